Context: an optimization exercise on an open-source flow, tuned for small area. The choices shown serve that exercise and are no tape-out recipe.
At most, simulation tests tie the RTL to the original design; equivalence was not proved.
Order is by start time. A run may have started before the one above it ended, and the first run may already hold edits.
Not every run is shown, and edits may drop behaviour that the tests do not exercise.
Only the layout flow was run in runs 1, 3 and 4; the RTL was not checked for function there.
Power is estimated from default activity; no workload was simulated.

==> flow/design.v <==
`timescale 1ns / 1ps
module CPU(result,pc_value,r0_value,rf_we,instr,rst, clk);
input clk;
input rst;
input [15:0] instr;
output [15:0] result;
output [15:0] pc_value;
output [15:0] r0_value;
output rf_we;
wire [15:0] r0;
wire [15:0]out_ireg;
wire [3:0]out_idec_to_addrRdest;
wire [3:0]out_idec_to_addrRsrc;
wire [2:0]out_idec_to_alu_select;
wire [3:0]out_immHigh_idec;
wire out_wr_en_idec;
wire out_arith_mux_select0_idec;
wire out_arith_mux_select1_idec;
wire [15:0]out_arith_mux_to_alu_input;
wire [15:0] out_rfRsrc_to_arith_mux;
wire [15:0] out_imm_sign_extended_to_arith_mux;
wire [15:0] out_imm_zero_extended_to_arith_mux;
wire [15:0]out_rfRdest_to_alu;
wire [15:0] out_alu_to_mux;
wire C,V,N,Z;
wire [15:0] out_muxload;
wire select_mux_load;
wire select_mux_mov;
wire [15:0] out_left_shifted_to_muxload_in;
wire [15:0] out_ram_to_muxload_in;
wire ram_en;
wire [15:0]out_pc;
assign pc_value = out_pc;
assign r0_value = r0;
assign rf_we = out_wr_en_idec;
wire [2:0]select_mux_which_load;
wire [15:0] out_mov_mux;
wire [15:0] out_mux_to_rf;
assign result = out_mux_to_rf;
wire [15:0] out_shifter_to_select_mux_which_load;
wire [15:0] out_mux_to_shifter_in;
wire select_which_to_shift;
wire branch;
wire jump;
wire [15:0] bj_value;
wire select_br_or_jump;
wire [15:0] out_psr;
wire [15:0]input_psr;
assign input_psr[0] = C;
assign input_psr[1] = V;
assign input_psr[2] = N;
assign input_psr[3] = Z;
assign input_psr[15:4] = 12'b0;
inde dec(ram_en, select_br_or_jump, branch, jump, select_which_to_shift, select_mux_mov, select_mux_load,select_mux_which_load,out_immHigh_idec,out_idec_to_addrRdest, out_idec_to_addrRsrc, out_idec_to_alu_select, out_wr_en_idec,out_arith_mux_select1_idec, out_arith_mux_select0_idec, out_ireg, out_psr[3:0]);
reg16 inst_reg(rst, clk, instr, out_ireg);
reg16 psr(rst, clk, input_psr, out_psr);
multiplexer_4_1 arith_mux(out_arith_mux_to_alu_input, out_rfRsrc_to_arith_mux, out_imm_sign_extended_to_arith_mux, out_imm_zero_extended_to_arith_mux, 16'b0, out_arith_mux_select1_idec, out_arith_mux_select0_idec);
Sign_Ex_Test sign_extended(out_idec_to_addrRsrc, out_immHigh_idec, out_imm_sign_extended_to_arith_mux, out_left_shifted_to_muxload_in, out_imm_zero_extended_to_arith_mux);
ALU alu(out_alu_to_mux,C,V,N,Z,out_rfRdest_to_alu,out_arith_mux_to_alu_input,out_idec_to_alu_select);
reg_file	reg_file16(rst, clk, out_wr_en_idec, out_idec_to_addrRdest, out_idec_to_addrRsrc,out_idec_to_addrRdest, out_mux_to_rf,out_rfRdest_to_alu, out_rfRsrc_to_arith_mux, r0);
multiplexer_2_1 muxload(out_muxload, out_ram_to_muxload_in,out_left_shifted_to_muxload_in , select_mux_load);
multiplexer_8_1	which_to_load_wdat_mux(out_mux_to_rf, out_alu_to_mux, out_muxload, out_mov_mux, out_shifter_to_select_mux_which_load, out_pc, 16'b1111111111111111, 16'b1111111111111111, 16'b1111111111111111, select_mux_which_load);
multiplexer_2_1 mux_mov(out_mov_mux, out_rfRsrc_to_arith_mux,out_imm_zero_extended_to_arith_mux , select_mux_mov);
multiplexer_2_1 mux_which_shift(out_mux_to_shifter_in, out_rfRsrc_to_arith_mux,out_imm_sign_extended_to_arith_mux , select_which_to_shift);
shifter shift(out_shifter_to_select_mux_which_load, out_rfRdest_to_alu, out_mux_to_shifter_in);
PC pc(clk,rst, branch, jump,bj_value, out_pc);
multiplexer_2_1 mux_brach(bj_value, out_rfRsrc_to_arith_mux, out_imm_sign_extended_to_arith_mux , select_br_or_jump);
spblockram_data ram(clk, ram_en, out_idec_to_addrRsrc, out_rfRdest_to_alu, out_ram_to_muxload_in);
endmodule
module PC(clock,rst, branch, jump,bj_value, count);
	 input clock;
	 input branch;
	 input jump;
	 input rst;
	 input [15:0]bj_value;
	 reg [15:0] new_count;  
	 output [15:0] count;  
	assign count = new_count;
	 always @(posedge rst or posedge clock) begin
	 if(rst)
	 begin
	 new_count <= 0;
	 end
	 else if(branch)
	 begin
	 new_count <= new_count + bj_value;	 
	 end
	 else if(jump)
	 begin
	 new_count <= bj_value;
	 end
	 else
	 begin
	 new_count <= new_count + 16'd1;
	 end  
    end
	 endmodule
module inde(ram_en, select_br_or_jump, branch, jump, select_which_to_shift,select_mux_mov,select_mux_load,select_mux_which_load,immHigh, rdest, rsrc, alu_out, wr_en,arith_mux_select1, arith_mux_select0, instruction, out_psr);
input [15:0] instruction;
output reg [2:0] alu_out;
output reg arith_mux_select0;
output reg arith_mux_select1;
output reg wr_en;
output reg ram_en;
output reg select_mux_load;
output reg select_mux_mov;
output reg select_which_to_shift;
output reg select_br_or_jump;
input  [3:0]out_psr;
output [3:0] rdest;
output [3:0] rsrc;
output [3:0] immHigh;
output reg [2:0]select_mux_which_load;
output reg branch;
output reg jump;
wire [3:0] op;
wire [3:0] rdest;
wire [3:0] op_ex ;
wire [3:0] rsrc ;
wire [3:0] immLow ;
assign op     = instruction[15:12];
assign rdest  = instruction[11:8];
assign op_ex  = instruction[7:4];
assign rsrc   = instruction[3:0];
assign immLow = instruction[3:0];
assign immHigh = instruction[7:4];
always @(*)
begin
	branch<=1'b0;
	jump<=1'b0;
	wr_en<=1'b0;
	ram_en<=1'b0;
	select_mux_load<=1'b0;
	select_mux_mov<=1'b0;
	select_which_to_shift<=1'b0;
	select_br_or_jump<=1'b0;
	select_mux_which_load<=3'b000;
	arith_mux_select0<=1'b0;
	arith_mux_select1<=1'b0;
	alu_out<=3'b000;
	if(op == 4'b0000)
	begin
	branch<=1'b0;
	jump<=1'b0;
	if(op_ex == 4'b1101)
	begin
	wr_en <= 1;
	select_mux_which_load <= 3'b010;
	select_mux_mov<=0;	 
	end
	else if(op_ex == 4'b1011)
	begin
	wr_en <= 0;
	select_mux_which_load <= 3'b000;
	arith_mux_select0 <= 1'b0;				 
	arith_mux_select1 <= 1'b0;	
	alu_out <= 3'b100;	 
	end
	else
	begin
	wr_en <= 1;
	select_mux_which_load <= 3'b000;
	arith_mux_select0 <= 1'b0;				 
	arith_mux_select1 <= 1'b0;	
	case(op_ex)
				4'b0101:alu_out <= 3'b000;	 
				4'b1001:alu_out <= 3'b001;	 
				4'b0001:alu_out <= 3'b010;	 
				4'b0010:alu_out <= 3'b011;	 
				4'b0011:alu_out <= 3'b100;	 
	endcase
	end
	end
	else if(op == 4'b0100)
	begin
	if (op_ex==4'b0000)
	begin
	branch<=1'b0;
	jump<=1'b0;
	wr_en <= 1; 
	select_mux_which_load <= 3'b001;
	select_mux_load<=0;	 
	ram_en <= 0;
	end	
	else if(op_ex == 4'b0100)	 
	begin
	branch<=1'b0;
	jump<=1'b0;
	wr_en <= 0; 
	ram_en <= 1;
	end
	else if (op_ex==4'b1100)
	begin
	if(rdest == 4'b0000)	 
	begin
	if(out_psr[3] == 1'b1)
	begin
	branch<=1'b0;
	jump<=1'b1;
	select_br_or_jump <= 1'b0;
	end
	else
	begin
	branch<=1'b0;
	jump<=1'b0;
	end
	end
	else if(rdest == 4'b0001)	 
	begin
	if(out_psr[3] == 1'b1)
	begin
	branch<=1'b0;
	jump<=1'b0;
	end
	else
	begin		
	branch<=1'b0;
	jump<=1'b1;
	select_br_or_jump <= 1'b0;
	end
	end
	end
	else if(op_ex==4'b1000)
	begin
	select_mux_which_load <= 3'b100; 
	wr_en <= 1;
	select_br_or_jump <= 1'b0;	
	branch<=1'b0;
	jump<=1'b1;
	end
	end
	else if(op == 4'b1111)
	begin
	branch<=1'b0;
	jump<=1'b0;
	wr_en <= 1;
	select_mux_which_load <= 3'b001;
	select_mux_load<=1;  
	ram_en <= 0;
	end
	else if(op == 4'b1101)
	begin
	branch<=1'b0;
	jump<=1'b0;
	wr_en <= 1;
	select_mux_which_load <= 3'b010;
	select_mux_mov<=1;  
	end
	else if(op == 4'b1000)
	begin
	if (op_ex==4'b0100)
	begin
	branch<=1'b0;
	jump<=1'b0;
	wr_en <= 1; 
	select_mux_which_load <= 3'b011;
	select_which_to_shift <= 0;	 
	end	
	else if (op_ex==4'b0000)
	begin
	branch<=1'b0;
	jump<=1'b0;
	wr_en <= 1; 
	select_mux_which_load <= 3'b011;
	select_which_to_shift <= 1;	 
	end	
	else if (op_ex==4'b0001)
	begin
	branch<=1'b0;
	jump<=1'b0;
	wr_en <= 1; 
	select_mux_which_load <= 3'b011;
	select_which_to_shift <= 1;	 
	end	
	end
	else if(op == 4'b1100)	 
	begin 
	if(rdest == 4'b0000)	 
	begin
	if(out_psr[3] == 1'b1)
	begin
	wr_en<= 1'b0;
	select_br_or_jump <= 1'b1;
	branch<=1'b1;
	jump<=1'b0;
	end
	else
	begin
	branch<=1'b0;
	jump<=1'b0;
	end
	end
	else if(rdest == 4'b0001)	 
	begin
	if(out_psr[3] == 1'b1)
	begin
	branch<=1'b0;
	jump<=1'b0;
	end
	else
	begin		
	select_br_or_jump <= 1'b1;
	branch<=1'b1;
	jump<=1'b0;
	end
	end
	end
	else if(op == 4'b0101)
	begin
	branch<=1'b0;
	jump<=1'b0;
	select_mux_which_load <= 3'b000;
	wr_en <= 1;
	arith_mux_select0 <= 1'b1;					 
	arith_mux_select1 <= 1'b0;	
	alu_out <= 3'b000;	 
	end
	else if(op == 4'b1001)
	begin
	branch<=1'b0;
	jump<=1'b0;
	select_mux_which_load <= 3'b000;
	wr_en <= 1;
	arith_mux_select0 <= 1'b1;					 
	arith_mux_select1 <= 1'b0;	
	alu_out <= 3'b001;	 
	end
	else if(op == 4'b1011)
	begin
	branch<=1'b0;
	jump<=1'b0;
	select_mux_which_load <= 3'b000;
	wr_en <= 0;
	arith_mux_select0 <= 1'b1;					 
	arith_mux_select1 <= 1'b0;		
	alu_out <= 3'b100;	 
	end
	else if(op == 4'b0001)
	begin
	branch<=1'b0;
	jump<=1'b0;
	select_mux_which_load <= 3'b000;
	wr_en <= 1;
	arith_mux_select0 <= 1'b0;					 
	arith_mux_select1 <= 1'b1;					 
	alu_out <= 3'b010;	 
	end
	else if(op == 4'b0010)
	begin
	branch<=1'b0;
	jump<=1'b0;
	select_mux_which_load <= 3'b000;
	wr_en <= 1;
	arith_mux_select0 <= 1'b0;					 
	arith_mux_select1 <= 1'b1;	
	alu_out <= 3'b011;	 
	end
	else if(op == 4'b0011)
	begin
	branch<=1'b0;
	jump<=1'b0;
	select_mux_which_load <= 3'b000;
	wr_en <= 1;
	arith_mux_select0 <= 1'b0;					 
	arith_mux_select1 <= 1'b1;		
	alu_out <= 3'b100;	 
	end
end
endmodule
module shifter(shifted_result, shifting_value, amount_of_shift);
input [15:0]amount_of_shift;
input [15:0]shifting_value;
output reg [15:0]shifted_result;
wire [3:0]amount ;
assign amount = amount_of_shift[3:0];
always @ (amount_of_shift or shifting_value)
begin
if(amount_of_shift[4] == 0)
begin
shifted_result <= shifting_value << amount;
end
else
begin
shifted_result <= shifting_value >> amount;
end
end
endmodule
module Sign_Ex_Test(immLow, immHigh, imm_sign_extended,left_shifted_value,zero_extended_value);
   output [15:0] imm_sign_extended;  
	output [15:0] left_shifted_value;
	output [15:0] zero_extended_value;
   input [3:0] immLow ;
	input [3:0] immHigh;
	wire [7:0]a;
	assign a = {immHigh,immLow};
	assign imm_sign_extended ={{8{a[7]}}, a};
	assign left_shifted_value={a, 8'b00000000};
	assign zero_extended_value={8'b00000000, a};
endmodule
module ALU(Y,C,V,N,Z,A,B,Op);
    output [15:0] Y;
    output C;  
    output N;  
    output V;  
    output Z;  
    input [15:0] A;
    input [15:0] B;
    input [2:0] Op;
    wire  [15:0] 	 AS, And, Or, Xor, Not, Xnor;
    wire 	 s; 
    wire 	 Vas;
    wire 	 Cas;
   carry_select_adder_subtractor addsub(AS, Cas, Vas, A, B, Op[0]);       
   andop aluand(And, A, B);                                               
   orop aluor(Or, A, B);                                                  
   xorop aluxor(Xor, A, B);                                               
   notop alunot(Not, A);                                                  
   xnorop aluxnor(Xnor, A, B);                                            
multiplexer_8_1 muxy(Y, AS, AS, And, Or, Xor, Not, Xnor, 16'b0, Op);  
   nor(s, Op[1], Op[2]);    
   and(C, Cas, s);
   and(V, Vas, s);
   and(N, Y[15], s);        
   zero z(Z, Y);            
endmodule
module andop(Y, A, B);
   output [15:0] Y;   
   input [15:0]  A;   
   input [15:0]  B;   
   and(Y[0], A[0], B[0]);
   and(Y[1], A[1], B[1]);
   and(Y[2], A[2], B[2]);
   and(Y[3], A[3], B[3]);
   and(Y[4], A[4], B[4]);
   and(Y[5], A[5], B[5]);
   and(Y[6], A[6], B[6]);
   and(Y[7], A[7], B[7]);
   and(Y[8], A[8], B[8]);
   and(Y[9], A[9], B[9]);
   and(Y[10], A[10], B[10]);
   and(Y[11], A[11], B[11]);
   and(Y[12], A[12], B[12]);
   and(Y[13], A[13], B[13]);
   and(Y[14], A[14], B[14]);
   and(Y[15], A[15], B[15]);
endmodule
module orop(Y, A, B);
   output [15:0] Y;  
   input [15:0]  A;  
   input [15:0]  B;  
   or(Y[0], A[0], B[0]);
   or(Y[1], A[1], B[1]);
   or(Y[2], A[2], B[2]);
   or(Y[3], A[3], B[3]);
   or(Y[4], A[4], B[4]);
   or(Y[5], A[5], B[5]);
   or(Y[6], A[6], B[6]);
   or(Y[7], A[7], B[7]);
   or(Y[8], A[8], B[8]);
   or(Y[9], A[9], B[9]);
   or(Y[10], A[10], B[10]);
   or(Y[11], A[11], B[11]);
   or(Y[12], A[12], B[12]);
   or(Y[13], A[13], B[13]);
   or(Y[14], A[14], B[14]);
   or(Y[15], A[15], B[15]);
endmodule
module xorop(Y, A, B);
   output [15:0] Y;  
   input [15:0]  A;  
   input [15:0]  B;  
   xor(Y[0], A[0], B[0]);
   xor(Y[1], A[1], B[1]);
   xor(Y[2], A[2], B[2]);
   xor(Y[3], A[3], B[3]);
   xor(Y[4], A[4], B[4]);
   xor(Y[5], A[5], B[5]);
   xor(Y[6], A[6], B[6]);
   xor(Y[7], A[7], B[7]);
   xor(Y[8], A[8], B[8]);
   xor(Y[9], A[9], B[9]);
   xor(Y[10], A[10], B[10]);
   xor(Y[11], A[11], B[11]);
   xor(Y[12], A[12], B[12]);
   xor(Y[13], A[13], B[13]);
   xor(Y[14], A[14], B[14]);
   xor(Y[15], A[15], B[15]);
endmodule
module notop(Y, A);
   output [15:0] Y;  
   input [15:0]  A;  
   not(Y[0], A[0]);
   not(Y[1], A[1]);
   not(Y[2], A[2]);
   not(Y[3], A[3]);
   not(Y[4], A[4]);
   not(Y[5], A[5]);
   not(Y[6], A[6]);
   not(Y[7], A[7]);
   not(Y[8], A[8]);
   not(Y[9], A[9]);
   not(Y[10], A[10]);
   not(Y[11], A[11]);
   not(Y[12], A[12]);
   not(Y[13], A[13]);
   not(Y[14], A[14]);
   not(Y[15], A[15]);
endmodule
module xnorop(Y, A, B);
   output [15:0] Y;  
   input [15:0]  A;  
   input [15:0]  B;  
   xnor(Y[0], A[0], B[0]);
   xnor(Y[1], A[1], B[1]);
   xnor(Y[2], A[2], B[2]);
   xnor(Y[3], A[3], B[3]);
   xnor(Y[4], A[4], B[4]);
   xnor(Y[5], A[5], B[5]);
   xnor(Y[6], A[6], B[6]);
   xnor(Y[7], A[7], B[7]);
   xnor(Y[8], A[8], B[8]);
   xnor(Y[9], A[9], B[9]);
   xnor(Y[10], A[10], B[10]);
   xnor(Y[11], A[11], B[11]);
   xnor(Y[12], A[12], B[12]);
   xnor(Y[13], A[13], B[13]);
   xnor(Y[14], A[14], B[14]);
   xnor(Y[15], A[15], B[15]);
endmodule
module zero(Z, A);
   output Z;         
   input [15:0]  A;  
   wire [15:0] 	 Y;  
   xnor(Y[0], A[0], 1'b0);
   xnor(Y[1], A[1], 1'b0);
   xnor(Y[2], A[2], 1'b0);
   xnor(Y[3], A[3], 1'b0);
   xnor(Y[4], A[4], 1'b0);
   xnor(Y[5], A[5], 1'b0);
   xnor(Y[6], A[6], 1'b0);
   xnor(Y[7], A[7], 1'b0);
   xnor(Y[8], A[8], 1'b0);
   xnor(Y[9], A[9], 1'b0);
   xnor(Y[10], A[10], 1'b0);
   xnor(Y[11], A[11], 1'b0);
   xnor(Y[12], A[12], 1'b0);
   xnor(Y[13], A[13], 1'b0);
   xnor(Y[14], A[14], 1'b0);
   xnor(Y[15], A[15], 1'b0);
   and(Z, Y[0], Y[1], Y[2], Y[3], Y[4],
       Y[5], Y[6], Y[7], Y[8],
       Y[9], Y[10], Y[11], Y[12],
       Y[13], Y[14], Y[15]);
endmodule
module carry_select_adder_subtractor(S, C, V, A, B, Op);
   output [15:0] S;    
   output 	 C;    
   output 	 V;    
   input [15:0]  A;    
   input [15:0]  B;    
   input 	 Op;   
   wire 	 C15;  
   wire [15:0] 	 Bx;
   xor(Bx[0], B[0], Op);
   xor(Bx[1], B[1], Op);
   xor(Bx[2], B[2], Op);
   xor(Bx[3], B[3], Op);
   xor(Bx[4], B[4], Op);
   xor(Bx[5], B[5], Op);
   xor(Bx[6], B[6], Op);
   xor(Bx[7], B[7], Op);
   xor(Bx[8], B[8], Op);
   xor(Bx[9], B[9], Op);
   xor(Bx[10], B[10], Op);
   xor(Bx[11], B[11], Op);
   xor(Bx[12], B[12], Op);
   xor(Bx[13], B[13], Op);
   xor(Bx[14], B[14], Op);
   xor(Bx[15], B[15], Op);
   xor(C, C15, Op);             
   carry_select_adder csa(S, C15, V, A, Bx, Op);   
endmodule
module carry_select_adder(S, C, V, A, B, Cin);
   output [15:0] S;    
   output 	 C;    
   output 	 V;    
   input [15:0]  A;    
   input [15:0]  B;    
   input 	 Cin;  
   wire [3:0] 	S1_0;    
   wire [3:0] 	S1_1;    
   wire [3:0] 	S2_0;    
   wire [3:0] 	S2_1;    
   wire [3:0] 	S3_0;    
   wire [3:0] 	S3_1;    
   wire 	C1_0;    
   wire 	C1_1;    
   wire 	C2_0;    
   wire 	C2_1;    
   wire 	C3_0;    
   wire 	C3_1;    
   wire 	C0;      
   wire 	C1;      
   wire 	C2;      
   wire         V0;      
   wire 	V1_0;    
   wire 	V1_1;    
   wire 	V2_0;    
   wire 	V2_1;    
   wire 	V3_0;    
   wire 	V3_1;    
   ripple_carry_adder rc_nibble_0(S[3:0], C0, V0, A[3:0], B[3:0], Cin);               
   ripple_carry_adder rc_nibble_1_carry_0(S1_0, C1_0, V1_0, A[7:4], B[7:4], 1'b0);       
   ripple_carry_adder rc_nibble_1_carry_1(S1_1, C1_1, V1_1, A[7:4], B[7:4], 1'b1);       
   ripple_carry_adder rc_nibble_2_carry_0(S2_0, C2_0, V2_0, A[11:8], B[11:8], 1'b0);     
   ripple_carry_adder rc_nibble_2_carry_1(S2_1, C2_1, V2_1, A[11:8], B[11:8], 1'b1);     
   ripple_carry_adder rc_nibble_3_carry_0(S3_0, C3_0, V3_0, A[15:12], B[15:12], 1'b0);   
   ripple_carry_adder rc_nibble_3_carry_1(S3_1, C3_1, V3_1, A[15:12], B[15:12], 1'b1);   
   multiplexer_2_1 #(1) muxc1(C1, C1_0, C1_1, C0);  
   multiplexer_2_1 #(1) muxc2(C2, C2_0, C2_1, C1);  
   multiplexer_2_1 #(1) muxc(C, C3_0, C3_1, C2);    
   multiplexer_2_1 #(1) muxv(V, V3_0, V3_1, C2);    
   multiplexer_2_1 #(4) muxs1(S[7:4], S1_0, S1_1, C0);     
   multiplexer_2_1 #(4) muxs2(S[11:8], S2_0, S2_1, C1);    
   multiplexer_2_1 #(4) muxs3(S[15:12], S3_0, S3_1, C2);   
endmodule
module ripple_carry_adder(S, C, V, A, B, Cin);
   output [3:0] S;    
   output 	C;    
   output       V;    
   input [3:0] 	A;    
   input [3:0] 	B;    
   input 	Cin;  
   wire 	C0;  
   wire 	C1;  
   wire 	C2;  
   full_adder fa0(S[0], C0, A[0], B[0], Cin);     
   full_adder fa1(S[1], C1, A[1], B[1], C0);
   full_adder fa2(S[2], C2, A[2], B[2], C1);
   full_adder fa3(S[3], C, A[3], B[3], C2);     
   xor(V, C, C2);   
endmodule
module full_adder(S, Cout, A, B, Cin);
   output S;
   output Cout;
   input  A;
   input  B;
   input  Cin;
   wire   w1;
   wire   w2;
   wire   w3;
   wire   w4;
   xor(w1, A, B);
   xor(S, Cin, w1);
   and(w2, A, B);   
   and(w3, A, Cin);
   and(w4, B, Cin);   
   or(Cout, w2, w3, w4);
endmodule
module multiplexer_2_1(X, A0, A1,S);
   parameter WIDTH=16;      
   output [WIDTH-1:0] X;    
   input [WIDTH-1:0]  A1;   
   input [WIDTH-1:0]  A0;   
   input 	      S;   
   assign X = (S == 1'b0) ? A0 : A1;
endmodule
module multiplexer_4_1(X, A0, A1, A2, A3, S1, S0);
   parameter WIDTH=16;      
   output [WIDTH-1:0] X;    
   input [WIDTH-1:0]  A3;   
   input [WIDTH-1:0]  A2;   
   input [WIDTH-1:0]  A1;   
   input [WIDTH-1:0]  A0;   
   input 	      S0;   
   input 	      S1;   
   assign X = (S1 == 0 
	       ? (S0 == 0 
		  ? A0        
		  : A1)       
	       : (S0 == 0 
		  ? A2        
		  : A3));     
endmodule
module multiplexer_8_1(X, A0, A1, A2, A3, A4, A5, A6, A7, S);
   parameter WIDTH=16;      
   output [WIDTH-1:0] X;    
   input [WIDTH-1:0]  A7;   
   input [WIDTH-1:0]  A6;   
   input [WIDTH-1:0]  A5;   
   input [WIDTH-1:0]  A4;   
   input [WIDTH-1:0]  A3;   
   input [WIDTH-1:0]  A2;   
   input [WIDTH-1:0]  A1;   
   input [WIDTH-1:0]  A0;   
   input [2:0]	      S;   
   assign X = (S[2] == 0 
	       ? (S[1] == 0 
		  ? (S[0] == 0 
		     ? A0        
		     : A1)       
		  : (S[0] == 0 
		     ? A2        
		     : A3))      
	       : (S[1] == 0 
		  ? (S[0] == 0 
		     ? A4        
		     : A5)       
		  : (S[0] == 0 
		     ? A6        
		     : A7)));    
endmodule
module reg_file(rst, clk, wr_en, rd0_addr, rd1_addr,wr_addr, wr_data,rd0_data, rd1_data, r0);
			input rst;
            input clk;
            input wr_en;
            input [3:0] rd0_addr;
            input [3:0] rd1_addr;
            input [3:0] wr_addr;
            input [15:0] wr_data;
            output [15:0] rd0_data;
            output [15:0] rd1_data;
			output [15:0] r0;
    reg [15:0] mem [15:0];
    integer i;
	 assign rd0_data = mem[rd0_addr];
	assign rd1_data = mem[rd1_addr];
	assign r0 = mem[0];
    always @(posedge rst or posedge clk)
    begin
        if (rst) begin
            for (i=0; i<16; i=i+1)
                mem[i] <= 0;
        end
        else if (wr_en) begin
            mem[wr_addr] <= wr_data;
        end
    end
endmodule
module reg16 (reset, CLK, D, Q);
input reset;
input CLK;
input [15:0] D;
output [15:0] Q;
reg [15:0] Q;
always @(posedge reset or posedge CLK)
if (reset)
Q <= 0;
else
Q <= D;
endmodule
module spblockram_data (clk, we, a, di, dout);		 
input clk;
input we;
input [3:0] a;
input [15:0] di;
output [15:0] dout;
reg [15:0] RAM[15:0];
always @(posedge clk) begin
if (we == 1'b1)
RAM[a] <= di;
end
assign dout = RAM[a];
endmodule
==> flow/run.sh <==
#!/bin/bash
# synth_recipe.tcl (not shown) runs the flow's synth.tcl, then flattens the netlist and writes it again
# the make line also repeats each setting of config.mk as NAME=value (left out here)
make -C /OpenROAD-flow-scripts/flow DESIGN_CONFIG=/design/flow/config.mk WORK_HOME=/design/flow/orfs CLKGATE_MAP_FILE= SYNTH_SCRIPT=/design/flow/synth_recipe.tcl finish
==> flow/config.mk <==
export PLATFORM = sky130hd
export DESIGN_NAME = CPU
export DESIGN_NICKNAME = CPU
export VERILOG_FILES = /design/flow/design.v
export SDC_FILE = /design/flow/constraint.sdc
export NUM_CORES = 4
export LEC_CHECK = 0
export CAP_MARGIN = 20
export CORE_MARGIN = 2
export CORE_UTILIZATION = 40
export PLACE_DENSITY = 0.6
export SLEW_MARGIN = 20
==> flow/constraint.sdc <==
create_clock -name core_clock -period 9.0 [get_ports {clk}]
set_input_delay 1.8000 -clock core_clock [delete_from_list [all_inputs] [get_ports {clk}]]
set_output_delay 1.8000 -clock core_clock [all_outputs]
set_load 0.01 [all_outputs]
==> summary.md, run 1 <==
| Metric | Value |
|---|---|
| Post-synth EDFFs | `256` |
| Power Density | `295.9 nW/um2` |
| DRT antenna net count | `0` |
| Fin util | `45.99%` |
| Synth Area in Compound Gates | `19.90%` |
| Internal power | `6.263 mW` |
| Mux cell area share after synthesis | `9.621%` |
| Design Area, Final | `36210 um2` |
| Clock sink count | `545` |
| Crit end category | `output pin` |
| Max Clock Skew | `0.07910 ns` |
| CTS Buf Count | `60` |
| WP data arrival | `7.05 ns` |
| Mapped Avg Cell Area | `10.46 um2` |
| Placed Cells | `4101` |
| Status | `no timing/DRC/antenna violations` |
| Initial Util | `40.30%` |
| Gate Count Post-Synth | `3033` |
| P_sw | `4.452 mW` |
| Total congestion overflow | `0` |
| Combinational Power Share | `38.0%` |
| Drt pass-1 iters | `8` |
| Clock latency (worst-skew pair) | `0.68 ns` |
| Root Buffer | `clkbuf_16` |
| Initial antenna violation count | `5` |
| Setup slack after layout | `0.1547 ns` |
| Via/cell ratio | `6.517` |
| Buffers on Ports | `66` |
| Worst path bufs/invs | `4` |
| DIE WIDTH | `285.7 um` |
| Nets@finish | `3207` |
| Synth Area in XOR/XNOR | `1.384%` |
| Post-Synth Adder-Cell Area | `2.697%` |
| Clk pwr share | `23.4%` |
| Synth-to-Final Area Change | `14.11%` |
| HPWL Detailed | `99870 um` |
| Htree depth | `2` |
| Top-count cell post-synth | `nand2_1` |
| Top-area cell type share of the netlist area | `24.23%` |
| CP Launch Type | `flip-flop` |
| Area leader, netlist | `edfxtp_1` |
| Count of unique library cells instantiated by Yosys | `117` |
| DP Worst Slack | `0.5398 ns` |
| Routability-driven placement congestion ratio | `1.013` |
| Net Sw Frac | `41.55%` |
| Hold slack | `0.5119 ns` |
| Dpl cell area | `33990 um2` |
| Largest net degree at the start of global routing | `166` |
| Worst-path fanout max | `18` |
| Cell mode on critical path | `fa_1` |
| Yosys Warn Count | `7` |
| Worst vdd ir | `184.5 uV` |
| TNS Setup | `0 ns` |
| Critical path type | `flip-flop to output pin` |
| Slowest stage delay, CP | `0.61 ns` |
| Register bit total from synthesis | `545` |
| Total power | `10.72 mW` |
| Via Count | `27523` |
| Largest family of logic cells by synthesized area | `compound AO/OA/AOI/OAI gates` |
| Tcrit/Tclk final | `98.28%` |
| Slew Limit Fails | `0` |
| Final hold vios | `0` |
| Post-synth top cells | `nand2_1 (346), dfrtp_1 (289), o21ai_0 (258)` |
| Worst rel slew slack | `18.55%` |
| Leak | `13.80 nW` |
| Residual DRC | `0` |
| Synthesized area | `31730 um2` |
| Reg clk slew, reported paths | `0.07 ns` |
| Hold-fix buffers, CTS | `0` |
| Final Non-Filler Cells | `4223` |
| CP max stage cell | `dfrtp_4` |
| CTS tree | `built` |
| Crit path cell chain | `buf_4, and3b_1, a32oi_1, o22a_1, a31oi_2, mux2i_2, xnor2_1, fa_1, fa_1, fa_1, nor2_1, a21oi_2, a21oi_1, nand3_2, and4b_1, nor4_4, and3_1, nor3_1, buf_4, o31a_2, inv_1, clkdlybuf4s50_1` |
| Die area | `81600 um2` |
| Post-synthesis simple-gate area fraction | `14.85%` |
| Wire length per cell | `33.40 um` |
| Total track usage | `33.91%` |
| Syn Nets | `3117` |
| DR iter-0 viols | `3933` |
| Register area share after synthesis | `47.02%` |
| Worst-margin pin slew | `1.219 ns` |
| Number of max-cap violations | `0` |
| RSZ-0062 raised after global routing | `true` |
| I/O pins | `67` |
| Clk buf depth | `3` |
| Final setup violation count | `0` |
| Die height | `285.7 um` |
| Layout cell share with drive strength beyond 1 | `17.16%` |
| Ys flop type | `dfrtp_1` |
| First-pass GRT wire length | `199100 um` |
| Sequential power share | `38.6%` |
| Worst Path Required | `7.20 ns` |
| Core region area | `78740 um2` |
| Number of global-route vias before repair | `26017` |
| Tmin final | `8.845 ns` |
| Maximum clock rate | `113.1 MHz` |
| Post-synth ARST share | `53.03%` |
| Top cells by area, synth | `edfxtp_1 (24%), dfrtp_1 (23%), mux4_2 (5.8%)` |
| Top delay family on crit path | `simple AND/OR/NAND/NOR gates` |
| Wirelength, routed | `141000 um` |
| HP Class | `flip-flop to flip-flop` |
| FP Rows | `103` |
power groups by stage:
stage / logic (mW) / registers (mW) / clock network, mW
after floorplan: 2.49 / 3.69 / 0
after global placement: 3.90 / 4.14 / 0
after detailed placement: 3.96 / 4.13 / 0
after CTS: 3.98 / 4.09 / 2.54
after global routing: 4.39 / 4.16 / 2.65
final: 4.07 / 4.14 / 2.51
per-layer routing:
metal | global-route usage (%) | up-vias | share of wire (%)
met5 | 0 | - | 0
met4 | 13.90 | 0 | 4.6
met3 | 6.978 | 325 | 9.8
met2 | 50.59 | 1590 | 43
met1 | 48.13 | 13972 | 42
li1 | - | 11636 | -
kinds of logic (layout without fill, tap and decap cells):
| logic type | after synthesis | after routing |
|---|---|---|
| compound gates | 923 | 923 |
| xor+xnor | 48 | 48 |
| other cells | 0 | 2 |
| buf+inv | 293 | 431 |
| mux | 195 | 195 |
| simple gates | 963 | 963 |
| flops | 545 | 545 |
| fa+ha+maj | 66 | 66 |
worst reg2reg max path, stage by stage, from the launching register on:
cell and delay [ns]:
dfrtp_4 0.61, buf_4 0.28, and3b_1 0.42, a32oi_1 0.13, o22a_1 0.24, a31oi_2 0.20
mux2i_2 0.14, xnor2_1 0.22, fa_1 0.46, fa_1 0.43, fa_1 0.47, nor2_1 0.16
a21oi_2 0.08, a21oi_1 0.25, nand3_2 0.22, a2111oi_4 0.33, buf_4 0.20, nor4_4 0.06
and3_1 0.20, nor3_1 0.17, buf_4 0.17, o31a_2 0.30, buf_4 0.28, o21ai_0 0.13
layout make-up:
type / count / area [um2]
clock buffers: 82 / 1677
diodes: 2 / 5.005
well taps: 1050 / 1314
flip-flops and latches: 545 / 14940
fillers: 7317 / 42530
repair buffers: 248 / 2098
clock inverters: 28 / 342.8
multi-input cells: 2195 / 15550
inverters: 73 / 277.8
what timing repair did:
item / CTS / global route
endpoints found under the setup margin: 2 / 8
pin swaps: 0 / 2
resized for setup: 4 / 12
buffers inserted: 1 / 9
path summary, 6_finish.rpt:
kind,startpoint,endpoint,slack [ns],cells after the start
setup / recovery,inst_reg.Q[2]$_DFF_PP0_,result[11],0.15,22
max in group asynchronous,rst,reg_file16.mem[5][3]$_DFFE_PP0P_,5.72,4
min in group asynchronous,rst,reg_file16.mem[1][14]$_DFFE_PP0P_,1.77,3
hold / removal,reg_file16.mem[15][8]$_DFFE_PP0P_,reg_file16.mem[15][8]$_DFFE_PP0P_,0.51,2
setup reg to reg,inst_reg.Q[2]$_DFF_PP0_,reg_file16.mem[13][11]$_DFFE_PP0P_,2.64,23
hold reg to reg,reg_file16.mem[15][8]$_DFFE_PP0P_,reg_file16.mem[15][8]$_DFFE_PP0P_,0.51,2
placed cells by master, fill, tap and decap left out, types with 15 or more instances in the layout:
cell and count:
a32oi_1 21, nand3_1 74, buf_4 173, nor2b_1 25
a211oi_1 29, a21oi_1 169, nand2b_1 33, clkdlybuf4s50_1 66
edfxtp_1 256, nor2_2 18, ha_1 62, o32a_1 15
nand2_1 341, dfrtp_1 281, clkbuf_1 15, a22oi_1 45
clkbuf_16 62, mux4_2 82, o211ai_1 42, a221oi_1 22
o22ai_1 21, xnor2_1 30, and3b_1 15, a31oi_1 26
inv_1 65, o21ai_0 257, a22o_1 15, o31ai_1 27
xor2_1 17, nand3b_1 30, nor3_1 35, and2_1 17
and3_1 33, mux2_2 49, mux2i_1 57, o21ai_1 20
nor2_1 221
sequential cells by signal (all words and copies together), names as in the netlist:
signal,flops
reg_file16.mem,256
inst_reg.Q,16
psr.Q,1
pc.new_count,16
ram.RAM,256
==> run 2: changes to the inputs <==
==> flow/design.v (replaced) <==
`timescale 1ns / 1ps
module CPU(result,pc_value,r0_value,rf_we,instr,rst, clk);
input clk;
input rst;
input [15:0] instr;
output [15:0] result;
output [15:0] pc_value;
output [15:0] r0_value;
output rf_we;
reg  [15:0] ir;        
reg         zf;        
reg  [15:0] pc;
reg  [15:0] r0;
reg  [15:0] rf [1:15];
reg  [15:1] valid;
reg  [15:0] dm [0:15];
always @(posedge rst or posedge clk)
  if (rst) begin
    ir[15:12] <= 4'b0;
    ir[7:4]   <= 4'b0;
  end else begin
    ir[15:12] <= instr[15:12];
    ir[7:4]   <= instr[7:4];
  end
always @(posedge clk) begin
  ir[11:8] <= instr[11:8];
  ir[3:0]  <= instr[3:0];
end
wire [3:0] op = ir[15:12];
wire [3:0] rd = ir[11:8];
wire [3:0] ex = ir[7:4];
wire [3:0] rs = ir[3:0];
wire [7:0] imm = ir[7:0];
wire op0 = (op == 4'b0000);
wire op4 = (op == 4'b0100);
wire op8 = (op == 4'b1000);
wire i_mov   = op0 & (ex == 4'b1101);
wire i_cmp   = op0 & (ex == 4'b1011);
wire i_rr    = op0 & ~i_mov & ~i_cmp;           
wire i_load  = op4 & (ex == 4'b0000);
wire i_stor  = op4 & (ex == 4'b0100);
wire i_jc    = op4 & (ex == 4'b1100);
wire i_jal   = op4 & (ex == 4'b1000);
wire i_lui   = (op == 4'b1111);
wire i_movi  = (op == 4'b1101);
wire i_lsh   = op8 & (ex == 4'b0100);
wire i_lshi  = op8 & (ex[3:1] == 3'b000);
wire i_shift = i_lsh | i_lshi;
wire i_bc    = (op == 4'b1100);
wire i_addi  = (op == 4'b0101);
wire i_subi  = (op == 4'b1001);
wire i_cmpi  = (op == 4'b1011);
wire i_andi  = (op == 4'b0001);
wire i_ori   = (op == 4'b0010);
wire i_xori  = (op == 4'b0011);
wire f_sub = (i_rr & (ex == 4'b1001)) | i_subi;
wire f_and = (i_rr & (ex == 4'b0001)) | i_andi;
wire f_or  = (i_rr & (ex == 4'b0010)) | i_ori;
wire f_xor = (i_rr & (ex == 4'b0011)) | i_cmp | i_cmpi | i_xori;
wire f_log = f_and | f_or | f_xor;
wire use_sext = i_addi | i_subi | i_cmpi;
wire use_zext = i_andi | i_ori | i_xori;
wire wr_alu = i_rr | i_addi | i_subi | i_andi | i_ori | i_xori;
wire wr_en  = wr_alu | i_mov | i_movi | i_load | i_lui | i_shift | i_jal;
wire cond = (rd[3:1] == 3'b000) & (rd[0] ^ zf);
wire take_br = i_bc & cond;
wire take_j  = (i_jc & cond) | i_jal;
wire [15:0] dec_rd, dec_rs;
genvar gi;
generate
  for (gi = 0; gi < 16; gi = gi + 1) begin : g_dec
    assign dec_rd[gi] = (rd == gi);
    assign dec_rs[gi] = (rs == gi);
  end
endgenerate
wire [15:0] vmask = {valid, 1'b1};
wire [15:0] sel_a = dec_rd & vmask;
wire [15:0] sel_b = dec_rs & vmask;
reg [15:0] ra, rb, mrd;
integer k;
always @(*) begin
  ra  = {16{sel_a[0]}} & r0;
  rb  = {16{sel_b[0]}} & r0;
  mrd = {16{dec_rs[0]}} & dm[0];
  for (k = 1; k < 16; k = k + 1) begin
    ra  = ra  | ({16{sel_a[k]}} & rf[k]);
    rb  = rb  | ({16{sel_b[k]}} & rf[k]);
    mrd = mrd | ({16{dec_rs[k]}} & dm[k]);
  end
end
wire [15:0] sext = {{8{imm[7]}}, imm};
wire [15:0] zext = {8'b0, imm};
wire [15:0] bop  = use_sext ? sext : (use_zext ? zext : rb);
wire [15:0] sum  = ra + (bop ^ {16{f_sub}}) + {15'b0, f_sub};
wire [15:0] lres = f_and ? (ra & bop) : (f_or ? (ra | bop) : (ra ^ bop));
wire [15:0] y    = f_log ? lres : sum;
wire        z_next = (y == 16'b0);
wire [4:0]  sh  = i_lsh ? rb[4:0] : imm[4:0];
wire [15:0] sin, sl, sout;
generate
  for (gi = 0; gi < 16; gi = gi + 1) begin : g_rev
    assign sin[gi]  = sh[4] ? ra[15-gi] : ra[gi];
    assign sout[gi] = sh[4] ? sl[15-gi] : sl[gi];
  end
endgenerate
assign sl = sin << sh[3:0];
reg [15:0] wd;
always @(*) begin
  if (wr_alu)       wd = y;
  else if (i_mov)   wd = rb;
  else if (i_movi)  wd = zext;
  else if (i_load)  wd = mrd;
  else if (i_lui)   wd = {imm, 8'b0};
  else if (i_shift) wd = sout;
  else              wd = pc;            
end
assign result   = wd;
assign rf_we    = wr_en;
assign pc_value = pc;
assign r0_value = r0;
always @(posedge rst or posedge clk)
  if (rst) zf <= 1'b0;
  else     zf <= z_next;
wire [15:0] pc_inc = pc + (take_br ? sext : 16'd1);
always @(posedge rst or posedge clk)
  if (rst)          pc <= 16'b0;
  else if (take_j & ~take_br) pc <= rb;
  else              pc <= pc_inc;
always @(posedge rst or posedge clk)
  if (rst)                     r0 <= 16'b0;
  else if (wr_en & dec_rd[0])  r0 <= wd;
always @(posedge rst or posedge clk)
  if (rst) valid <= 15'b0;
  else if (wr_en) valid <= valid | dec_rd[15:1];
always @(posedge clk)
  for (k = 1; k < 16; k = k + 1)
    if (wr_en & dec_rd[k]) rf[k] <= wd;
always @(posedge clk)
  for (k = 0; k < 16; k = k + 1)
    if (i_stor & dec_rs[k]) dm[k] <= ra;
endmodule
--- a/flow/config.mk
+++ b/flow/config.mk
@@ -6,7 +6,8 @@
 export NUM_CORES = 4
 export LEC_CHECK = 0
+export ABC_AREA = 1
 export CAP_MARGIN = 20
 export CORE_MARGIN = 2
-export CORE_UTILIZATION = 40
-export PLACE_DENSITY = 0.6
+export CORE_UTILIZATION = 65
+export PLACE_DENSITY = 0.75
 export SLEW_MARGIN = 20
==> run 2 against run 1 <==
Still clean on timing, DRC and antenna. Sequential power is 21% lower. Die area is 45% lower. Register-to-register slack better by 0.20 ns. Sequential share of layout area is 11 points higher. Clock-buffer cell count is 9 lower. Highest routed layer is now met5.
==> summary.md, run 2 <==
| Metric | Value |
|---|---|
| DP Worst Slack | `1.349 ns (was 0.5398 ns)` |
| Worst-margin pin slew | `1.300 ns (was 1.219 ns)` |
| Reg2reg start | `ir[11]$_DFF_P_ (was inst_reg.Q[2]$_DFF_PP0_)` |
| Slowest stage delay, CP | `0.74 ns (was 0.61 ns)` |
| Power Density | `225.5 nW/um2 (was 295.9 nW/um2)` |
| Maximum clock rate | `115.5 MHz (was 113.1 MHz)` |
| Worst path bufs/invs | `4 (unchanged)` |
| Initial antenna violation count | `4 (was 5)` |
| Largest reg by FF count | `dm` |
| Nets@finish | `3066 (was 3207)` |
| Number of global-route vias before repair | `23003 (was 26017)` |
| Layout cell share with drive strength beyond 1 | `10.17% (was 17.16%)` |
| Synthesized area | `28110 um2 (was 31730 um2)` |
| Biggest regs | `dm: 256 flops, rf: 240 flops (was ram.RAM: 256 flops, reg_file16.mem: 256 flops)` |
| Clock sink count | `560 (was 545)` |
| Most frequent cells in the layout | `nand2_1 (836), edfxtp_1 (496), nand3_1 (239), inv_1 (200), nor2_1 (200) (was nand2_1 (341), dfrtp_1 (281), o21ai_0 (257), edfxtp_1 (256), nor2_1 (221))` |
| Worst rel slew slack | `13.12% (was 18.55%)` |
| Hold-fix buffers, CTS | `0 (unchanged)` |
| Routability-driven placement congestion ratio | `1.116 (was 1.013)` |
| Via/cell ratio | `6.828 (was 6.517)` |
| Post-synth ARST share | `10.00% (was 53.03%)` |
| Post-synth EDFFs | `496 (was 256)` |
| Worst Path Required | `7.20 ns (about the same)` |
| Total congestion overflow | `0 (unchanged)` |
| Dpl cell area | `29770 um2 (was 33990 um2)` |
| Syn Nets | `2946 (was 3117)` |
| Max FFs per register | `256` |
| Synth-to-Final Area Change | `12.36% (was 14.11%)` |
| Drt pass-1 iters | `10 (was 8)` |
| Buffers on Ports | `66 (unchanged)` |
| Fin util | `73.63% (was 45.99%)` |
| Gate Count Post-Synth | `2865 (was 3033)` |
| Slew Limit Fails | `0 (unchanged)` |
| HP Class | `flip-flop to flip-flop (unchanged)` |
| Postcts setup bufs | `0 (was 1)` |
| Top-area cell type share of the netlist area | `52.99% (was 24.23%)` |
| Core region area | `42890 um2 (was 78740 um2)` |
| Top delay family on crit path | `compound AO/OA/AOI/OAI gates (was simple AND/OR/NAND/NOR gates)` |
| Total power | `7.120 mW (was 10.72 mW)` |
| I/O pins | `67 (unchanged)` |
| Ys flop type | `edfxtp_1 (was dfrtp_1)` |
| Final Non-Filler Cells | `3618 (was 4223)` |
| Worst vdd ir | `217.1 uV (was 184.5 uV)` |
| Worst-path fanout max | `18 (unchanged)` |
| Top-count cell post-synth | `nand2_1 (unchanged)` |
| Area leader, netlist | `edfxtp_1 (unchanged)` |
| Tmin final | `8.659 ns (was 8.845 ns)` |
| CP Launch Type | `flip-flop (unchanged)` |
| Reg clk slew, reported paths | `0.06 ns (was 0.07 ns)` |
| Leak | `12.48 nW (was 13.80 nW)` |
| Root Buffer | `clkbuf_16 (unchanged)` |
| Setup slack after layout | `0.3411 ns (was 0.1547 ns)` |
| CP max stage cell | `dfxtp_1 (was dfrtp_4)` |
| Cell mode on critical path | `a21oi_1 (was fa_1)` |
| Top cells by area, synth | `edfxtp_1 (53%), nand2_1 (11%), dfrtp_1 (5.0%) (was edfxtp_1 (24%), dfrtp_1 (23%), mux4_2 (5.8%))` |
| Die area | `44920 um2 (was 81600 um2)` |
| Final hold vios | `0 (unchanged)` |
| Mapped Avg Cell Area | `9.810 um2 (was 10.46 um2)` |
| Wirelength, routed | `105000 um (was 141000 um)` |
| Via Count | `24704 (was 27523)` |
| Total track usage | `46.97% (was 33.91%)` |
| DIE WIDTH | `211.9 um (was 285.7 um)` |
| Residual DRC | `0 (unchanged)` |
| Final setup violation count | `0 (unchanged)` |
| Die height | `211.9 um (was 285.7 um)` |
| Clock latency (worst-skew pair) | `0.63 ns (was 0.68 ns)` |
| Yosys Warn Count | `3 (was 7)` |
| Largest net degree at the start of global routing | `57 (was 166)` |
| CTS tree | `built (unchanged)` |
| Tcrit/Tclk final | `96.21% (was 98.28%)` |
| FP Rows | `76 (was 103)` |
| HPWL Detailed | `74460 um (was 99870 um)` |
| Status | `no timing/DRC/antenna violations (unchanged)` |
| Wire length per cell | `29.01 um (was 33.40 um)` |
| Crit path cell chain | `inv_2, nand2_4, nor2_4, nand2_2, inv_2, a22oi_1, nand2_1, a221oi_1, o2111ai_1, a2111oi_1, buf_4, o21ai_0, xnor2_1, ha_1, a21oi_1, o21ai_0, a21oi_1, o21ai_2, a21oi_1, xor2_1, a21oi_1, nand2_1, a21boi_1, clkdlybuf4s50_1 (was buf_4, and3b_1, a32oi_1, o22a_1, a31oi_2, mux2i_2, xnor2_1, fa_1, fa_1, fa_1, nor2_1, a21oi_2, a21oi_1, nand3_2, and4b_1, nor4_4, and3_1, nor3_1, buf_4, o31a_2, inv_1, clkdlybuf4s50_1)` |
| Worst hold start | `r0[5]$_DFFE_PP0P_ (was reg_file16.mem[15][8]$_DFFE_PP0P_)` |
| Number of max-cap violations | `0 (unchanged)` |
| RSZ-0062 raised after global routing | `false (was true)` |
| Crit end category | `output pin (unchanged)` |
| Count of unique library cells instantiated by Yosys | `62 (was 117)` |
| Register bit total from synthesis | `560 (was 545)` |
| Clk buf depth | `3 (unchanged)` |
| DR iter-0 viols | `4617 (was 3933)` |
| Max Clock Skew | `0.02274 ns (was 0.07910 ns)` |
| WP data arrival | `6.86 ns (was 7.05 ns)` |
| Post-CTS resize count | `0 (was 4)` |
| Crit path launch | `ir[2]$_DFF_P_ (was inst_reg.Q[2]$_DFF_PP0_)` |
| Register area share after synthesis | `58.55% (was 47.02%)` |
| DRT antenna net count | `0 (unchanged)` |
| TNS Setup | `0 ns (unchanged)` |
| Design Area, Final | `31580 um2 (was 36210 um2)` |
| Placed Cells | `3512 (was 4101)` |
| Critical path type | `flip-flop to output pin (unchanged)` |
| CTS Buf Count | `55 (was 60)` |
| Hold slack | `0.5924 ns (was 0.5119 ns)` |
| First-pass GRT wire length | `150200 um (was 199100 um)` |
| Htree depth | `2 (unchanged)` |
| Leading cell type in the layout, fill and taps excluded | `nand2_1 (unchanged)` |
| Initial Util | `65.54% (was 40.30%)` |
| Post-synth top cells | `nand2_1 (836), edfxtp_1 (496), nand3_1 (239) (was nand2_1 (346), dfrtp_1 (289), o21ai_0 (258))` |
## run 2: changes by cell type in the layout (fill, tap and decap cells not counted), sizes merged, moves of 39 or more
| cell | change |
|---|---|
| nand2 | +517 |
| inv | +154 |
| dfrtp | -233 |
| nand4 | +65 |
| a21oi | -77 |
| mux4 | -82 |
| mux2 | -54 |
| o21ai | -150 |
| mux2i | -59 |
| buf | -93 |
| edfxtp | +240 |
| a22oi | -39 |
| nand3 | +170 |
## run 2: worst paths after layout
check | end | slack [ns] | cells after the start
worst max-delay path | result[13] | 0.34 | 24
worst min-delay path | r0[5]$_DFFE_PP0P_ | 0.59 | 2
worst max register to register | pc[14]$_DFF_PP0_ | 2.84 | 24
worst min register to register | r0[5]$_DFFE_PP0P_ | 0.59 | 2
max in group asynchronous | r0[7]$_DFFE_PP0P_ | 6.59 | 3
min in group asynchronous | r0[5]$_DFFE_PP0P_ | 1.79 | 3
## run 2: layout make-up
class | count | area (um2)
Antenna cell | 3 | 7.507
Clock buffer | 73 | 1474
Clock inverter | 29 | 302.8
Fill cell | 3019 | 11310
Inverter | 232 | 878.3
Multi-Input combinational cell | 1981 | 10390
Sequential cell | 560 | 16460
Tap cell | 585 | 732.0
Timing Repair Buffer | 155 | 1344
## run 2: report_power, final
part	internal (mW)	switching [mW]	total [mW]
clock network	1.30	1.01	2.31
logic	0.483	1.07	1.56
registers	3.08	0.179	3.26
## run 2: kinds of logic after synthesis
group           Yosys count  share of synthesized area (%)
simple gates           1468                          23.03
flops                   560                          58.55
compound gates          418                          9.807
buf+inv                 324                          4.759
fa+ha+maj                63                          2.858
xor+xnor                 32                         0.9972
## run 2: tightest hold or removal path: stages, from the launching register on
cell	delay, ns
dfrtp_1	0.43
nand2_1	0.07
nand2_1	0.06
## run 2: per-layer routing
metal / global-route usage, % / part of all wire [%] / vias to the layer above
met2: 68.42 / 42 / 2442
met3: 15.75 / 16 / 564
li1: - / - / 10263
met1: 61.32 / 34 / 11433
met4: 28.14 / 7.8 / 2
met5: 0 / 0.012 / -
==> run 3: changes to the inputs <==
--- a/flow/design.v
+++ b/flow/design.v
@@ -76,5 +76,6 @@
 wire [15:0] vmask = {valid, 1'b1};
 wire [15:0] sel_a = dec_rd & vmask;
-wire [15:0] sel_b = dec_rs & vmask;
+wire        use_imm = use_sext | use_zext;
+wire [15:0] sel_b = dec_rs & vmask & {16{~use_imm}};
 reg [15:0] ra, rb, mrd;
 integer k;
@@ -91,28 +92,35 @@
 wire [15:0] sext = {{8{imm[7]}}, imm};
 wire [15:0] zext = {8'b0, imm};
-wire [15:0] bop  = use_sext ? sext : (use_zext ? zext : rb);
-wire [15:0] sum  = ra + (bop ^ {16{f_sub}}) + {15'b0, f_sub};
-wire [15:0] lres = f_and ? (ra & bop) : (f_or ? (ra | bop) : (ra ^ bop));
-wire [15:0] y    = f_log ? lres : sum;
+wire [15:0] bop  = rb | {{8{use_sext & imm[7]}}, {8{use_imm}} & imm};
+wire [15:0] bx   = bop ^ {16{f_sub}};
+wire [15:0] sum  = ra + bx + {15'b0, f_sub};
+wire [15:0] p    = ra ^ bx;
+wire [15:0] g    = ra & bx;
+wire t_g = f_and | f_or;            
+wire t_p = f_or | f_xor;            
+wire f_ar = ~f_log;
+wire [15:0] y    = ({16{t_g}} & g) | ({16{t_p}} & p) | ({16{f_ar}} & sum);
 wire        z_next = (y == 16'b0);
 wire [4:0]  sh  = i_lsh ? rb[4:0] : imm[4:0];
-wire [15:0] sin, sl, sout;
+wire [3:0]  rot = sh[4] ? (4'd0 - sh[3:0]) : sh[3:0];
+wire [15:0] r1 = rot[0] ? {ra[14:0], ra[15]}    : ra;
+wire [15:0] r2 = rot[1] ? {r1[13:0], r1[15:14]} : r1;
+wire [15:0] r4 = rot[2] ? {r2[11:0], r2[15:12]} : r2;
+wire [15:0] r8 = rot[3] ? {r4[7:0],  r4[15:8]}  : r4;
+wire [15:0] mleft, mask;
 generate
-  for (gi = 0; gi < 16; gi = gi + 1) begin : g_rev
-    assign sin[gi]  = sh[4] ? ra[15-gi] : ra[gi];
-    assign sout[gi] = sh[4] ? sl[15-gi] : sl[gi];
+  for (gi = 0; gi < 16; gi = gi + 1) begin : g_mask
+    assign mleft[gi] = (gi >= sh[3:0]);
+  end
+  for (gi = 0; gi < 16; gi = gi + 1) begin : g_mask2
+    assign mask[gi] = sh[4] ? mleft[15-gi] : mleft[gi];
   end
 endgenerate
-assign sl = sin << sh[3:0];
-reg [15:0] wd;
-always @(*) begin
-  if (wr_alu)       wd = y;
-  else if (i_mov)   wd = rb;
-  else if (i_movi)  wd = zext;
-  else if (i_load)  wd = mrd;
-  else if (i_lui)   wd = {imm, 8'b0};
-  else if (i_shift) wd = sout;
-  else              wd = pc;            
-end
+wire [15:0] wd = ({16{wr_alu}} & y)
+               | ({16{i_mov}}  & rb)
+               | ({16{i_load}} & mrd)
+               | ({16{i_shift}} & mask & r8)
+               | ({16{i_jal}}  & pc)
+               | {{8{i_lui}} & imm, {8{i_movi}} & imm};
 assign result   = wd;
 assign rf_we    = wr_en;
@@ -122,8 +130,11 @@
   if (rst) zf <= 1'b0;
   else     zf <= z_next;
-wire [15:0] pc_inc = pc + (take_br ? sext : 16'd1);
+wire [7:0]  pc_add = take_br ? imm : 8'd1;
+wire [8:0]  pc_lo  = {1'b0, pc[7:0]} + {1'b0, pc_add};
+wire [7:0]  pc_hi  = pc[15:8] + {8{take_br & imm[7]}} + {7'b0, pc_lo[8]};
+wire [15:0] pc_inc = {pc_hi, pc_lo[7:0]};
 always @(posedge rst or posedge clk)
   if (rst)          pc <= 16'b0;
-  else if (take_j & ~take_br) pc <= rb;
+  else if (take_j)  pc <= rb;
   else              pc <= pc_inc;
 always @(posedge rst or posedge clk)
==> flow/flow/run.sh (new file) <==
#!/bin/bash
# Own layout flow: the standard ORFS flow (standard.sh), with one change to
# synthesis: the ABC technology-mapping script is replaced by an area-oriented
# one (flow/abc_area.script). Everything else in synthesis is synth_recipe.tcl
# unchanged (same passes, flattening and renaming, so the registers are the
# standard synthesis's). Floorplan to finish are standard.sh's.
set -euo pipefail
W=$(pwd)
{
  cat <<EOT
proc abc {args} {
  set i [lsearch \$args -script]
  if {\$i >= 0} { lset args [expr {\$i + 1}] {$W/flow/abc_area.script} }
  yosys abc {*}\$args
}
EOT
  cat "$W/synth_recipe.tcl"
} > "$W/own_synth.tcl"
sed "s#SYNTH_SCRIPT=[^ ]*#SYNTH_SCRIPT=$W/own_synth.tcl#" "$W/standard.sh" > "$W/own_standard.sh"
grep -q "SYNTH_SCRIPT=$W/own_synth.tcl" "$W/own_standard.sh"
bash "$W/own_standard.sh" > "$W/own_flow.log" 2>&1
==> flow/flow/abc_area.script (new file) <==
&get -n
&st
&dch -f
&nf -p -R 1000
&put
&get -n
&st
&dch -f
&nf -p -R 1000
&put
topo
==> flow/standard.sh (new file) <==
#!/bin/bash
# synth_recipe.tcl (not shown) runs the flow's synth.tcl, then flattens the netlist and writes it again
# the make line also repeats each setting of config.mk as NAME=value (left out here)
make -C /OpenROAD-flow-scripts/flow DESIGN_CONFIG=/design/flow/config.mk WORK_HOME=/design/flow/orfs CLKGATE_MAP_FILE= SYNTH_SCRIPT=/design/flow/synth_recipe.tcl "${@:-finish}"
--- a/flow/config.mk
+++ b/flow/config.mk
@@ -9,5 +9,5 @@
 export CAP_MARGIN = 20
 export CORE_MARGIN = 2
-export CORE_UTILIZATION = 65
-export PLACE_DENSITY = 0.75
+export CORE_UTILIZATION = 50
+export PLACE_DENSITY = 0.65
 export SLEW_MARGIN = 20
removed: flow/run.sh
==> run 3 against run 2 <==
Via count shrank 26%. Wire length decreased by 22%. Still clean. Clock-buffer cell count unchanged. Clock power grew 2%. Die area is 11% higher.
==> summary.md, run 3 <==
| Metric | Value |
|---|---|
| Count of unique library cells instantiated by Yosys | `47 (was 62)` |
| Worst Path Required | `7.20 ns (about the same)` |
| Htree depth | `2 (unchanged)` |
| Max FFs per register | `256 (unchanged)` |
| Top-count cell post-synth | `edfxtp_1 (was nand2_1)` |
| Clock sink count | `560 (unchanged)` |
| Wirelength, routed | `81550 um (was 105000 um)` |
| Post-synth top cells | `edfxtp_1 (496), a222oi_1 (166), nand2_1 (107) (was nand2_1 (836), edfxtp_1 (496), nand3_1 (239))` |
| Mux cell area share after synthesis | `3.089% (was 0%)` |
| Largest reg by FF count | `dm (unchanged)` |
| Power Density | `230.2 nW/um2 (was 225.5 nW/um2)` |
| Routed wl met2 | `36860 um (was 44080 um)` |
| CP Launch Type | `flip-flop (unchanged)` |
| DR iter-0 viols | `4062 (was 4617)` |
| Top Metal Used | `met5 (unchanged)` |
| WP data arrival | `6.82 ns (was 6.86 ns)` |
| Hold slack | `0.5299 ns (was 0.5924 ns)` |
| Root Buffer | `clkbuf_16 (unchanged)` |
| Number of max-cap violations | `0 (unchanged)` |
| M1 wire length | `31090 um (was 35870 um)` |
| Top delay family on crit path | `compound AO/OA/AOI/OAI gates (unchanged)` |
| FP Rows | `80 (was 76)` |
| Slowest stage delay, CP | `0.46 ns (was 0.74 ns)` |
| Cell mode on critical path | `a21o_1 (was a21oi_1)` |
| Tmin final | `8.620 ns (was 8.659 ns)` |
| Synthesized area | `24100 um2 (was 28110 um2)` |
| Slew Limit Fails | `0 (unchanged)` |
| Most frequent cells in the layout | `edfxtp_1 (496), a222oi_1 (166), buf_4 (136), nand2_1 (107), a22oi_1 (96) (was nand2_1 (836), edfxtp_1 (496), nand3_1 (239), inv_1 (200), nor2_1 (200))` |
| Total track usage | `32.20% (was 46.97%)` |
| Die area | `49980 um2 (was 44920 um2)` |
| Initial antenna violation count | `2 (was 4)` |
| RSZ-0062 raised after global routing | `false (unchanged)` |
| Register bit total from synthesis | `560 (unchanged)` |
| CP max stage cell | `dfrtp_2 (was dfxtp_1)` |
| Ys flop type | `edfxtp_1 (unchanged)` |
| Leading cell type in the layout, fill and taps excluded | `edfxtp_1 (was nand2_1)` |
| First-pass GRT wire length | `117800 um (was 150200 um)` |
| Layout cell share with drive strength beyond 1 | `13.83% (was 10.17%)` |
| Final hold vios | `0 (unchanged)` |
| Largest net degree at the start of global routing | `57 (unchanged)` |
| Worst vdd ir | `163.4 uV (was 217.1 uV)` |
| Metal3 WL | `10720 um (was 16810 um)` |
| Clk buf depth | `3 (unchanged)` |
| Post-Synth Adder-Cell Area | `2.045% (was 2.858%)` |
| Max Clock Skew | `0.02796 ns (was 0.02274 ns)` |
| Tcrit/Tclk final | `95.78% (was 96.21%)` |
| Gate Count Post-Synth | `1633 (was 2865)` |
| Via Count | `18267 (was 24704)` |
| Post-synth ARST share | `10.00% (unchanged)` |
| Post-synth EDFFs | `496 (unchanged)` |
| Biggest regs | `dm: 256 flops, rf: 240 flops (unchanged)` |
| Wire length per cell | `31.93 um (was 29.01 um)` |
| Top-area cell type share of the netlist area | `61.79% (was 52.99%)` |
| Register area share after synthesis | `68.27% (was 58.55%)` |
| TNS Setup | `0 ns (unchanged)` |
| Buffers on Ports | `66 (unchanged)` |
| Routability-driven placement congestion ratio | `1.016 (was 1.116)` |
| Final setup violation count | `0 (unchanged)` |
| Worst-margin pin slew | `1.055 ns (was 1.300 ns)` |
| Residual DRC | `0 (unchanged)` |
| Synth Area in Compound Gates | `16.15% (was 9.807%)` |
| Synth Area in XOR/XNOR | `1.599% (was 0.9972%)` |
| Syn Nets | `1688 (was 2946)` |
| Clock latency (worst-skew pair) | `0.63 ns (about the same)` |
| Top cells by area, synth | `edfxtp_1 (62%), a222oi_1 (6.9%), dfrtp_1 (5.8%) (was edfxtp_1 (53%), nand2_1 (11%), dfrtp_1 (5.0%))` |
| Core region area | `47650 um2 (was 42890 um2)` |
| Total congestion overflow | `0 (unchanged)` |
| Largest family of logic cells by synthesized area | `compound AO/OA/AOI/OAI gates (was simple AND/OR/NAND/NOR gates)` |
| Worst path bufs/invs | `2 (was 4)` |
| HPWL Detailed | `55690 um (was 74460 um)` |
| Worst-path fanout max | `16 (was 18)` |
| CTS Buf Count | `56 (was 55)` |
| DRT antenna net count | `0 (unchanged)` |
| Fin util | `60.07% (was 73.63%)` |
| Leak | `10.19 nW (was 12.48 nW)` |
| Post-synthesis simple-gate area fraction | `8.705% (was 23.03%)` |
| Die height | `223.6 um (was 211.9 um)` |
| CTS tree | `built (unchanged)` |
| Area leader, netlist | `edfxtp_1 (unchanged)` |
| Mapped Avg Cell Area | `14.76 um2 (was 9.810 um2)` |
| Maximum clock rate | `116.0 MHz (was 115.5 MHz)` |
| Reg clk slew, reported paths | `0.06 ns (about the same)` |
| Via/cell ratio | `7.152 (was 6.828)` |
| Initial Util | `50.59% (was 65.54%)` |
| Synth-to-Final Area Change | `18.73% (was 12.36%)` |
| Number of global-route vias before repair | `17307 (was 23003)` |
| Yosys Warn Count | `3 (unchanged)` |
| Worst rel slew slack | `29.68% (was 13.12%)` |
| Status | `no timing/DRC/antenna violations (unchanged)` |
| Drt pass-1 iters | `11 (was 10)` |
| Critical path type | `flip-flop to output pin (unchanged)` |
| HP Class | `flip-flop to flip-flop (unchanged)` |
| I/O pins | `67 (unchanged)` |
| DIE WIDTH | `223.6 um (was 211.9 um)` |
| Crit end category | `output pin (unchanged)` |
| Nets@finish | `1948 (was 3066)` |
| Hold-fix buffers, CTS | `0 (unchanged)` |
-- run 3: cell types whose count changed in the layout (fill, tap and decap cells not counted), moves of 90 or more --
cell / previous run / this run
inv_1: 200 / 0
nand2_1: 836 / 107
nor2_1: 200 / 63
nand3_1: 239 / 59
a222oi_1: 0 / 166
a22oi_1: 6 / 96
-- run 3: path summary, 6_finish.rpt --
kind / to / depth (start not counted) / slack [ns] / from
worst max-delay path: result[10] / 28 / 0.38 / ir[14]$_DFF_PP0_
min in group asynchronous: r0[14]$_DFFE_PP0P_ / 3 / 1.75 / rst
max in group asynchronous: ir[12]$_DFF_PP0_ / 3 / 6.62 / rst
worst min register to register: valid[15]$_DFFE_PP0N_ / 1 / 0.53 / valid[15]$_DFFE_PP0N_
worst max register to register: zf$_DFF_PP0_ / 30 / 2.31 / ir[14]$_DFF_PP0_
worst min-delay path: valid[15]$_DFFE_PP0N_ / 1 / 0.53 / valid[15]$_DFFE_PP0N_
-- run 3: report_power, final --
group	switching [mW]	total (mW)	internal, mW
clock network	0.990	2.35	1.36
logic	0.710	1.12	0.408
registers	0.101	3.12	3.02
total	1.80	6.59	4.79
-- run 3: metrics by stage --
step           std cells  power [mW]  cell area (um2)  setup WS (ns)
2_1_floorplan       1633       3.709            24100         0.2289
3_3_place_gp        2443       4.229            26640         0.4352
3_5_place_dp        2443       4.243            26650         0.2424
4_1_cts             2547       6.569            28530        0.03116
5_1_grt             2553       6.776            28620        0.03084
6_report            2554       6.590            28620         0.3798
-- run 3: kinds of logic after synthesis --
group | Yosys count
AO/OA/AOI/OAI | 492
adder cells (fa/ha/maj) | 37
multiplexers | 72
flip-flops | 560
XOR/XNOR | 44
buffers and inverters | 9
AND/OR/NAND/NOR | 419
-- run 3: routing by layer --
layer / track usage, % / vias up
met4: 10.39 / 2
met2: 49.92 / 1463
li1: - / 7581
met5: 0 / -
met3: 6.571 / 214
met1: 46.01 / 9007
-- run 3: repair_timing --
item	in CTS	in global routing
gates resized for setup	7	13
pin swaps	1	6
buffers inserted	1	6
gates cloned	0	0
endpoints found under the hold margin	0	0
setup endpoints to repair	2	8
-- run 3: area by class of cell --
cell class	count	area [um2]
timing repair buffer	202	1687
multi-input combinational	1064	7810
antenna	1	2.502
tap	615	769.5
fill	3674	19030
sequential	560	16460
inverter	9	33.78
clock inverter	30	341.6
clock buffer	73	1515
==> run 4: changes to the inputs <==
--- a/flow/flow/run.sh
+++ b/flow/flow/run.sh
@@ -4,5 +4,6 @@
 # one (flow/abc_area.script). Everything else in synthesis is synth_recipe.tcl
 # unchanged (same passes, flattening and renaming, so the registers are the
-# standard synthesis's). Floorplan to finish are standard.sh's.
+# standard synthesis's). Floorplan to finish are standard.sh's, with the clock
+# tree and port buffer options set below.
 set -euo pipefail
 W=$(pwd)
@@ -19,3 +20,7 @@
 sed "s#SYNTH_SCRIPT=[^ ]*#SYNTH_SCRIPT=$W/own_synth.tcl#" "$W/standard.sh" > "$W/own_standard.sh"
 grep -q "SYNTH_SCRIPT=$W/own_synth.tcl" "$W/own_standard.sh"
+# Clock tree: no dummy loads, small clock buffers in larger sink clusters.
+export CTS_ARGS="-sink_clustering_enable -repair_clock_nets -dont_use_dummy_load -buf_list {sky130_fd_sc_hd__clkbuf_4 sky130_fd_sc_hd__clkbuf_8} -sink_clustering_size 18 -sink_clustering_max_diameter 50"
+# Every input and output port still gets its own buffer; the smallest buffer does.
+export BUFFER_PORTS_ARGS="-buffer_cell sky130_fd_sc_hd__buf_1"
 bash "$W/own_standard.sh" > "$W/own_flow.log" 2>&1
--- a/flow/config.mk
+++ b/flow/config.mk
@@ -7,7 +7,7 @@
 export LEC_CHECK = 0
 export ABC_AREA = 1
-export CAP_MARGIN = 20
+export CAP_MARGIN = 5
 export CORE_MARGIN = 2
 export CORE_UTILIZATION = 50
 export PLACE_DENSITY = 0.65
-export SLEW_MARGIN = 20
+export SLEW_MARGIN = 5
==> run 4 against run 3 <==
Still clean on timing, DRC and antenna. Clock power is 48% lower. Clock-buffer cell count fell by 26. Setup slack got worse by 0.12 ns. Non-clock buffer count is 31 lower. Synthesized cell count unchanged. Wire length rose by 0.14%. Combinational power is 9% lower.
==> summary.md, run 4 <==
| Metric | Value |
|---|---|
| Combinational Power Share | `19.0% (was 17.0%)` |
| Max Clock Skew | `0.08827 ns (was 0.02796 ns)` |
| Clk buf depth | `3 (unchanged)` |
| Tcrit/Tclk final | `97.08% (was 95.78%)` |
| Number of global-route vias before repair | `17068 (was 17307)` |
| Worst Setup EP | `result[10] (unchanged)` |
| GR peak layer | `met2 (unchanged)` |
| Worst path bufs/invs | `3 (was 2)` |
| Routability-driven placement congestion ratio | `1.119 (was 1.016)` |
| Total congestion overflow | `0 (unchanged)` |
| Htree depth | `2 (unchanged)` |
| Final setup violation count | `0 (unchanged)` |
| Post-synth top cells | `edfxtp_1 (496), a222oi_1 (166), nand2_1 (107) (unchanged)` |
| Slew Limit Fails | `0 (unchanged)` |
| Placed Cells | `2411 (was 2443)` |
| Die area | `49980 um2 (unchanged)` |
| Tmin final | `8.737 ns (was 8.620 ns)` |
| CP Launch Type | `flip-flop (unchanged)` |
| First-pass GRT wire length | `117600 um (was 117800 um)` |
| Nets@finish | `1908 (was 1948)` |
| GRT met1 Usage | `45.18% (was 46.01%)` |
| Top cells by area, synth | `edfxtp_1 (62%), a222oi_1 (6.9%), dfrtp_1 (5.8%) (unchanged)` |
| DIE WIDTH | `223.6 um (unchanged)` |
| Max FFs per register | `256 (unchanged)` |
| Critical path type | `flip-flop to output pin (unchanged)` |
| Largest net degree at the start of global routing | `57 (unchanged)` |
| Via Count | `18088 (was 18267)` |
| CP max stage cell | `dfrtp_2 (unchanged)` |
| Top-area cell type share of the netlist area | `61.79% (unchanged)` |
| Worst-margin pin slew | `1.340 ns (was 1.055 ns)` |
| Total track usage | `32.44% (was 32.20%)` |
| Ys flop type | `edfxtp_1 (unchanged)` |
| Slowest stage delay, CP | `0.45 ns (was 0.46 ns)` |
| CTS Buf Count | `47 (was 56)` |
| Reg2reg setup slack | `2.20 ns (was 2.31 ns)` |
| Clock sink count | `560 (unchanged)` |
| Register area share after synthesis | `68.27% (unchanged)` |
| Layout cell share with drive strength beyond 1 | `10.86% (was 13.83%)` |
| CTS tree | `built (unchanged)` |
| WP data arrival | `6.94 ns (was 6.82 ns)` |
| Net Sw Frac | `29.31% (was 27.33%)` |
| Register bit total from synthesis | `560 (unchanged)` |
| Reg2reg path depth | `31 (was 30)` |
| Number of max-cap violations | `0 (unchanged)` |
| Hold slack | `0.5409 ns (was 0.5299 ns)` |
| Status | `no timing/DRC/antenna violations (unchanged)` |
| Worst rel slew slack | `10.57% (was 29.68%)` |
| R2R Path End | `r0[10]$_DFFE_PP0P_ (was zf$_DFF_PP0_)` |
| DRT antenna net count | `0 (unchanged)` |
| Area leader, netlist | `edfxtp_1 (unchanged)` |
| Met2 usage | `50.07% (was 49.92%)` |
| Die height | `223.6 um (unchanged)` |
| M3 GR Usage | `7.988% (was 6.571%)` |
| Yosys Warn Count | `3 (unchanged)` |
| Maximum clock rate | `114.5 MHz (was 116.0 MHz)` |
| Leading cell type in the layout, fill and taps excluded | `edfxtp_1 (unchanged)` |
| DR iter-0 viols | `4509 (was 4062)` |
| Drt pass-1 iters | `11 (unchanged)` |
| Core region area | `47650 um2 (unchanged)` |
| Worst-path fanout max | `16 (unchanged)` |
| Residual DRC | `0 (unchanged)` |
| Crit path launch | `ir[14]$_DFF_PP0_ (unchanged)` |
| Syn Nets | `1688 (unchanged)` |
| HPWL Detailed | `55430 um (was 55690 um)` |
| Post-synth ARST share | `10.00% (unchanged)` |
| Biggest regs | `dm: 256 flops, rf: 240 flops (unchanged)` |
| Internal power | `3.807 mW (was 4.789 mW)` |
| Reg clk slew, reported paths | `0.11 ns (was 0.06 ns)` |
| Reg2reg start | `ir[14]$_DFF_PP0_ (unchanged)` |
| Synth-to-Final Area Change | `11.07% (was 18.73%)` |
| P_sw | `1.579 mW (was 1.801 mW)` |
| Wirelength, routed | `81660 um (was 81550 um)` |
| Buffers on Ports | `66 (unchanged)` |
| FP Rows | `80 (unchanged)` |
| Initial Util | `50.59% (unchanged)` |
| Critical path depth | `30 (was 28)` |
| Worst vdd ir | `140.8 uV (was 163.4 uV)` |
| Largest reg by FF count | `dm (unchanged)` |
| Mapped Avg Cell Area | `14.76 um2 (unchanged)` |
| FILL cells | `3805 (was 3674)` |
| Crit end category | `output pin (unchanged)` |
| I/O pins | `67 (unchanged)` |
| Worst Path Required | `7.20 ns (about the same)` |
| Via/cell ratio | `7.335 (was 7.152)` |
| Clk pwr share | `22.9% (was 35.7%)` |
| Wire length per cell | `33.11 um (was 31.93 um)` |
| Power Density | `201.2 nW/um2 (was 230.2 nW/um2)` |
| Initial antenna violation count | `1 (was 2)` |
| Gate Count Post-Synth | `1633 (unchanged)` |
| Most frequent cells in the layout | `edfxtp_1 (496), a222oi_1 (166), nand2_1 (106), buf_4 (105), a22oi_1 (96) (was edfxtp_1 (496), a222oi_1 (166), buf_4 (136), nand2_1 (107), a22oi_1 (96))` |
| Count of unique library cells instantiated by Yosys | `47 (unchanged)` |
| Leak | `9.280 nW (was 10.19 nW)` |
| Synthesized area | `24100 um2 (unchanged)` |
| Clock latency (worst-skew pair) | `0.67 ns (was 0.63 ns)` |
| Final hold vios | `0 (unchanged)` |
| Post-synth EDFFs | `496 (unchanged)` |
| ANT cells | `0 (was 1)` |
| Top-count cell post-synth | `edfxtp_1 (unchanged)` |
| Top delay family on crit path | `compound AO/OA/AOI/OAI gates (unchanged)` |
| HP Class | `flip-flop to flip-flop (unchanged)` |
| Sequential power share | `58.1% (was 47.4%)` |
| Final Non-Filler Cells | `2466 (was 2554)` |
| Root Buffer | `clkbuf_8 (was clkbuf_16)` |
-- run 4: cell count changes in the layout (fill, tap and decap cells not counted), moves of 13 or more --
cell             delta
buf_1              +66
clkdlybuf4s50_1    -64
clkbuf_16          -56
clkbuf_8           +42
buf_4              -31
clkinv_2           -13
-- run 4: power groups by stage --
stage	clock network (mW)	logic, mW	registers [mW]
finish	1.23	1.02	3.13
global route	1.34	1.09	3.13
CTS	1.25	0.982	3.12
detailed placement	0	0.978	3.18
global placement	0	0.961	3.18
floorplan	0	0.563	3.15
-- run 4: what timing repair did --
item,CTS,global route
cloned,0,0
pin swaps,0,6
hold buffers,0,0
resized for setup,1,18
setup buffers,0,8
setup endpoints to repair,2,7
-- run 4: metal layers --
| metal | part of all wire (%) | vias up |
|---|---|---|
| li1 | - | 7422 |
| met1 | 38 | 8949 |
| met2 | 45 | 1479 |
| met3 | 13 | 235 |
| met4 | 3.9 | 3 |
| met5 | 0.11 | - |
-- run 4: logic make-up after synthesis --
family	count (synthesis)	synth area share (%)
AO/OA/AOI/OAI	492	16.15
XOR/XNOR	44	1.599
adder cells (fa/ha/maj)	37	2.045
buffers and inverters	9	0.1401
flip-flops	560	68.27
multiplexers	72	3.089
AND/OR/NAND/NOR	419	8.705
-- run 4: worst register-to-register path: cells and delay by family (launching register included) --
family	cells	cell delay, ns
buf+inv	3	0.71
fa+ha+maj	1	0.38
xor+xnor	2	0.24
flops	1	0.45
simple gates	9	1.48
mux	1	0.31
compound gates	15	3.13
-- run 4: cell type report --
| type | instances | area (um2) | area share, % |
|---|---|---|---|
| well taps | 615 | 769.5 | 2.874 |
| inverters | 9 | 33.78 | 0.1262 |
| multi-input cells | 1064 | 7825 | 29.23 |
| flip-flops and latches | 560 | 16460 | 61.49 |
| clock buffers | 47 | 646.9 | 2.416 |
| repair buffers | 171 | 1036 | 3.870 |
-- run 4: through the flow --
stage               total power [mW]  setup WS [ns]  cell area [um2]   TNS [ns]  utilization (%)
floorplan                      3.709         0.2289            24100          0                -
global placement               4.139         0.8583            26000          0            54.58
detailed placement             4.157         0.6576            26000          0            54.58
CTS                            5.352        0.02407            26650          0            55.94
global route                   5.560      -0.005985            26770  -0.005985            56.19
finish                         5.386         0.2626            26770          0            56.19
-- run 4: worst min-delay path by stage --
stage / slack [ns] / start / cells after the start / end
2_1_floorplan: 0.45 / valid[10]$_DFFE_PP0N_ / 1 / valid[10]$_DFFE_PP0N_
3_3_place_gp: 0.50 / valid[14]$_DFFE_PP0N_ / 1 / valid[14]$_DFFE_PP0N_
3_5_place_dp: 0.52 / valid[14]$_DFFE_PP0N_ / 1 / valid[14]$_DFFE_PP0N_
4_1_cts: 0.53 / valid[14]$_DFFE_PP0N_ / 1 / valid[14]$_DFFE_PP0N_
5_1_grt: 0.55 / valid[14]$_DFFE_PP0N_ / 1 / valid[14]$_DFFE_PP0N_
6_report: 0.54 / valid[14]$_DFFE_PP0N_ / 1 / valid[14]$_DFFE_PP0N_
==> run 5: changes to the inputs <==
--- a/flow/design.v
+++ b/flow/design.v
@@ -130,8 +130,23 @@
   if (rst) zf <= 1'b0;
   else     zf <= z_next;
-wire [7:0]  pc_add = take_br ? imm : 8'd1;
-wire [8:0]  pc_lo  = {1'b0, pc[7:0]} + {1'b0, pc_add};
-wire [7:0]  pc_hi  = pc[15:8] + {8{take_br & imm[7]}} + {7'b0, pc_lo[8]};
-wire [15:0] pc_inc = {pc_hi, pc_lo[7:0]};
+wire [7:0]  pc_add = {{7{take_br}} & imm[7:1], ~take_br | imm[0]};
+wire [8:0]  pcc;
+wire [15:0] pc_inc;
+assign pcc[0] = 1'b0;
+generate
+  for (gi = 0; gi < 8; gi = gi + 1) begin : g_pclo
+    assign pc_inc[gi] = pc[gi] ^ pc_add[gi] ^ pcc[gi];
+    assign pcc[gi+1]  = (pc[gi] & pc_add[gi]) | (pcc[gi] & (pc[gi] | pc_add[gi]));
+  end
+endgenerate
+wire       pc_dec = take_br & imm[7];
+wire [8:0] hc;    
+assign hc[0] = pcc[8] ^ pc_dec;
+generate
+  for (gi = 0; gi < 8; gi = gi + 1) begin : g_pchi
+    assign pc_inc[8+gi] = pc[8+gi] ^ hc[gi];
+    assign hc[gi+1]     = hc[gi] & (pc[8+gi] ^ pc_dec);
+  end
+endgenerate
 always @(posedge rst or posedge clk)
   if (rst)          pc <= 16'b0;
==> run 5 against run 4 <==
Final cell count is the same. Global-route usage increased by 0.19 points. Largest power group unchanged. Core utilization is essentially flat. Still clean. Register-to-register slack got worse by 0.14 ns. Critical endpoint unchanged.
==> summary.md, run 5 <==
| Metric | Value |
|---|---|
| Clock latency (worst-skew pair) | `0.66 ns (was 0.67 ns)` |
| Worst hold path depth | `1 (unchanged)` |
| Root Buffer | `clkbuf_8 (unchanged)` |
| Reg2reg setup slack | `2.06 ns (was 2.20 ns)` |
| Area leader, netlist | `edfxtp_1 (unchanged)` |
| Largest reg by FF count | `dm (unchanged)` |
| Critical path type | `flip-flop to output pin (unchanged)` |
| Count of unique library cells instantiated by Yosys | `45 (was 47)` |
| Worst Path Required | `7.20 ns (about the same)` |
| Post-synth EDFFs | `496 (unchanged)` |
| Final setup violation count | `0 (unchanged)` |
| Reg clk slew, reported paths | `0.07 ns (was 0.11 ns)` |
| Top-area cell type share of the netlist area | `62.19% (was 61.79%)` |
| Top delay family on crit path | `compound AO/OA/AOI/OAI gates (unchanged)` |
| Hold slack | `0.5182 ns (was 0.5409 ns)` |
| Initial Util | `50.37% (was 50.59%)` |
| M3 GR Usage | `7.309% (was 7.988%)` |
| Met2 usage | `49.39% (was 50.07%)` |
| Synth-to-Final Area Change | `11.49% (was 11.07%)` |
| Top-count cell post-synth | `edfxtp_1 (unchanged)` |
| Maximum clock rate | `117.2 MHz (was 114.5 MHz)` |
| Layout cell share with drive strength beyond 1 | `11.78% (was 10.86%)` |
| Yosys Warn Count | `3 (unchanged)` |
| Worst path bufs/invs | `4 (was 3)` |
| Mapped Avg Cell Area | `14.76 um2 (about the same)` |
| FP Rows | `80 (unchanged)` |
| Dpl cell area | `26010 um2 (was 26000 um2)` |
| Crit end category | `output pin (unchanged)` |
| Worst hold start | `valid[10]$_DFFE_PP0N_ (was valid[14]$_DFFE_PP0N_)` |
| CTS Buf Count | `45 (was 47)` |
| Wirelength, routed | `82070 um (was 81660 um)` |
| Core region area | `47550 um2 (was 47650 um2)` |
| Tmin final | `8.533 ns (was 8.737 ns)` |
| Status | `no timing/DRC/antenna violations (unchanged)` |
| Syn Nets | `1669 (was 1688)` |
| HP Class | `flip-flop to flip-flop (unchanged)` |
| Residual DRC | `0 (unchanged)` |
| Placed Cells | `2420 (was 2411)` |
| First-pass GRT wire length | `117800 um (was 117600 um)` |
| Hold EP | `valid[10]$_DFFE_PP0N_ (was valid[14]$_DFFE_PP0N_)` |
| Clock sink count | `560 (unchanged)` |
| Die area | `49660 um2 (was 49980 um2)` |
| Ys flop type | `edfxtp_1 (unchanged)` |
| Leading cell type in the layout, fill and taps excluded | `edfxtp_1 (unchanged)` |
| DRT antenna net count | `0 (unchanged)` |
| Number of max-cap violations | `0 (unchanged)` |
| Total congestion overflow | `0 (unchanged)` |
| Htree depth | `2 (unchanged)` |
| Register bit total from synthesis | `560 (unchanged)` |
| WP data arrival | `6.73 ns (was 6.94 ns)` |
| Number of global-route vias before repair | `16868 (was 17068)` |
| Drt pass-1 iters | `11 (unchanged)` |
| Synthesized area | `23950 um2 (was 24100 um2)` |
| TNS Setup | `0 ns (unchanged)` |
| Power Density | `201.7 nW/um2 (was 201.2 nW/um2)` |
| GR peak layer | `met2 (unchanged)` |
| Max FFs per register | `256 (unchanged)` |
| DIE WIDTH | `222.9 um (was 223.6 um)` |
| I/O pins | `67 (unchanged)` |
| Routability-driven placement congestion ratio | `0.9623 (was 1.119)` |
| Worst-margin pin slew | `1.329 ns (was 1.340 ns)` |
| Via/cell ratio | `7.217 (was 7.335)` |
| Wire length per cell | `33.28 um (was 33.11 um)` |
| Tcrit/Tclk final | `94.81% (was 97.08%)` |
| CP max stage cell | `o21ai_1 (was dfrtp_2)` |
| Reg2reg path depth | `24 (was 31)` |
| Final Non-Filler Cells | `2466 (unchanged)` |
| ANT cells | `0 (unchanged)` |
| Largest net degree at the start of global routing | `57 (unchanged)` |
| HPWL Detailed | `55300 um (was 55430 um)` |
| Top cells by area, synth | `edfxtp_1 (62%), a222oi_1 (7.2%), dfrtp_1 (5.9%) (was edfxtp_1 (62%), a222oi_1 (6.9%), dfrtp_1 (5.8%))` |
| Biggest regs | `dm: 256 flops, rf: 240 flops (unchanged)` |
| Total track usage | `32.64% (was 32.44%)` |
| Final hold vios | `0 (unchanged)` |
| DR iter-0 viols | `3860 (was 4509)` |
| Gate Count Post-Synth | `1623 (was 1633)` |
| Total power | `5.386 mW (about the same)` |
| Worst-path fanout max | `16 (unchanged)` |
| Register area share after synthesis | `68.71% (was 68.27%)` |
| CTS tree | `built (unchanged)` |
| Post-synth top cells | `edfxtp_1 (496), a222oi_1 (172), nand2_1 (139) (was edfxtp_1 (496), a222oi_1 (166), nand2_1 (107))` |
| R2R Path End | `pc[15]$_DFF_PP0_ (was r0[10]$_DFFE_PP0P_)` |
| Clk buf depth | `3 (unchanged)` |
| CP Launch Type | `flip-flop (unchanged)` |
| Nets@finish | `1899 (was 1908)` |
| Most frequent cells in the layout | `edfxtp_1 (496), a222oi_1 (172), nand2_1 (139), buf_4 (117), a22oi_1 (86) (was edfxtp_1 (496), a222oi_1 (166), nand2_1 (106), buf_4 (105), a22oi_1 (96))` |
| Slowest stage delay, CP | `0.59 ns (was 0.45 ns)` |
| Design Area, Final | `26700 um2 (was 26770 um2)` |
| Reg2reg start | `ir[11]$_DFF_P_ (was ir[14]$_DFF_PP0_)` |
| Worst vdd ir | `126.9 uV (was 140.8 uV)` |
| Hold-fix buffers, CTS | `0 (unchanged)` |
| Die height | `222.9 um (was 223.6 um)` |
| Via Count | `17797 (was 18088)` |
| GRT met1 Usage | `46.78% (was 45.18%)` |
| Leak | `9.070 nW (was 9.280 nW)` |
| Post-synth ARST share | `10.00% (unchanged)` |
| Initial antenna violation count | `4 (was 1)` |
| Worst rel slew slack | `11.13% (was 10.57%)` |
| RSZ-0062 raised after global routing | `false` |
| Buffers on Ports | `66 (unchanged)` |
| Slew Limit Fails | `0 (unchanged)` |
| Max Clock Skew | `0.07275 ns (was 0.08827 ns)` |
[run 5: final cells by class]
type	count	area (um2)
tap	615	769.5
clock buffer	45	619.3
multi-input combinational	1051	7680
fill	3802	20840
timing repair buffer	183	1126
sequential	560	16460
inverter	12	45.04
[run 5: cells by family (layout without fill, tap and decap cells)]
family | after synthesis | after routing | synth area share (%)
flip-flops | 560 | 560 | 68.71
AO/OA/AOI/OAI | 477 | 477 | 15.81
AND/OR/NAND/NOR | 427 | 427 | 8.693
multiplexers | 76 | 76 | 3.307
XOR/XNOR | 43 | 43 | 1.573
adder cells (fa/ha/maj) | 28 | 28 | 1.714
buffers and inverters | 12 | 240 | 0.1881
[run 5: worst reg2reg max path: cells and delay by family, from the launching register on]
kind / cells / cell delay (ns)
AO/OA/AOI/OAI: 2 / 0.24
XOR/XNOR: 1 / 0.16
AND/OR/NAND/NOR: 9 / 2.48
buffers and inverters: 3 / 0.34
flip-flops: 1 / 0.41
adder cells (fa/ha/maj): 8 / 3.02
multiplexers: 1 / 0.16
[run 5: stage by stage]
step / setup WS (ns) / util, %
global placement: 1.033 / 54.71
CTS: 0.3008 / 56.01
detailed placement: 0.9854 / 54.71
floorplan: 0.4247 / -
finish: 0.4671 / 56.16
global route: 0.01427 / 56.16
[run 5: repair_timing]
| item | CTS | global route |
|---|---|---|
| endpoints found under the setup margin | 0 | 3 |
| gates resized for setup | 0 | 17 |
| setup buffers | 0 | 1 |
[run 5: per-layer routing]
| metal | up-vias | part of all wire (%) | wire (um) |
|---|---|---|---|
| met1 | 8846 | 39 | 31740 |
| met5 | - | 0.055 | 45 |
| met4 | 6 | 3.7 | 3020 |
| li1 | 7372 | - | - |
| met3 | 177 | 13 | 10850 |
| met2 | 1396 | 44 | 36420 |
[run 5: power by group]
group	internal, mW	switching, mW	total (mW)
clock network	0.447	0.769	1.22
logic	0.316	0.709	1.03
registers	3.02	0.119	3.14
[run 5: how the worst max path moves through the flow]
| stage | start | end | depth (start not counted) |
|---|---|---|---|
| after global routing | ir[13]$_DFF_PP0_ | result[14] | 35 |
| final | ir[13]$_DFF_PP0_ | result[10] | 31 |
| after CTS | ir[3]$_DFF_P_ | result[14] | 30 |
| after detailed placement | ir[14]$_DFF_PP0_ | result[14] | 31 |
| after floorplan | ir[14]$_DFF_PP0_ | result[14] | 17 |
| after global placement | ir[14]$_DFF_PP0_ | result[14] | 31 |
==> run 6: changes to the inputs <==
--- a/flow/flow/run.sh
+++ b/flow/flow/run.sh
@@ -21,5 +21,5 @@
 grep -q "SYNTH_SCRIPT=$W/own_synth.tcl" "$W/own_standard.sh"
 # Clock tree: no dummy loads, small clock buffers in larger sink clusters.
-export CTS_ARGS="-sink_clustering_enable -repair_clock_nets -dont_use_dummy_load -buf_list {sky130_fd_sc_hd__clkbuf_4 sky130_fd_sc_hd__clkbuf_8} -sink_clustering_size 18 -sink_clustering_max_diameter 50"
+export CTS_ARGS="-sink_clustering_enable -repair_clock_nets -dont_use_dummy_load -buf_list {sky130_fd_sc_hd__clkbuf_4} -sink_clustering_size 10 -sink_clustering_max_diameter 40"
 # Every input and output port still gets its own buffer; the smallest buffer does.
 export BUFFER_PORTS_ARGS="-buffer_cell sky130_fd_sc_hd__buf_1"
==> flow/flow/abc_area.script (replaced) <==
&get -n
&st
&dch -f
&nf -p -R 1000
&put
&get -n
&st
&dch -f
&nf -p -R 1000
&put
&get -n
&st
&dch -f
&nf -p -R 1000
&put
&get -n
&st
&dch -f
&nf -p -R 1000
&put
&get -n
&st
&dch -f
&nf -p -R 1000
&put
&get -n
&st
&dch -f
&nf -p -R 1000
&put
topo
==> run 6 against run 5 <==
Synthesized cell count fell by 4.6%. Setup slack got worse by 0.19 ns. Cell area decreased by 0.36%. First-iteration DRC count up 12%. Area after synthesis down 0.83%. Sequential share of layout area rose by 0.22 points. Sequential power barely moved. Register-to-register slack got worse by 0.89 ns. Global-route usage up 2.2 points. Fmax decreased by 2.2%. Flip-flop and latch count unchanged. Via count rose by 2.2%.
==> summary.md, run 6 <==
| Metric | Value |
|---|---|
| Top-count cell post-synth | `edfxtp_1 (unchanged)` |
| TNS Setup | `0 ns (unchanged)` |
| Status | `no timing/DRC/antenna violations (unchanged)` |
| WP data arrival | `6.92 ns (was 6.73 ns)` |
| HP Class | `flip-flop to flip-flop (unchanged)` |
| Final setup violation count | `0 (unchanged)` |
| Most frequent cells in the layout | `edfxtp_1 (496), a222oi_1 (189), buf_4 (124), clkbuf_4 (83), nand2_1 (67) (was edfxtp_1 (496), a222oi_1 (172), nand2_1 (139), buf_4 (117), a22oi_1 (86))` |
| Total congestion overflow | `0 (unchanged)` |
| RSZ-0062 raised after global routing | `true (was false)` |
| Wire length per cell | `35.54 um (was 33.28 um)` |
| Reg2reg start | `ir[11]$_DFF_P_ (unchanged)` |
| Post-synth top cells | `edfxtp_1 (496), a222oi_1 (189), nor2_1 (75) (was edfxtp_1 (496), a222oi_1 (172), nand2_1 (139))` |
| Hold slack | `0.5139 ns (was 0.5182 ns)` |
| Clock latency (worst-skew pair) | `0.91 ns (was 0.66 ns)` |
| Gate Count Post-Synth | `1549 (was 1623)` |
| Nets@finish | `1870 (was 1899)` |
| HPWL Detailed | `55850 um (was 55300 um)` |
| Initial Util | `50.80% (was 50.37%)` |
| Top cells by area, synth | `edfxtp_1 (63%), a222oi_1 (8.0%), dfrtp_1 (5.9%) (was edfxtp_1 (62%), a222oi_1 (7.2%), dfrtp_1 (5.9%))` |
| Via/cell ratio | `7.473 (was 7.217)` |
| Die area | `49260 um2 (was 49660 um2)` |
| Number of global-route vias before repair | `17318 (was 16868)` |
| Leading cell type in the layout, fill and taps excluded | `edfxtp_1 (unchanged)` |
| Ys flop type | `edfxtp_1 (unchanged)` |
| Critical path type | `flip-flop to output pin (unchanged)` |
| Worst hold path depth | `1 (unchanged)` |
| Power Density | `202.0 nW/um2 (was 201.7 nW/um2)` |
| Tcrit/Tclk final | `96.91% (was 94.81%)` |
| Root Buffer | `clkbuf_4 (was clkbuf_8)` |
| Die height | `222.0 um (was 222.9 um)` |
| Tmin final | `8.722 ns (was 8.533 ns)` |
| Clk buf depth | `3 (unchanged)` |
| CTS Buf Count | `83 (was 45)` |
| Worst hold start | `valid[14]$_DFFE_PP0N_ (was valid[10]$_DFFE_PP0N_)` |
| Hold EP | `valid[14]$_DFFE_PP0N_ (was valid[10]$_DFFE_PP0N_)` |
| Htree depth | `3 (was 2)` |
| Core region area | `46750 um2 (was 47550 um2)` |
| Largest net degree at the start of global routing | `57 (unchanged)` |
| Final Non-Filler Cells | `2433 (was 2466)` |
| Syn Nets | `1595 (was 1669)` |
| Maximum clock rate | `114.6 MHz (was 117.2 MHz)` |
| Max Clock Skew | `0.1460 ns (was 0.07275 ns)` |
| Buffers on Ports | `66 (unchanged)` |
| DIE WIDTH | `222.0 um (was 222.9 um)` |
| Register bit total from synthesis | `560 (unchanged)` |
| Crit end category | `output pin (unchanged)` |
| Clock sink count | `560 (unchanged)` |
| Yosys Warn Count | `3 (unchanged)` |
| Worst Path Required | `7.20 ns (about the same)` |
| Post-synth EDFFs | `496 (unchanged)` |
| Top-area cell type share of the netlist area | `62.71% (was 62.19%)` |
| Worst-path fanout max | `16 (unchanged)` |
| Reg2reg setup slack | `1.17 ns (was 2.06 ns)` |
| Total track usage | `34.84% (was 32.64%)` |
| DR iter-0 viols | `4310 (was 3860)` |
| Wirelength, routed | `86480 um (was 82070 um)` |
| Number of max-cap violations | `0 (unchanged)` |
| Biggest regs | `dm: 256 flops, rf: 240 flops (unchanged)` |
| Total power | `5.374 mW (was 5.386 mW)` |
| CTS tree | `built (unchanged)` |
| Count of unique library cells instantiated by Yosys | `46 (was 45)` |
| Max FFs per register | `256 (unchanged)` |
| Synthesized area | `23750 um2 (was 23950 um2)` |
| Leak | `9.144 nW (was 9.070 nW)` |
| DRT antenna net count | `0 (unchanged)` |
| Layout cell share with drive strength beyond 1 | `15.15% (was 11.78%)` |
| Reg clk slew, reported paths | `0.06 ns (was 0.07 ns)` |
| Largest reg by FF count | `dm (unchanged)` |
| Slew Limit Fails | `0 (unchanged)` |
| Mapped Avg Cell Area | `15.33 um2 (was 14.76 um2)` |
| Worst vdd ir | `116.5 uV (was 126.9 uV)` |
| Synth-to-Final Area Change | `12.02% (was 11.49%)` |
| Routability-driven placement congestion ratio | `0.9873 (was 0.9623)` |
| Post-synth ARST share | `10.00% (unchanged)` |
| Initial antenna violation count | `4 (unchanged)` |
| Via Count | `18182 (was 17797)` |
| Worst rel slew slack | `9.857% (was 11.13%)` |
| CP Launch Type | `flip-flop (unchanged)` |
| Final hold vios | `0 (unchanged)` |
| Area leader, netlist | `edfxtp_1 (unchanged)` |
| Drt pass-1 iters | `17 (was 11)` |
| Register area share after synthesis | `69.28% (was 68.71%)` |
| Residual DRC | `0 (unchanged)` |
| Worst-margin pin slew | `1.348 ns (was 1.329 ns)` |
| R2R Path End | `pc[15]$_DFF_PP0_ (unchanged)` |
| Reg2reg path depth | `22 (was 24)` |
| I/O pins | `67 (unchanged)` |
| Placed Cells | `2340 (was 2420)` |
| First-pass GRT wire length | `122400 um (was 117800 um)` |
| FP Rows | `79 (was 80)` |
## run 6: cell types whose count changed after synthesis, sizes merged, moves of 7 or more
cell / before / now
a221o: 4 / 11
nand2: 139 / 67
a222oi: 172 / 189
o21ai: 54 / 28
a221oi: 43 / 62
a22oi: 86 / 56
nor2: 62 / 75
nand3: 56 / 63
## run 6: cell families after synthesis
family / Yosys count / synth area share, %
flip-flops: 560 / 69.28
AO/OA/AOI/OAI: 457 / 15.85
AND/OR/NAND/NOR: 369 / 7.881
multiplexers: 79 / 3.487
XOR/XNOR: 42 / 1.549
adder cells (fa/ha/maj): 28 / 1.728
buffers and inverters: 14 / 0.2212
## run 6: cell type report
| type | count | area (um2) |
|---|---|---|
| multi-input combinational | 975 | 7518 |
| clock buffer | 83 | 623.1 |
| inverter | 14 | 52.55 |
| sequential | 560 | 16460 |
| fill | 3749 | 20150 |
| timing repair buffer | 190 | 1180 |
| antenna | 4 | 10.01 |
| tap | 607 | 759.5 |
## run 6: repair_timing
action                                  in CTS  in global routing
buffers inserted                             0                  6
pin swaps                                    0                 12
hold buffers                                 0                  0
endpoints found under the setup margin       1                 16
resized for setup                            1                 36
## run 6: worst max-delay path, stage by stage (launching register included)
cell	delay [ns]
dfrtp_2	0.45
or2_4	0.29
a21oi_2	0.16
a21oi_1	0.07
buf_4	0.20
and3_1	0.41
a222oi_1	0.37
nand2_1	0.10
a221oi_2	0.23
nand3_2	0.19
buf_4	0.19
buf_4	0.14
mux2i_1	0.47
clkinv_1	0.19
ha_1	0.35
a21oi_4	0.40
mux2i_1	0.34
mux2i_1	0.18
a2111oi_0	0.80
a221oi_1	0.19
o21ai_1	0.21
clkbuf_2	0.19
## run 6: worst max path at each step
stage,from,end,slack [ns],cells past startpoint
final,ir[15]$_DFF_PP0_,result[14],0.28,21
after global routing,ir[15]$_DFF_PP0_,result[14],-0.08,31
after CTS,ir[15]$_DFF_PP0_,result[14],0.03,32
after detailed placement,ir[15]$_DFF_PP0_,result[14],0.87,33
after global placement,ir[15]$_DFF_PP0_,result[14],0.98,32
after floorplan,ir[15]$_DFF_PP0_,result[10],0.40,16
## run 6: layer usage
layer  global-route usage (%)  routed length (um)
met1                    45.83               31130
met2                    53.24               38740
met5                        0                   0
met3                    10.65               12060
met4                    16.35                4556
## run 6: where the power goes
part           internal [mW]  leakage, nW  total (mW)  switching [mW]
clock network          0.422        0.382        1.23           0.805
registers               3.04         5.29        3.15           0.110
logic                  0.318         3.47        1.00           0.685
## run 6: stage by stage
step | area (um2) | utilization, % | setup slack [ns]
after floorplan | 23760 | - | 0.4048
after global placement | 25800 | 55.19 | 0.9808
after detailed placement | 25800 | 55.19 | 0.8660
after CTS | 26430 | 56.53 | 0.02890
after global routing | 26610 | 56.91 | -0.07979
final | 26610 | 56.91 | 0.2777
==> run 7: changes to the inputs <==
--- a/flow/config.mk
+++ b/flow/config.mk
@@ -9,5 +9,5 @@
 export CAP_MARGIN = 5
 export CORE_MARGIN = 2
-export CORE_UTILIZATION = 50
-export PLACE_DENSITY = 0.65
+export CORE_UTILIZATION = 62
+export PLACE_DENSITY = 0.74
 export SLEW_MARGIN = 5
==> run 7 against run 6 <==
Synthesized cell count stayed put. First-iteration DRC count grew 13%. Wire length is 5.3% lower. Sequential share of layout area rose by 0.92 points. Die area fell by 19%. Cell area is 1.5% lower. Critical path type unchanged. Highest routed layer unchanged.
==> summary.md, run 7 <==
| Metric | Value |
|---|---|
| Max Clock Skew | `0.1137 ns (was 0.1460 ns)` |
| Largest reg by FF count | `dm (unchanged)` |
| Number of global-route vias before repair | `17538 (was 17318)` |
| Post-synth EDFFs | `496 (unchanged)` |
| HP Class | `flip-flop to flip-flop (unchanged)` |
| Placed Cells | `2226 (was 2340)` |
| Sequential power share | `59.6% (was 58.5%)` |
| Total track usage | `41.69% (was 34.84%)` |
| Wirelength, routed | `81920 um (was 86480 um)` |
| CTS tree | `built (unchanged)` |
| Combinational Power Share | `18.5% (was 18.6%)` |
| Top cells by area, synth | `edfxtp_1 (63%), a222oi_1 (8.0%), dfrtp_1 (5.9%) (unchanged)` |
| Routability-driven placement congestion ratio | `1.025 (was 0.9873)` |
| Residual DRC | `0 (unchanged)` |
| Final Non-Filler Cells | `2306 (was 2433)` |
| I/O pins | `67 (unchanged)` |
| Setup slack after layout | `0.2851 ns (was 0.2777 ns)` |
| Top-count cell post-synth | `edfxtp_1 (unchanged)` |
| Critical path type | `flip-flop to output pin (unchanged)` |
| Number of max-cap violations | `0 (unchanged)` |
| CP Launch Type | `flip-flop (unchanged)` |
| Worst Path Required | `7.20 ns (about the same)` |
| Worst path bufs/invs | `2 (was 5)` |
| Power Density | `201.3 nW/um2 (was 202.0 nW/um2)` |
| Wire length per cell | `35.53 um (was 35.54 um)` |
| Register bit total from synthesis | `560 (unchanged)` |
| Worst-path fanout max | `16 (unchanged)` |
| Tmin final | `8.715 ns (was 8.722 ns)` |
| Worst rel slew slack | `7.030% (was 9.857%)` |
| Die area | `39890 um2 (was 49260 um2)` |
| FP Rows | `71 (was 79)` |
| Register area share after synthesis | `69.28% (unchanged)` |
| Core region area | `37670 um2 (was 46750 um2)` |
| Die height | `199.7 um (was 222.0 um)` |
| Leak | `8.973 nW (was 9.144 nW)` |
| Count of unique library cells instantiated by Yosys | `46 (unchanged)` |
| Clk pwr share | `21.9% (was 22.8%)` |
| Post-synth top cells | `edfxtp_1 (496), a222oi_1 (189), nor2_1 (75) (unchanged)` |
| Worst vdd ir | `168.0 uV (was 116.5 uV)` |
| Top-area cell type share of the netlist area | `62.71% (unchanged)` |
| Ys flop type | `edfxtp_1 (unchanged)` |
| Hold slack | `0.5142 ns (was 0.5139 ns)` |
| Htree depth | `3 (unchanged)` |
| Reg clk slew, reported paths | `0.10 ns (was 0.06 ns)` |
| Drt pass-1 iters | `14 (was 17)` |
| Status | `no timing/DRC/antenna violations (unchanged)` |
| Clock latency (worst-skew pair) | `0.84 ns (was 0.91 ns)` |
| Clk buf depth | `3 (unchanged)` |
| Most frequent cells in the layout | `edfxtp_1 (496), a222oi_1 (189), buf_4 (104), clkbuf_4 (75) (was edfxtp_1 (496), a222oi_1 (189), buf_4 (124), clkbuf_4 (83), nand2_1 (67))` |
| Via/cell ratio | `7.909 (was 7.473)` |
| Layout cell share with drive strength beyond 1 | `13.21% (was 15.15%)` |
| Max FFs per register | `256 (unchanged)` |
| Top delay family on crit path | `compound AO/OA/AOI/OAI gates (unchanged)` |
| Post-synth ARST share | `10.00% (unchanged)` |
| Syn Nets | `1595 (unchanged)` |
| Net Sw Frac | `29.40% (was 29.77%)` |
| Tcrit/Tclk final | `96.83% (was 96.91%)` |
| DP Worst Slack | `0.6482 ns (was 0.8660 ns)` |
| Nets@finish | `1842 (was 1870)` |
| HPWL Detailed | `52800 um (was 55850 um)` |
| Clock sink count | `560 (unchanged)` |
| Gate Count Post-Synth | `1549 (unchanged)` |
| First-pass GRT wire length | `116900 um (was 122400 um)` |
| Total power | `5.276 mW (was 5.374 mW)` |
| Maximum clock rate | `114.7 MHz (was 114.6 MHz)` |
| DR iter-0 viols | `4888 (was 4310)` |
| Leading cell type in the layout, fill and taps excluded | `edfxtp_1 (unchanged)` |
| RSZ-0062 raised after global routing | `true (unchanged)` |
| P_sw | `1.551 mW (was 1.600 mW)` |
| Initial antenna violation count | `2 (was 4)` |
| Total congestion overflow | `0 (unchanged)` |
| Worst-margin pin slew | `1.391 ns (was 1.348 ns)` |
| Buffers on Ports | `66 (unchanged)` |
| Slowest stage delay, CP | `0.46 ns (was 0.80 ns)` |
| DRT antenna net count | `0 (unchanged)` |
| Final setup violation count | `0 (unchanged)` |
| Yosys Warn Count | `3 (unchanged)` |
| WP data arrival | `6.91 ns (was 6.92 ns)` |
| DIE WIDTH | `199.7 um (was 222.0 um)` |
| Largest net degree at the start of global routing | `57 (unchanged)` |
| Root Buffer | `clkbuf_4 (unchanged)` |
| Synthesized area | `23750 um2 (unchanged)` |
| Slew Limit Fails | `0 (unchanged)` |
| Internal power | `3.725 mW (was 3.774 mW)` |
| Synth-to-Final Area Change | `10.36% (was 12.02%)` |
| CTS Buf Count | `75 (was 83)` |
| CP max stage cell | `dfrtp_2 (was a2111oi_0)` |
| Crit end category | `output pin (unchanged)` |
| Biggest regs | `dm: 256 flops, rf: 240 flops (unchanged)` |
| Mapped Avg Cell Area | `15.33 um2 (unchanged)` |
| Initial Util | `63.06% (was 50.80%)` |
| Final hold vios | `0 (unchanged)` |
| Area leader, netlist | `edfxtp_1 (unchanged)` |
| Via Count | `18238 (was 18182)` |
==> run 7: cell type report <==
class	instances	area, um2
diodes	1	2.502
clock buffers	75	563.0
fillers	2633	11450
inverters	14	52.55
multi-input cells	975	7467
flip-flops and latches	560	16460
well taps	511	639.4
repair buffers	170	1028
==> run 7: power by group through the flow <==
stage,clock [mW],combinational [mW],sequential [mW]
floorplan,0,0.526,3.17
global placement,0,0.906,3.19
detailed placement,0,0.924,3.19
CTS,1.17,0.931,3.14
global route,1.26,1.04,3.15
finish,1.16,0.974,3.14
==> run 7: metal layers <==
metal / up-vias / part of all wire (%) / track usage [%]
met5: - / 0 / 0
met4: 0 / 6.8 / 24.14
met2: 1860 / 43 / 60.21
met1: 8700 / 33 / 55.13
li1: 7243 / - / -
met3: 435 / 17 / 14.70
==> run 7: path summary, 6_finish.rpt <==
kind | start | to | slack [ns] | cells past startpoint
max reg2reg | ir[11]$_DFF_P_ | pc[15]$_DFF_PP0_ | 2.13 | 22
min reg2reg | valid[15]$_DFFE_PP0N_ | valid[15]$_DFFE_PP0N_ | 0.51 | 1
min in group asynchronous | rst | r0[8]$_DFFE_PP0P_ | 1.17 | 3
max in group asynchronous | rst | ir[15]$_DFF_PP0_ | 7.10 | 3
max | ir[13]$_DFF_PP0_ | result[14] | 0.29 | 32
min | valid[15]$_DFFE_PP0N_ | valid[15]$_DFFE_PP0N_ | 0.51 | 1
==> run 7: timing repair <==
action                     in CTS  in global routing
setup endpoints to repair       1                 13
pin swaps                       1                  7
buffers inserted                1                  3
hold buffers                    0                  0
gates cloned                    0                  0
resized for setup               3                 19
==> run 7: worst reg2reg max path, stage by stage, from the launching register on <==
cell	delay [ns]
dfxtp_1	0.39
or2_0	0.47
nor3_1	0.44
nand4_1	0.42
or2_0	0.34
ha_1	0.18
clkinv_1	0.06
fa_1	0.16
clkinv_1	0.08
fa_1	0.43
fa_1	0.44
fa_1	0.43
fa_1	0.43
fa_1	0.45
fa_1	0.47
nor3_1	0.20
nor2_1	0.15
nor4_1	0.49
nand2_1	0.17
nor2_1	0.19
nand2_1	0.09
xor2_1	0.14
a21oi_1	0.15
==> run 7: cell families after synthesis <==
logic type      count (synthesis)  synth area share (%)
compound gates                457                 15.85
xor+xnor                       42                 1.549
fa+ha+maj                      28                 1.728
buf+inv                        14                0.2212
flops                         560                 69.28
mux                            79                 3.487
simple gates                  369                 7.881
==> run 7: through the flow <==
| stage | util, % | TNS, ns | cell area, um2 |
|---|---|---|---|
| floorplan | - | 0 | 23760 |
| global placement | 67.82 | 0 | 25540 |
| detailed placement | 67.82 | 0 | 25540 |
| CTS | 69.35 | 0 | 26120 |
| global route | 69.59 | -0.09862 | 26210 |
| finish | 69.59 | 0 | 26210 |
==> run 8: changes to the inputs <==
--- a/flow/flow/run.sh
+++ b/flow/flow/run.sh
@@ -24,3 +24,12 @@
 # Every input and output port still gets its own buffer; the smallest buffer does.
 export BUFFER_PORTS_ARGS="-buffer_cell sky130_fd_sc_hd__buf_1"
+# Let the resizer use every buffer size (no buffer pruning) when it repairs
+# slew and capacitance during global placement and resizing. The setting is
+# kept in the database, so turn pruning back on for the later steps (their
+# timing repair does not run with it off).
+export PRE_GLOBAL_PLACE_TCL="$W/flow/rsz_noprune.tcl"
+export PRE_RESIZE_TCL="$W/flow/rsz_noprune.tcl"
+for step in DETAIL_PLACE REPAIR_TIMING_POST_PLACE CTS GLOBAL_ROUTE DETAIL_ROUTE; do
+  export PRE_${step}_TCL="$W/flow/rsz_prune.tcl"
+done
 bash "$W/own_standard.sh" > "$W/own_flow.log" 2>&1
==> flow/flow/rsz_noprune.tcl (new file) <==
set_opt_config -disable_buffer_pruning true
==> flow/flow/rsz_prune.tcl (new file) <==
set_opt_config -disable_buffer_pruning false
--- a/flow/config.mk
+++ b/flow/config.mk
@@ -9,5 +9,5 @@
 export CAP_MARGIN = 5
 export CORE_MARGIN = 2
-export CORE_UTILIZATION = 62
-export PLACE_DENSITY = 0.74
+export CORE_UTILIZATION = 50
+export PLACE_DENSITY = 0.65
 export SLEW_MARGIN = 5
==> run 8 against run 7 <==
Flip-flop and latch count unchanged. Cell area increased by 0.45%. Fmax about the same. Sequential power about the same. Clock power increased by 5%. Die area increased by 23%. First-iteration DRC count decreased by 15%. Final cell count increased by 6.0%. Register-to-register slack got worse by 0.45 ns. Global-route usage decreased by 6.5 points. Worst hold slack improved by 0.012 ns. Highest routed layer unchanged.
==> summary.md, run 8 <==
| Metric | Value |
|---|---|
| Top-count cell post-synth | `edfxtp_1 (unchanged)` |
| Synth Area in Compound Gates | `15.85% (unchanged)` |
| HP Class | `flip-flop to flip-flop (unchanged)` |
| DIE WIDTH | `222.0 um (was 199.7 um)` |
| Critical path type | `flip-flop to output pin (unchanged)` |
| Root Buffer | `clkbuf_4 (unchanged)` |
| Synthesized area | `23750 um2 (unchanged)` |
| Clk buf depth | `3 (unchanged)` |
| Core region area | `46750 um2 (was 37670 um2)` |
| Post-synth top cells | `edfxtp_1 (496), a222oi_1 (189), nor2_1 (75) (unchanged)` |
| Number of global-route vias before repair | `17535 (was 17538)` |
| Worst-margin pin slew | `1.409 ns (was 1.391 ns)` |
| Htree depth | `3 (unchanged)` |
| Worst Path Required | `7.20 ns (about the same)` |
| Reg2reg setup slack | `1.68 ns (was 2.13 ns)` |
| Count of unique library cells instantiated by Yosys | `46 (unchanged)` |
| Worst hold start | `valid[4]$_DFFE_PP0N_ (was valid[15]$_DFFE_PP0N_)` |
| Mapped Avg Cell Area | `15.33 um2 (unchanged)` |
| Crit end category | `output pin (unchanged)` |
| Nets@finish | `1881 (was 1842)` |
| Top-area cell type share of the netlist area | `62.71% (unchanged)` |
| Residual DRC | `0 (unchanged)` |
| Clock sink count | `560 (unchanged)` |
| R2R Path End | `pc[15]$_DFF_PP0_ (unchanged)` |
| Mux cell area share after synthesis | `3.487% (unchanged)` |
| Synth-to-Final Area Change | `10.85% (was 10.36%)` |
| DRT antenna net count | `0 (unchanged)` |
| Total congestion overflow | `0 (unchanged)` |
| FILL cells | `3749 (was 2633)` |
| Ys flop type | `edfxtp_1 (unchanged)` |
| Reg2reg start | `ir[11]$_DFF_P_ (unchanged)` |
| Worst path bufs/invs | `4 (was 2)` |
| Post-synthesis simple-gate area fraction | `7.881% (unchanged)` |
| I/O pins | `67 (unchanged)` |
| Post-Synth Adder-Cell Area | `1.728% (unchanged)` |
| Die area | `49260 um2 (was 39890 um2)` |
| Final hold vios | `0 (unchanged)` |
| Buffers on Ports | `66 (unchanged)` |
| FP Rows | `79 (was 71)` |
| Wire length per cell | `35.77 um (was 35.53 um)` |
| Largest reg by FF count | `dm (unchanged)` |
| Maximum clock rate | `114.7 MHz (about the same)` |
| Crit path cell chain | `or2_4, a21oi_4, a21oi_4, and3_4, clkbuf_2, a222oi_1, nand3_1, a221oi_1, nand3_1, buf_1, a21oi_1, nor2_1, xnor2_2, buf_1, mux2i_1, a21oi_1, nand3_1, o211ai_1, buf_1` |
| Syn Nets | `1595 (unchanged)` |
| Yosys Warn Count | `3 (unchanged)` |
| Critical path depth | `19 (was 32)` |
| Reg clk slew, reported paths | `0.11 ns (was 0.10 ns)` |
| Die height | `222.0 um (was 199.7 um)` |
| CTS tree | `built (unchanged)` |
| Register area share after synthesis | `69.28% (unchanged)` |
| HPWL Detailed | `57980 um (was 52800 um)` |
| Final setup violation count | `0 (unchanged)` |
| Hold EP | `valid[4]$_DFFE_PP0N_ (was valid[15]$_DFFE_PP0N_)` |
| Via Count | `18492 (was 18238)` |
| Worst-path fanout max | `10 (was 16)` |
| Initial antenna violation count | `3 (was 2)` |
| CP Launch Type | `flip-flop (unchanged)` |
| Wirelength, routed | `87470 um (was 81920 um)` |
| Worst vdd ir | `129.9 uV (was 168.0 uV)` |
| Top delay family on crit path | `compound AO/OA/AOI/OAI gates (unchanged)` |
| Leak | `8.800 nW (was 8.973 nW)` |
| Worst hold path depth | `1 (unchanged)` |
| CTS Buf Count | `80 (was 75)` |
| Total power | `5.363 mW (was 5.276 mW)` |
| Most frequent cells in the layout | `edfxtp_1 (496), a222oi_1 (189), buf_1 (160), clkbuf_4 (80), nand2_1 (67) (was edfxtp_1 (496), a222oi_1 (189), buf_4 (104), clkbuf_4 (75))` |
| WP data arrival | `6.92 ns (was 6.91 ns)` |
| Gate Count Post-Synth | `1549 (unchanged)` |
| First-pass GRT wire length | `124000 um (was 116900 um)` |
| Largest family of logic cells by synthesized area | `compound AO/OA/AOI/OAI gates (unchanged)` |
| TNS Setup | `0 ns (unchanged)` |
| Max Clock Skew | `0.1251 ns (was 0.1137 ns)` |
| Max FFs per register | `256 (unchanged)` |
| Slew Limit Fails | `0 (unchanged)` |
| Synth Area in XOR/XNOR | `1.549% (unchanged)` |
| Area leader, netlist | `edfxtp_1 (unchanged)` |
| Status | `no timing/DRC/antenna violations (unchanged)` |
| Worst rel slew slack | `6.083% (was 7.030%)` |
| Total track usage | `35.16% (was 41.69%)` |
| Clock latency (worst-skew pair) | `0.93 ns (was 0.84 ns)` |
| Slowest stage delay, CP | `0.71 ns (was 0.46 ns)` |
| Number of max-cap violations | `0 (unchanged)` |
| Drt pass-1 iters | `20 (was 14)` |
| Largest net degree at the start of global routing | `39 (was 57)` |
| Top cells by area, synth | `edfxtp_1 (63%), a222oi_1 (8.0%), dfrtp_1 (5.9%) (unchanged)` |
| Tmin final | `8.719 ns (was 8.715 ns)` |
| Leading cell type in the layout, fill and taps excluded | `edfxtp_1 (unchanged)` |
| Reg2reg path depth | `22 (unchanged)` |
| Power Density | `203.7 nW/um2 (was 201.3 nW/um2)` |
| CP max stage cell | `a21oi_1 (was dfrtp_2)` |
| Layout cell share with drive strength beyond 1 | `11.07% (was 13.21%)` |
| Routability-driven placement congestion ratio | `1.049 (was 1.025)` |
| Post-synth EDFFs | `496 (unchanged)` |
| Tcrit/Tclk final | `96.87% (was 96.83%)` |
| DR iter-0 viols | `4138 (was 4888)` |
| Biggest regs | `dm: 256 flops, rf: 240 flops (unchanged)` |
| Register bit total from synthesis | `560 (unchanged)` |
| Post-synth ARST share | `10.00% (unchanged)` |
| Hold-fix buffers, CTS | `0 (unchanged)` |
| Via/cell ratio | `7.563 (was 7.909)` |
| Initial Util | `50.80% (was 63.06%)` |
[run 8: cell counts after synthesis]
Identical to the previous run, type by type.
[run 8: kinds of logic (layout without fill, tap and decap cells)]
logic type | after synthesis | count (layout)
xor gates and xnor gates | 42 | 42
adders and majority gates | 28 | 28
DFF | 560 | 560
buffers and inverters | 14 | 297
and+or+nand+nor | 369 | 369
muxes | 79 | 79
other | 0 | 5
AOI/OAI and AO/OA | 457 | 458
[run 8: metrics by stage]
| stage | cell area, um2 | hold WS [ns] | worst slack (ns) | cells | utilization (%) |
|---|---|---|---|---|---|
| final | 26330 | 0.5264 | 0.2815 | 2445 | 56.31 |
| after global routing | 26320 | 0.5513 | -0.07342 | 2443 | 56.30 |
| after CTS | 26050 | 0.5098 | 0.01635 | 2427 | 55.71 |
| after detailed placement | 25420 | 0.4912 | 0.4531 | 2347 | 54.37 |
| after global placement | 25420 | 0.4953 | 0.8191 | 2347 | 54.37 |
| after floorplan | 23760 | 0.4493 | 0.4048 | 1549 | - |
[run 8: worst max path at each step]
stage                startpoint    endpoint
6_report       ir[14]$_DFF_PP0_   result[7]
5_1_grt        ir[14]$_DFF_PP0_  result[14]
4_1_cts        ir[15]$_DFF_PP0_  result[14]
3_5_place_dp   ir[15]$_DFF_PP0_  result[14]
3_3_place_gp   ir[15]$_DFF_PP0_  result[14]
2_1_floorplan  ir[15]$_DFF_PP0_  result[10]
[run 8: power breakdown]
part | internal, mW | leakage, nW | total (mW) | switching (mW)
logic | 0.297 | 3.14 | 0.991 | 0.694
clock network | 0.407 | 0.368 | 1.22 | 0.814
registers | 3.04 | 5.29 | 3.15 | 0.113
total | 3.74 | 8.80 | 5.36 | 1.62
[run 8: per-layer routing]
metal  vias up  part of all wire (%)  track usage, %
li1       7343                     -               -
met1      9043                    36           46.60
met2      1732                    44           52.58
met3       374                    14           10.51
met4         0                   6.0           18.61
met5         -                     0               0
[run 8: cell type report]
cell class / instances / area (um2) / area share, %
Multi-Input combinational cell: 976 / 7591 / 28.83
Antenna cell: 5 / 12.51 / 0.04752
Clock buffer: 80 / 600.6 / 2.281
Tap cell: 607 / 759.5 / 2.885
Inverter: 14 / 52.55 / 0.1996
Timing Repair Buffer: 203 / 850.8 / 3.231
Sequential cell: 560 / 16460 / 62.52
[run 8: timing repair]
item	CTS	global route
pin swaps	1	11
setup endpoints to repair	7	11
gates resized for setup	7	57
buffers inserted	1	12
cloned	0	1
==> run 9: changes to the inputs <==
--- a/flow/flow/run.sh
+++ b/flow/flow/run.sh
@@ -21,5 +21,5 @@
 grep -q "SYNTH_SCRIPT=$W/own_synth.tcl" "$W/own_standard.sh"
 # Clock tree: no dummy loads, small clock buffers in larger sink clusters.
-export CTS_ARGS="-sink_clustering_enable -repair_clock_nets -dont_use_dummy_load -buf_list {sky130_fd_sc_hd__clkbuf_4} -sink_clustering_size 10 -sink_clustering_max_diameter 40"
+export CTS_ARGS="-sink_clustering_enable -repair_clock_nets -dont_use_dummy_load -buf_list {sky130_fd_sc_hd__clkbuf_4} -sink_clustering_size 8 -sink_clustering_max_diameter 40"
 # Every input and output port still gets its own buffer; the smallest buffer does.
 export BUFFER_PORTS_ARGS="-buffer_cell sky130_fd_sc_hd__buf_1"
--- a/flow/config.mk
+++ b/flow/config.mk
@@ -9,5 +9,5 @@
 export CAP_MARGIN = 5
 export CORE_MARGIN = 2
-export CORE_UTILIZATION = 50
-export PLACE_DENSITY = 0.65
+export CORE_UTILIZATION = 62
+export PLACE_DENSITY = 0.74
 export SLEW_MARGIN = 5
==> run 9 against run 8 <==
Still clean on timing, DRC and antenna. Non-clock buffer count fell by 11. Fmax barely moved. Power rose by 0.23%. First-iteration DRC count rose by 10%. Area after synthesis did not move. Largest cell class unchanged.
==> summary.md, run 9 <==
| Metric | Value |
|---|---|
| Leak | `8.793 nW (was 8.800 nW)` |
| Routability-driven placement congestion ratio | `1.039 (was 1.049)` |
| Htree depth | `3 (unchanged)` |
| Clk pwr share | `23.1% (was 22.8%)` |
| Combinational Power Share | `18.3% (was 18.5%)` |
| Metal3 WL | `14580 um (was 12600 um)` |
| Tmin final | `8.720 ns (was 8.719 ns)` |
| CTS Buf Count | `85 (was 80)` |
| Worst Setup EP | `result[10] (was result[7])` |
| Power Density | `205.9 nW/um2 (was 203.7 nW/um2)` |
| FP Rows | `71 (was 79)` |
| Synth-to-Final Area Change | `9.919% (was 10.85%)` |
| Final setup violation count | `0 (unchanged)` |
| Hold slack | `0.5149 ns (was 0.5264 ns)` |
| I/O pins | `67 (unchanged)` |
| Top-count cell post-synth | `edfxtp_1 (unchanged)` |
| DIE WIDTH | `199.7 um (was 222.0 um)` |
| Total power | `5.375 mW (was 5.363 mW)` |
| WP data arrival | `6.92 ns (about the same)` |
| Clock sink count | `560 (unchanged)` |
| Area leader, netlist | `edfxtp_1 (unchanged)` |
| Leading cell type in the layout, fill and taps excluded | `edfxtp_1 (unchanged)` |
| Top Metal Used | `met5 (was met4)` |
| Max FFs per register | `256 (unchanged)` |
| Residual DRC | `0 (unchanged)` |
| Total track usage | `43.03% (was 35.16%)` |
| DRT antenna net count | `0 (unchanged)` |
| Sequential power share | `58.5% (was 58.8%)` |
| Core region area | `37670 um2 (was 46750 um2)` |
| Largest net degree at the start of global routing | `30 (was 39)` |
| Net Sw Frac | `29.96% (was 30.24%)` |
| Via/cell ratio | `8.019 (was 7.563)` |
| Total congestion overflow | `0 (unchanged)` |
| Largest reg by FF count | `dm (unchanged)` |
| HPWL Detailed | `56070 um (was 57980 um)` |
| Ys flop type | `edfxtp_1 (unchanged)` |
| Register bit total from synthesis | `560 (unchanged)` |
| First-pass GRT wire length | `119900 um (was 124000 um)` |
| Mapped Avg Cell Area | `15.33 um2 (unchanged)` |
| Worst Path Required | `7.20 ns (about the same)` |
| RSZ-0062 raised after global routing | `false` |
| DR iter-0 viols | `4572 (was 4138)` |
| Layout cell share with drive strength beyond 1 | `10.24% (was 11.07%)` |
| Drt pass-1 iters | `14 (was 20)` |
| Register area share after synthesis | `69.28% (unchanged)` |
| Syn Nets | `1595 (unchanged)` |
| Max Clock Skew | `0.1018 ns (was 0.1251 ns)` |
| Critical path type | `flip-flop to output pin (unchanged)` |
| Reg2reg start | `ir[11]$_DFF_P_ (unchanged)` |
| Worst-margin pin slew | `1.394 ns (was 1.409 ns)` |
| R2R Path End | `pc[15]$_DFF_PP0_ (unchanged)` |
| Die height | `199.7 um (was 222.0 um)` |
| Post-synth EDFFs | `496 (unchanged)` |
| Gate Count Post-Synth | `1549 (unchanged)` |
| Fin util | `69.31% (was 56.31%)` |
| Reg2reg setup slack | `1.64 ns (was 1.68 ns)` |
| Initial antenna violation count | `2 (was 3)` |
| Crit path launch | `ir[8]$_DFF_P_ (was ir[14]$_DFF_PP0_)` |
| TNS Setup | `0 ns (unchanged)` |
| Yosys Warn Count | `3 (unchanged)` |
| Hold-fix buffers, CTS | `0 (unchanged)` |
| Internal power | `3.765 mW (was 3.741 mW)` |
| CP Launch Type | `flip-flop (unchanged)` |
| Worst-path fanout max | `16 (was 10)` |
| CTS tree | `built (unchanged)` |
| Biggest regs | `dm: 256 flops, rf: 240 flops (unchanged)` |
| Reg clk slew, reported paths | `0.09 ns (was 0.11 ns)` |
| Status | `no timing/DRC/antenna violations (unchanged)` |
| Final hold vios | `0 (unchanged)` |
| Number of max-cap violations | `0 (unchanged)` |
| Number of global-route vias before repair | `17784 (was 17535)` |
| Clk buf depth | `3 (unchanged)` |
| Post-synth top cells | `edfxtp_1 (496), a222oi_1 (189), nor2_1 (75) (unchanged)` |
| HP Class | `flip-flop to flip-flop (unchanged)` |
| Most frequent cells in the layout | `edfxtp_1 (496), a222oi_1 (189), buf_1 (153), clkbuf_4 (85), nand2_1 (67) (was edfxtp_1 (496), a222oi_1 (189), buf_1 (160), clkbuf_4 (80), nand2_1 (67))` |
| Synthesized area | `23750 um2 (unchanged)` |
| Count of unique library cells instantiated by Yosys | `46 (unchanged)` |
| Buffers on Ports | `66 (unchanged)` |
| Clock latency (worst-skew pair) | `0.85 ns (was 0.93 ns)` |
| Crit end category | `output pin (unchanged)` |
| Die area | `39890 um2 (was 49260 um2)` |
| Reg2reg path depth | `22 (unchanged)` |
| Root Buffer | `clkbuf_4 (unchanged)` |
| Slew Limit Fails | `0 (unchanged)` |
| M1 wire length | `28460 um (was 31510 um)` |
| Tcrit/Tclk final | `96.89% (was 96.87%)` |
| Wirelength, routed | `85230 um (was 87470 um)` |
| Nets@finish | `1874 (was 1881)` |
| Routed wl met2 | `35850 um (was 38080 um)` |
| Initial Util | `63.06% (was 50.80%)` |
| Top-area cell type share of the netlist area | `62.71% (unchanged)` |
| Worst vdd ir | `131.2 uV (was 129.9 uV)` |
| Via Count | `18773 (was 18492)` |
| P_sw | `1.611 mW (was 1.622 mW)` |
| Worst rel slew slack | `6.937% (was 6.083%)` |
| Maximum clock rate | `114.7 MHz (about the same)` |
| Top cells by area, synth | `edfxtp_1 (63%), a222oi_1 (8.0%), dfrtp_1 (5.9%) (unchanged)` |
| Wire length per cell | `36.41 um (was 35.77 um)` |
| Post-synth ARST share | `10.00% (unchanged)` |
==> run 9: cell counts after synthesis <==
Identical to the previous run, type by type.
==> run 9: layout make-up <==
| type | instances | area [um2] |
|---|---|---|
| repair buffers | 192 | 799.5 |
| clock buffers | 85 | 638.1 |
| well taps | 511 | 639.4 |
| diodes | 4 | 10.01 |
| multi-input cells | 975 | 7508 |
| fillers | 2618 | 11560 |
| inverters | 14 | 52.55 |
| flip-flops and latches | 560 | 16460 |
==> run 9: worst min-delay path by stage <==
stage / from / depth (start not counted) / endpoint
floorplan: valid[10]$_DFFE_PP0N_ / 1 / valid[10]$_DFFE_PP0N_
CTS: valid[12]$_DFFE_PP0N_ / 1 / valid[12]$_DFFE_PP0N_
global placement: valid[12]$_DFFE_PP0N_ / 1 / valid[12]$_DFFE_PP0N_
global route: valid[12]$_DFFE_PP0N_ / 1 / valid[12]$_DFFE_PP0N_
finish: valid[12]$_DFFE_PP0N_ / 1 / valid[12]$_DFFE_PP0N_
detailed placement: valid[12]$_DFFE_PP0N_ / 1 / valid[12]$_DFFE_PP0N_
==> run 9: cell families (layout without fill, tap and decap cells) <==
kind of cell,count (synthesis),count (layout),synth area share (%)
muxes,79,79,3.487
AOI/OAI and AO/OA,457,457,15.85
and+or+nand+nor,369,369,7.881
other,0,4,0
xor gates and xnor gates,42,42,1.549
buffers and inverters,14,291,0.2212
adders and majority gates,28,28,1.728
DFF,560,560,69.28
==> run 9: power groups by stage <==
stage / Sequential (mW) / Combinational (mW) / Clock, mW
final: 3.15 / 0.985 / 1.24
after global routing: 3.15 / 1.04 / 1.34
after CTS: 3.14 / 0.925 / 1.25
after detailed placement: 3.20 / 0.920 / 0
after global placement: 3.19 / 0.906 / 0
after floorplan: 3.17 / 0.526 / 0
==> run 9: layer usage <==
metal	track usage (%)	up-vias
li1	-	7325
met1	55.96	8980
met2	61.47	1976
met3	16.86	490
met4	25.49	2
met5	1.852	-
==> run 9: worst max-delay path: stages (launching register included) <==
cell      delay [ns]
dfxtp_1         0.59
nor2b_1         0.36
and3_1          0.99
a222oi_1        0.30
clkinv_1        0.10
a221oi_1        0.05
nand3_1         0.48
clkinv_1        0.22
fa_1            0.42
nor2b_1         0.17
o21ai_1         0.08
nand2b_1        0.11
a21o_1          0.12
a21o_1          0.12
and2_0          0.16
o21ai_1         0.07
nand2b_1        0.09
and2_0          0.18
o21ai_2         0.08
a21oi_1         0.21
a311oi_1        0.10
a221oi_2        0.28
nor2_1          0.09
a211oi_1        0.38
o41ai_2         0.20
buf_1           0.17
==> run 9: what timing repair did <==
item,4_1_cts,5_1_grt
pin swaps,0,5
buffers inserted,0,6
resized for setup,1,37
setup endpoints to repair,1,5
==> run 9: metrics by stage <==
| stage | worst slack [ns] | cell area, um2 | instances |
|---|---|---|---|
| after detailed placement | 0.8472 | 25300 | 2246 |
| after global placement | 1.044 | 25300 | 2246 |
| after floorplan | 0.4048 | 23760 | 1549 |
| after global routing | 0.002267 | 26100 | 2339 |
| final | 0.2801 | 26110 | 2341 |
| after CTS | 0.02566 | 25930 | 2331 |

## port drivers added, routing unchanged
No port has a modelled driver above. Below, the same layouts with a new extraction and two added sets of constraints.
Step 1 (the two cells are an assumption about what drives the block):
set clk [get_ports {clk}]
set_driving_cell -lib_cell sky130_fd_sc_hd__clkbuf_16 $clk
set_driving_cell -lib_cell sky130_fd_sc_hd__buf_2 [delete_from_list [all_inputs] $clk]
Step 2, shift: input delay + t, output delay - t, t = (earliest + latest rising clock arrival at the registers) / 2. This alone moves slack from input paths to output paths.
Slacks: ideal ports / drivers / drivers and shift; pairs: ideal ports / drivers.
| run | shift t [ns] | setup WS [ns] | hold WS [ns] | worst slew at a driven data input, ns |
|---|---|---|---|---|
| run 1 | 0.710 | 0.155 / 0.083 / 0.792 | 0.512 / 0.512 / 0.512 | 0.04 |
| run 2 | 0.684 | 0.341 / 0.280 / 0.965 | 0.592 / 0.592 / 0.592 | 0.07 |
| run 3 | 0.673 | 0.380 / 0.321 / 0.994 | 0.530 / 0.530 / 0.530 | 0.04 |
| run 4 | 0.680 | 0.263 / 0.207 / 0.887 | 0.541 / 0.541 / 0.541 | 0.03 |
| run 5 | 0.677 | 0.467 / 0.410 / 1.088 | 0.518 / 0.518 / 0.518 | 0.04 |
| run 6 | 0.890 | 0.278 / 0.225 / 1.115 | 0.514 / 0.514 / 0.514 | 0.04 |
| run 7 | 0.844 | 0.285 / 0.228 / 1.072 | 0.514 / 0.514 / 0.514 | 0.05 |
| run 8 | 0.927 | 0.281 / 0.223 / 1.150 | 0.526 / 0.526 / 0.526 | 0.05 |
| run 9 | 0.851 | 0.280 / 0.226 / 1.077 | 0.515 / 0.515 / 0.515 | 0.21 |
After both steps setup and hold are still met in every run listed.
